Background: an optimization exercise with open tools, aiming at small area, a short achievable clock period and few clock cycles. Do not read the settings as production practice. Where RTL was checked, it was by simulation tests only, not by an equivalence proof against the original. Order is by start time. A run may have started before the one above it ended, and the first run may already hold edits. Some runs may be left out. An edit can pass the tests and still lose a function that they never use. Only the layout flow was run in runs 2 to 4; the RTL was not checked for function there. No activity file was given, so power comes from the tool's default toggle rates.

<file path="run.sh">
#!/bin/bash
# synth_recipe.tcl (not shown) runs the flow's synth.tcl, then flattens the netlist and writes it again
# the make line also repeats each setting of config.mk as NAME=value (left out here)
make -C /OpenROAD-flow-scripts/flow DESIGN_CONFIG=/design/flow/config.mk WORK_HOME=/design/flow/orfs CLKGATE_MAP_FILE= SYNTH_SCRIPT=/design/flow/synth_recipe.tcl finish
</file>
<file path="config.mk">
export PLATFORM = sky130hd
export DESIGN_NAME = riscie
export DESIGN_NICKNAME = riscie
export VERILOG_FILES = /design/flow/design.v
export SDC_FILE = /design/flow/constraint.sdc
export NUM_CORES = 4
export LEC_CHECK = 0
export CAP_MARGIN = 20
export CORE_MARGIN = 2
export CORE_UTILIZATION = 40
export PLACE_DENSITY = 0.6
export SLEW_MARGIN = 20
</file>
<file path="constraint.sdc">
create_clock -name core_clock -period 8.0 [get_ports {clk}]
set_input_delay 1.6000 -clock core_clock [delete_from_list [all_inputs] [get_ports {clk}]]
set_output_delay 1.6000 -clock core_clock [all_outputs]
set_load 0.01 [all_outputs]
</file>
<file path="design.v">
module PC(
	input [31:0] branchAddr,
	input clk, pcSrc, pcwrite, reset,
	output [31:0] addrOut
);
	reg [31:0] store;
	parameter ofsetAddr = 4;     
	assign addrOut = store;
	always@(posedge clk)
	begin
		if(reset)
			store <= 32'b0;
		else if(pcSrc)
			store <= branchAddr;
		else if(pcwrite)
			store <= store;
		else
			store <= store + ofsetAddr;
	end
	endmodule
module stage1(
	input [31:0] branchAddr,   
	input clk, reset, pcSrc,   
	input pcWrite, ifidWrite,   
	output [31:0] imemAddr,    
	input [31:0] imemData,     
	output reg [31:0] ifidINST, ifidPc   
);
	wire[31:0] nextAddr, data;
	PC pc(branchAddr, clk, pcSrc, pcWrite, reset, nextAddr);
	assign imemAddr = nextAddr;
	assign data = imemData;
	always@(posedge clk)
	begin
		if(reset || pcSrc) begin
			ifidPc <= 32'b0;
			ifidINST <= 32'b0;    
		end
		else if(ifidWrite) begin
			ifidPc <= ifidPc;
			ifidINST <= ifidINST;
		end
		else begin
			ifidPc <= nextAddr;
			ifidINST <= data;
		end
	end
endmodule
module REGFILE(
	input [4:0] readReg1, readReg2,
	input [4:0] writeReg,
	input clk,
	input writeEnable,
	input [31:0] writeData,
	output [31:0] data1, data2
);
	reg [31:0] store [31:0];
	assign data1 = (readReg1 == 5'd0) ? 32'b0 :
		(writeEnable && writeReg == readReg1) ? writeData : store[readReg1];
	assign data2 = (readReg2 == 5'd0) ? 32'b0 :
		(writeEnable && writeReg == readReg2) ? writeData : store[readReg2];
	always@(posedge clk)
	begin
		if(writeEnable)
			store[writeReg] <= writeData;
	end
endmodule
module BITEXPAND(
	input [31:0] inData,
	output [63:0] outData
);
	assign outData[31:0] = inData[31:0];
	assign outData[63:32] = inData[31] ? 32'hFFFFFFFF : 32'h00000000;
endmodule
module controlUnit(
    input [31:0] inst,
    output [2:0] exCtrl,
    output[2:0] memCtrl,
    output[1:0] wbCtrl
);
    reg AluSrc;
    reg [1:0] AluOp;
    assign exCtrl = {AluSrc, AluOp};
    reg dataMemRead, dataMemWrite, Branch;
    assign memCtrl = {dataMemRead, dataMemWrite, Branch};
    reg MemtoReg;  
    reg regwrite;  
    assign wbCtrl = {MemtoReg, regwrite};
    always@(*)
    begin
        AluSrc = 1'b0; AluOp = 2'b00;
        dataMemRead = 1'b0; dataMemWrite = 1'b0; Branch = 1'b0;
        MemtoReg = 1'b0; regwrite = 1'b0;
        case(inst[6:0])
            7'b0110011: begin   
                AluOp = 2'b10; regwrite = 1'b1;
            end
            7'b0010011: begin   
                AluSrc = 1'b1; regwrite = 1'b1;
            end
            7'b0000011: begin   
                AluSrc = 1'b1; dataMemRead = 1'b1; MemtoReg = 1'b1; regwrite = 1'b1;
            end
            7'b0100011: begin   
                AluSrc = 1'b1; dataMemWrite = 1'b1;
            end
            7'b1100011: begin   
                AluOp = 2'b01; Branch = 1'b1;
            end
            default: ;
        endcase
    end
endmodule
module hazardDetectionUnit(
	input [4:0] idexregrd, ifidRs1, ifidRs2,
	input idexMemRead,
	output reg ifidWrite, idexStall , pcwrite
);
	always@(*)
	begin
		if(idexMemRead && (idexregrd == ifidRs1 || idexregrd == ifidRs2))
		begin
			ifidWrite = 1;
			idexStall = 1;
			pcwrite = 1;
		end
		else
		begin
			ifidWrite = 0;
			idexStall = 0;
			pcwrite = 0;
		end
	end
endmodule
module stage2(
	input[31:0] ifidInst, ifidPc,   
	input clk,
	input reset,            
	input flush,            
	input stall,            
	input regWriteEnable,   
	input [4:0] writeReg,   
	input [31:0] writeData,   
	output reg [31:0] idexPc,
	output reg [31:0] idexData1, idexData2,
	output reg [4:0] idexRd,
	output reg [6:0] idexFunc7,
	output reg [2:0] idexFunc3,
	output reg [63:0] idexExpandInst,
	output reg [2:0] idexExCtrl,    
	output reg [2:0] idexMemCtrl,   
	output reg [1:0] idexWbCtrl    
);
	wire [31:0] d1, d2;
	wire [63:0] expandInst;
	REGFILE regFile(ifidInst[24:20], ifidInst[19:15], writeReg,  
		clk, regWriteEnable, writeData, d2, d1);
	BITEXPAND bitExpand(ifidInst, expandInst);
	wire [2:0] wire_exCtrl, wire_memCtrl;
	wire [1:0] wire_wbCtrl;
	controlUnit ctrlUnit(ifidInst, wire_exCtrl, wire_memCtrl, wire_wbCtrl);
	always@(posedge clk) begin
		idexData1 <= d1;
		idexData2 <= d2;
		idexPc <= ifidPc;
		idexRd <= ifidInst[11:7];
		idexFunc7 <= ifidInst[31:25];
		idexFunc3 <= ifidInst[14:12];
		idexExpandInst <= expandInst;
		if(reset || flush || stall) begin
			idexExCtrl <= 3'b0;
			idexMemCtrl <= 3'b0;
			idexWbCtrl <= 2'b0;
		end
		else begin
			idexExCtrl <= wire_exCtrl;
			idexMemCtrl <= wire_memCtrl;
			idexWbCtrl <= wire_wbCtrl;
		end
	end
endmodule
module ALU(
	input [31:0] a, b,
	input [3:0] control,
	output [31:0] c,
	output zero
);
	parameter AND = 4'h0,
		OR = 4'h1,
		ADD = 4'h2,
		SUB = 4'h6;
	assign c = (control == AND) ? a&b :
		(control == OR) ? a | b :
		(control == ADD) ? a + b:
		(control == SUB) ? a-b:
		32'h0;
	assign zero = (c == 0) ? 1'b1 : 1'b0;
endmodule
module ALUCONTROL(
	input[31:0] inReg1, inReg2, imm,
	input ALUSrc,
	input [6:0] func7,
	input [2:0] func3,
	input [1:0] AluOp,
	output [31:0] result,
	output zero
);
	wire [31:0] dataOut1, dataOut2;
	wire [3:0] controlOut;
	ALU Alu(dataOut1, dataOut2, controlOut, result, zero);
	assign dataOut1 = inReg1;
	assign dataOut2 = ALUSrc ? imm : inReg2;
	parameter loadStore = 2'b00,
		branch = 2'b01,
		AluInstruction = 2'b10;
	parameter AND = 4'h0,
		OR = 4'h1,
		ADD = 4'h2,
		SUB = 4'h6;
	assign controlOut = (AluOp == loadStore) ? ADD :
		(AluOp == branch) ? SUB :
		(AluOp == AluInstruction) ?
			(func7 == 7'b0000000 && func3 == 3'b000) ? ADD :
			(func7 == 7'b0100000 && func3 == 3'b000) ? SUB :
			(func7 == 7'b0000000 && func3 == 3'b111) ? AND :
			(func7 == 7'b0000000 && func3 == 3'b110) ? OR  :
			4'hf:
		4'hf;
endmodule
module FORWARDUNIT(
	input [4:0] idexRs1, idexRs2,
	input [4:0] exmemRegrd, memwbRegrd,
	input exmemWb, memwbWb,
	output reg[1:0] forwardA, forwardB
);
	always@(*)
	begin
		forwardA = 2'b00;
		forwardB = 2'b00;
		if(exmemWb && exmemRegrd != 0 && exmemRegrd == idexRs1)
			forwardA = 2'b10;
		if(exmemWb && exmemRegrd != 0 && exmemRegrd == idexRs2)
			forwardB = 2'b10;
		if(memwbWb && memwbRegrd != 0 && 
			!(exmemWb && exmemRegrd != 0 && exmemRegrd == idexRs1) &&
			memwbRegrd == idexRs1)
			forwardA = 2'b01;
		if(memwbWb && memwbRegrd != 0 &&
			!(exmemWb && exmemRegrd != 0 && exmemRegrd == idexRs2) &&
			memwbRegrd == idexRs2)
			forwardB = 2'b01;
	end
	endmodule
module stage3(
	input [31:0] idexPc,
	input [31:0] idexData1, idexData2,
	input [4:0] idexRd,
	input [6:0] idexFunc7,
	input [2:0] idexFunc3,
	input [63:0] idexExpandInst,
	input [2:0] idexExCtrl,    
	input [2:0] idexMemCtrl,   
	input [1:0] idexWbCtrl,    
	input clk,
	input reset,          
	input flush,          
	input memwbWb,        
	input [4:0] memwbRd,  
	input [31:0] wbData,  
	output reg [4:0] exmemRd,   
	output reg [31:0] exmemAlu, exmemReg2,
	output reg exmemZero,
	output reg [31:0] exmemBranchAddr,   
	output reg [2:0] exmemMemCtrl,
	output reg [1:0] exmemWbCtrl
);
	wire AluSrc;
	wire [1:0] AluOp;
	assign AluSrc = idexExCtrl[2];
	assign AluOp = idexExCtrl[1:0];
	wire [1:0] forwardA, forwardB;
	FORWARDUNIT forwardUnit(idexExpandInst[19:15], idexExpandInst[24:20],
		exmemRd, memwbRd, exmemWbCtrl[0], memwbWb, forwardA, forwardB);
	wire[31:0] AluinA, AluinB;
	assign AluinA = (forwardA == 0) ? idexData1 :
		(forwardA == 2'b10) ? exmemAlu :
		(forwardA == 2'b01) ? wbData : 0;
	assign AluinB = (forwardB == 0) ? idexData2 :
		(forwardB == 2'b10) ? exmemAlu :
		(forwardB == 2'b01) ? wbData : 0;
	wire [31:0] inst = idexExpandInst[31:0];
	wire [31:0] immI = {{20{inst[31]}}, inst[31:20]};
	wire [31:0] immS = {{20{inst[31]}}, inst[31:25], inst[11:7]};
	wire [31:0] immB = {{19{inst[31]}}, inst[31], inst[7], inst[30:25], inst[11:8], 1'b0};
	wire [31:0] imm = idexMemCtrl[1] ? immS : immI;
	wire [31:0] AluResult;
	wire zero;
	ALUCONTROL AluControl(AluinA, AluinB, imm, AluSrc, idexFunc7, idexFunc3, AluOp, AluResult, zero);
	always@(posedge clk)
	begin
		exmemRd <= idexRd;
		exmemAlu <= AluResult;
		exmemReg2 <= AluinB;
		exmemZero <= zero;
		exmemBranchAddr <= idexPc + immB;
		if(reset || flush) begin
			exmemMemCtrl <= 3'b0;
			exmemWbCtrl <= 2'b0;
		end
		else begin
			exmemMemCtrl<= idexMemCtrl;
			exmemWbCtrl<= idexWbCtrl;
		end
	end
endmodule
module stage4 (
	input [31:0] exmemMemWriteAddr, exmemMemWriteData,
	input [4:0] exmemRd,  
	input [31:0] exmemBranchAddr,  
	input clk,
	input reset,
	input [2:0] exmemMemCtrl,
	input [1:0] exmemWbCtrl,
	input exmemZero,
	output [31:0] dmemAddr, dmemWData,
	output dmemWe,
	input [31:0] dmemRData,
	output reg [31:0] memwbData, memwbAddr,
	output reg branch,
	output reg [31:0] branchAddr,
	output reg [4:0] memwbRd,   
	output reg [1:0] memwbWbCtrl   
);
	wire exmemMemWrite, exmemMemRead, exmemBranch;
	assign  exmemMemRead = exmemMemCtrl[2];
	assign exmemMemWrite = exmemMemCtrl[1];
	assign  exmemBranch = exmemMemCtrl[0];
	wire [31:0] memData;
	assign dmemAddr = exmemMemWriteAddr;
	assign dmemWData = exmemMemWriteData;
	assign dmemWe = exmemMemWrite & ~branch;
	assign memData = dmemRData;
	always@(posedge clk)
	begin
		memwbData <= memData;
		memwbAddr <= exmemMemWriteAddr;
		branchAddr <= exmemBranchAddr;
		memwbRd <= exmemRd;   
		if(reset || branch) begin
			branch <= 1'b0;
			memwbWbCtrl <= 2'b0;
		end
		else begin
			branch <= exmemBranch & exmemZero;
			memwbWbCtrl <= exmemWbCtrl;   
		end
	end
endmodule
module stage5(
    input[31:0] memwbData, memwbAddr,
	input [4:0] memwbRd,   
    input [1:0] memwbWbCtrl,
    output regwrite,  
    output[31:0] writebackData,  
    output [4:0] wbRd   
);
    assign regwrite = memwbWbCtrl[0];
    assign writebackData = memwbWbCtrl[1] ? memwbData : memwbAddr;
    assign wbRd = memwbRd;
endmodule
module riscie(
	input clk,
	input reset,
	output [31:0] imem_addr,
	input [31:0] imem_rdata,
	output [31:0] dmem_addr,
	output [31:0] dmem_wdata,
	output dmem_we,
	input [31:0] dmem_rdata
);
wire branch;
wire [31:0] ifidINST, ifidPc;
wire [31:0] branchAddr;
wire pcWrite, ifidWrite, idexStall;
stage1 s1(branchAddr, clk, reset, branch, pcWrite, ifidWrite,
    imem_addr, imem_rdata, ifidINST, ifidPc);
wire regWriteEnable;
wire [4:0] writeReg;
wire [31:0] writeData;
wire [31:0] idexPc, idexData1, idexData2;
wire [4:0] idexRd;
wire [6:0] idexFunc7;
wire [2:0] idexFunc3;
wire [63:0] idexExpandInst;
wire [2:0] idexExCtrl, idexMemCtrl;
wire [1:0] idexWbCtrl;
stage2 s2(ifidINST, ifidPc, clk, reset, branch, idexStall, regWriteEnable, writeReg, writeData,
    idexPc, idexData1, idexData2, idexRd, idexFunc7, idexFunc3,idexExpandInst,
    idexExCtrl, idexMemCtrl, idexWbCtrl);
hazardDetectionUnit hdu(idexRd, ifidINST[19:15], ifidINST[24:20], idexMemCtrl[2],
    ifidWrite, idexStall, pcWrite);
wire [4:0] exmemRd;
wire [31:0] exmemAlu, exmemReg2, exmemBranchAddr;
wire exmemZero;
wire [2:0] exmemMemCtrl;
wire [1:0] exmemWbCtrl;
stage3 s3(idexPc, idexData1, idexData2, idexRd, idexFunc7, idexFunc3, idexExpandInst,
    idexExCtrl, idexMemCtrl, idexWbCtrl, clk, reset, branch, regWriteEnable, writeReg, writeData,
    exmemRd, exmemAlu, exmemReg2, exmemZero, exmemBranchAddr, exmemMemCtrl, exmemWbCtrl);
wire [31:0] memwbData, memwbAddr;
wire [4:0] memwbRd;
wire [1:0] memwbWbCtrl;
stage4 s4(exmemAlu, exmemReg2, exmemRd, exmemBranchAddr, clk, reset, exmemMemCtrl, exmemWbCtrl, exmemZero,
    dmem_addr, dmem_wdata, dmem_we, dmem_rdata,
    memwbData, memwbAddr, branch, branchAddr, memwbRd, memwbWbCtrl);
stage5 s5(memwbData, memwbAddr, memwbRd, memwbWbCtrl, regWriteEnable, writeData, writeReg);
endmodule
</file>
==> key figures, run 1 <==
Status
  • Outcome: timing/DRC/antenna clean

Timing
  • Max Clock Skew: 0.02958 ns
  • PnR worst setup slack: 0.7449 ns
  • Pins over their slew limit: 0
  • Slew HR: 25.10%
  • Least-Margin Pin Slew: 1.117 ns
  • Setup Viol. Count Final: 0
  • Fin. Hold Viols: 0
  • Tcrit/Tclk final: 90.69%
  • Max Freq: 137.8 MHz
  • Fin crit period: 7.255 ns
  • RSZ-0062 raised after global routing: no
  • Post-route setup TNS: 0 ns

Global routing
  • Routing usage on met3: 4.983%
  • Met1 Track Usage GR: 32.63%
  • Via count of the first global-routing pass: 42,195
  • Initial antenna violation count: 7
  • Global Route met2 Usage: 37.97%
  • First-pass GRT wire length: 301.7 mm
  • GR Overflow Total: 0
  • Most Crowded Layer GR: met2
  • Gr usage total: 23.97%
  • Pin count of the biggest net entering global routing: 113

CTS
  • Hold buffers post-CTS: 0
  • Post-CTS Setup Repair Bufs: 0
  • Skew-Pair Late Insertion Delay: 0.79 ns
  • H-Tree Depth: 4
  • Root buffer cell: clkbuf_16
  • CTS resizes: 0
  • CTS tree: yes
  • Inserted Clock Buffers: 157
  • Clock Tree Buf Depth: 3
  • Sink Count: 1,457
  • Reg clk slew, reported paths: 0.06 ns

Cells and area
  • Final Instance Count excl. Fillers: 7,060
  • FF+latch area: 39,460 µm²
  • Multi-input logic area: 26,790 µm²
  • Fill cell count: 14,505
  • Final net count: 4,924
  • Fraction of layout cells with a size suffix above 1: 20.19%
  • P&R area growth vs syn: 14.38%
  • Fin util: 46.13%

Setup path
  • Crit-path max FO: 36
  • Critical path arrival: 7.92 ns
  • Most used cell, CP: o21ai_0
  • Crit-path slowest cell: nor4_1
  • Cell Chain, Critical Path: or3_1, o31ai_1, nor4_2, buf_4, nand2_1, o21ai_0, o21ai_0, o21ai_0, ha_1, nor2b_1, o211ai_1, a21oi_1, nor3_1, or2_2, a221oi_1, o22ai_1, nor4_1, nand4b_1, or4_1, or4b_1, nor4_2
  • CP Class: register to register
  • Slowest stage delay, CP: 0.65 ns
  • CP required: 8.67 ns
  • CP startpoint kind: register
  • Setup crit end kind: register

Floorplanning
  • Rows: 150
  • Initial Util: 40.33%
  • Die width: 414.9 µm
  • Die span in y: 414.9 µm
  • IO Count: 163
  • Die area: 172,100 µm²
  • CORE AREA: 167,400 µm²

Min path
  • Worst hold-check path type: register to register

Power
  • P_int: 14,380 µW
  • Cell Pwr Density: 257.8 nW/µm²
  • Tot Pwr: 19,910 µW
  • Sequential Power Share: 46.9%
  • Switching Fraction: 27.79%
  • Combinational Power Share: 16.2%
  • Leakage power: 0.02605 µW
  • Clock power frac: 36.9%
  • Peak supply drop: 0.1556 mV
  • Net switching power: 5533 µW

Synthesis
  • Post-Syn Nets: 4,805
  • Synth Cell Area: 67,520 µm²
  • Yosys synthesis warning count: 9
  • Mean Syn Cell Area: 14.65 µm²
  • Asr flop ratio synth: 0%
  • Top FF cell, synth: edfxtp_1
  • Yosys cell types: 78
  • Mapped Cells: 4,610
  • Post-synth EDFFs: 1,024
  • Post-synthesis register bit count: 1,457
  • Seq/Total Area, Yosys: 58.38%

Place
  • Dpl ws: 0.9274 ns
  • PortBufs: 162
  • DPL Wire Length: 125.6 mm
  • GPL Wtd Cong: 0.9040
  • DP Cell Count: 6,770

Route
  • ANT nets after route: 0
  • Post-detailed-route wirelength per cell: 29.78 µm
  • WL final: 210.2 mm
  • Drt pass-1 iters: 5
  • DRT iter0 DRCs: 5,097
  • Drt via density: 6.073
  • # DRC: 0
  • Via count: 42,874

Flow run
  • Max-cap viol count: 0
layer usage:
metal  vias up  wire, µm  share of wire, %
met4         6      7469               3.6
met1     22069     85120                40
met2      2106     98340                47
met3       391     19290               9.2
met5         -        29             0.014
li1      18302         -                 -
critical path, delay by kind of cell, from the launching register on:
| kind | cells | cell delay, ns |
|---|---|---|
| AO/OA/AOI/OAI | 8 | 2.14 |
| adder cells (fa/ha/maj) | 1 | 0.37 |
| buffers and inverters | 1 | 0.45 |
| flip-flops | 1 | 0.58 |
| AND/OR/NAND/NOR | 11 | 3.60 |
registers in the layout, summed over array words and instances (netlist names), 4 cells and up:
register	flops
s1.ifidINST	32
s2.idexPc	32
s3.exmemRd	5
s1.ifidPc	32
s4.memwbRd	5
s3.exmemBranchAddr	32
s1.pc.store	32
s4.memwbData	32
s2.idexFunc7	7
s4.memwbAddr	32
s2.regFile.store	1024
s3.exmemAlu	32
s4.branchAddr	32
s2.idexRd	4
s2.idexExpandInst	12
s3.exmemReg2	32
s2.idexData1	32
s2.idexData2	32
synthesized netlist by cell type (72+ instances only):
library cell  number  share of area, %
edfxtp_1        1024                46
a21oi_1          202               1.5
ha_1             126               2.3
clkbuf_1         221               1.2
mux4_2           502                17
nand2_1          198               1.1
inv_1            117              0.65
o21ai_0          213               1.6
dfxtp_1          433                13
nor2_1           355               2.0
mux2i_1          329               4.9
buf_1             72              0.40
stage by stage:
step | hold slack, ns | area, µm²
6_report | 0.3223 | 77230
5_1_grt | 0.3309 | 77230
4_1_cts | 0.3260 | 77140
3_5_place_dp | 0.3121 | 71920
3_3_place_gp | 0.3107 | 71890
2_1_floorplan | 0.3096 | 67520
area by class of cell:
cell class	instances	area share [%]
clock inverter	84	1.124
clock buffer	200	5.633
timing repair buffer	269	3.315
inverter	117	0.5686
sequential	1457	51.09
antenna	2	0.006480
multi-input combinational	2727	34.69
tap	2204	3.571
cells in the final DEF (no fill, tap or decap), drive strengths merged, types with 115 or more instances in the layout:
cell | netlist | layout
nor2 | 355 | 355
ha | 126 | 126
mux2i | 329 | 329
nand2 | 198 | 198
clkbuf | 221 | 201
o21ai | 216 | 216
inv | 117 | 115
clkdlybuf4s50 | 0 | 162
dfxtp | 433 | 433
a21oi | 202 | 202
mux4 | 502 | 502
edfxtp | 1024 | 1024
final timing paths:
| kind | startpoint | to | slack (ns) | cells past startpoint |
|---|---|---|---|---|
| worst max-delay path | s4.memwbRd[2] | s3.exmemZero | 0.74 | 21 |
| worst min-delay path | s3.exmemBranchAddr[12] | s4.branchAddr[12] | 0.32 | 0 |
| worst max register to register | s4.memwbRd[2] | s3.exmemZero | 0.74 | 21 |
| worst min register to register | s3.exmemBranchAddr[12] | s4.branchAddr[12] | 0.32 | 0 |
cell families (layout without fill, tap and decap cells):
family                     Yosys count  after routing  share of synthesized area, %
DFF                               1457           1457                         58.38
muxes                              881            881                         22.45
AOI/OAI and AO/OA                  777            777                         7.299
adders and majority gates          129            129                         2.424
other                                0              2                             0
and+or+nand+nor                    831            831                         5.607
xor gates and xnor gates           109            109                         1.414
buffers and inverters              426            670                         2.426
power groups by stage:
stage	sequential, µW	clock (µW)	combinational, µW
global route	9360	7750	3440
detailed placement	9500	0	3120
floorplan	9320	0	1830
global placement	9510	0	3080
CTS	9340	7450	3130
finish	9340	7340	3230
Testbench counts, summed over its fixed seeds: cycles 80,938.
==> inputs of run 2 (changes only) <==
==> design.v (replaced) <==
module riscie(
	input clk,
	input reset,
	output [31:0] imem_addr,
	input [31:0] imem_rdata,
	output [31:0] dmem_addr,
	output [31:0] dmem_wdata,
	output dmem_we,
	input [31:0] dmem_rdata
);
	reg [31:1] pc;
	assign imem_addr = {pc, 1'b0};
	wire [31:0] fi = imem_rdata;
	wire f_beq = fi[6:0] == 7'b1100011 && fi[14:12] == 3'b000;
	wire f_pred = f_beq && (fi[19:15] == fi[24:20] || fi[31]);
	wire [12:1] f_immb = {fi[31], fi[7], fi[30:25], fi[11:8]};
	wire [12:0] f_lo = {1'b0, pc[12:1]} + {1'b0, f_immb};
	wire [31:13] pc_hi_inc = pc[31:13] + 19'd1;
	wire [31:13] pc_hi_dec = pc[31:13] - 19'd1;
	wire [31:13] f_hi = (f_lo[12] & ~fi[31]) ? pc_hi_inc :
		(~f_lo[12] & fi[31]) ? pc_hi_dec : pc[31:13];
	wire [31:1] f_target = {f_hi, f_lo[11:0]};
	wire [31:1] pc_plus4 = pc + 31'd2;
	reg [31:0] d_inst;
	reg [31:1] d_pc;
	reg d_pred, d_valid;
	wire [4:0] d_rs1 = d_inst[19:15];
	wire [4:0] d_rs2 = d_inst[24:20];
	wire [4:0] d_rd = d_inst[11:7];
	wire [6:0] d_op = d_inst[6:0];
	wire d_isR = d_op == 7'b0110011;
	wire d_isI = d_op == 7'b0010011;
	wire d_isL = d_op == 7'b0000011;
	wire d_isS = d_op == 7'b0100011;
	wire d_isB = d_op == 7'b1100011;
	wire d_we = d_valid && (d_isR || d_isI || d_isL) && d_rd != 5'd0;
	wire d_uses2 = d_isR || d_isS || d_isB;
	reg [31:0] e_a, e_b;
	reg [11:0] e_imm;
	reg [31:1] e_alt;
	reg [4:0] e_rd;
	reg e_fwda, e_fwdb, e_useimm, e_sub, e_and, e_or;
	reg e_we, e_ld, e_st, e_br, e_pred;
	reg [31:0] m_res, m_wdata;
	reg [4:0] m_rd;
	reg m_we, m_ld, m_st;
	reg [31:0] rf [1:31];
	wire [31:0] wb_data = m_ld ? dmem_rdata : m_res;
	always @(posedge clk)
		if (m_we)
			rf[m_rd] <= wb_data;
	wire [31:0] r1 = (d_rs1 == 5'd0) ? 32'd0 : rf[d_rs1];
	wire [31:0] r2 = (d_rs2 == 5'd0) ? 32'd0 : rf[d_rs2];
	wire byp1 = m_we && m_rd == d_rs1;
	wire byp2 = m_we && m_rd == d_rs2;
	wire [31:0] d_a = byp1 ? wb_data : r1;
	wire [31:0] d_b = byp2 ? wb_data : r2;
	wire stall = e_ld && (e_rd == d_rs1 || (d_uses2 && e_rd == d_rs2));
	wire [31:1] d_pc4 = d_pc + 31'd2;
	wire [31:1] d_tgt = d_pc + {{19{d_inst[31]}}, d_inst[31], d_inst[7], d_inst[30:25], d_inst[11:8]};
	wire [31:0] x_a = e_fwda ? m_res : e_a;
	wire [31:0] x_b = e_fwdb ? m_res : e_b;
	wire [31:0] x_op2 = e_useimm ? {{20{e_imm[11]}}, e_imm} : x_b;
	wire [31:0] x_sum = x_a + (x_op2 ^ {32{e_sub}}) + {31'd0, e_sub};
	wire [31:0] x_res = e_and ? (x_a & x_op2) : e_or ? (x_a | x_op2) : x_sum;
	wire x_eq = x_a == x_b;
	wire redirect = e_br && (x_eq != e_pred);
	assign dmem_addr = m_res;
	assign dmem_wdata = m_wdata;
	assign dmem_we = m_st;
	always @(posedge clk) begin
		if (reset)
			pc <= 31'd0;
		else if (redirect)
			pc <= e_alt;
		else if (!stall)
			pc <= f_pred ? f_target : pc_plus4;
		if (reset || redirect)
			d_valid <= 1'b0;
		else if (!stall)
			d_valid <= 1'b1;
		if (!stall) begin
			d_inst <= fi;
			d_pc <= pc;
			d_pred <= f_pred;
		end
		e_a <= d_a;
		e_b <= d_b;
		e_imm <= d_isS ? {d_inst[31:25], d_inst[11:7]} : d_inst[31:20];
		e_alt <= d_pred ? d_pc4 : d_tgt;
		e_rd <= d_rd;
		e_fwda <= e_we && e_rd == d_rs1;
		e_fwdb <= e_we && e_rd == d_rs2;
		e_useimm <= !d_isR;
		e_sub <= d_isR && d_inst[30];
		e_and <= d_isR && d_inst[14:12] == 3'b111;
		e_or <= d_isR && d_inst[14:12] == 3'b110;
		e_pred <= d_pred;
		if (reset || redirect || stall || !d_valid) begin
			e_we <= 1'b0;
			e_ld <= 1'b0;
			e_st <= 1'b0;
			e_br <= 1'b0;
		end else begin
			e_we <= d_we;
			e_ld <= d_isL && d_we;
			e_st <= d_isS;
			e_br <= d_isB && d_inst[14:12] == 3'b000;
		end
		m_res <= x_res;
		m_wdata <= x_b;
		m_rd <= e_rd;
		if (reset) begin
			m_we <= 1'b0;
			m_ld <= 1'b0;
			m_st <= 1'b0;
		end else begin
			m_we <= e_we;
			m_ld <= e_ld;
			m_st <= e_st;
		end
	end
endmodule
==> key figures, run 2 <==
Status
  • Outcome: timing/DRC/antenna clean

Power
  • Clock power frac: 38.3%
  • Peak supply drop: 0.1705 mV
  • Switching Fraction: 26.97%
  • Cell Pwr Density: 238.0 nW/µm²
  • Leakage power: 0.02413 µW
  • Sequential Power Share: 48.4%
  • Net switching power: 4620 µW
  • P_int: 12,510 µW
  • Tot Pwr: 17,130 µW
  • Combinational Power Share: 13.4%

Floorplanning
  • Die area: 160,700 µm²
  • IO Count: 163
  • Die width: 400.9 µm
  • Die span in y: 400.9 µm
  • Initial Util: 40.29%
  • Rows: 145
  • CORE AREA: 156,400 µm²

Synthesis
  • Seq/Total Area, Yosys: 57.86%
  • Most frequent cell after synthesis: edfxtp_1
  • Cell taking the most area after synthesis: edfxtp_1
  • Mapped Cells: 4,042
  • Top FF cell, synth: edfxtp_1
  • Asr flop ratio synth: 0%
  • Post-synthesis register bit count: 1,293
  • Post-Syn Nets: 4,204
  • Synth area leaders: edfxtp_1 50%, mux4_2 19%, dfxtp_1 7.5%
  • Synth Cell Area: 63,010 µm²
  • Top post-synthesis cells by count: 1,056 x edfxtp_1, 544 x mux4_2, 237 x dfxtp_1
  • Yosys cell types: 78
  • Post-synth EDFFs: 1,056
  • Mean Syn Cell Area: 15.59 µm²
  • Yosys synthesis warning count: 1
  • Post-synth top area share: 50.33%

Route
  • Drt pass-1 iters: 6
  • WL final: 192.2 mm
  • Drt via density: 6.204
  • Post-detailed-route wirelength per cell: 30.24 µm
  • DRT iter0 DRCs: 5,152
  • Via count: 39,423
  • ANT nets after route: 0
  • # DRC: 0

Cells and area
  • Fin area: 71,960 µm²
  • Most frequent cells in the layout: 1,056 x edfxtp_1, 544 x mux4_2, 223 x dfxtp_1
  • P&R area growth vs syn: 14.21%
  • Most common cell after layout, fill and taps aside: edfxtp_1
  • Fraction of layout cells with a size suffix above 1: 22.33%
  • Biggest register: rf
  • Final net count: 4,340
  • Fill cell count: 13,358
  • FF+latch area: 36,500 µm²
  • Max reg flops: 992
  • Multi-input logic area: 25,460 µm²

CTS
  • Sink Count: 1,293
  • CTS tree: yes
  • Skew-Pair Late Insertion Delay: 0.81 ns
  • Reg clk slew, reported paths: 0.06 ns
  • H-Tree Depth: 4
  • Clock Tree Buf Depth: 3
  • CTS resizes: 0
  • Root buffer cell: clkbuf_16
  • Inserted Clock Buffers: 140
  • Hold buffers post-CTS: 0
  • Post-CTS Setup Repair Bufs: 0

Timing
  • PnR worst setup slack: 1.342 ns
  • RSZ-0062 raised after global routing: no
  • Max Clock Skew: 0.04215 ns
  • Max Freq: 150.2 MHz
  • Setup Viol. Count Final: 0
  • Fin crit period: 6.658 ns
  • Least-Margin Pin Slew: 1.206 ns
  • Slew HR: 17.32%
  • Post-route setup TNS: 0 ns
  • Tcrit/Tclk final: 83.22%
  • Fin. Hold Viols: 0
  • Worst hold margin: 0.3898 ns
  • Pins over their slew limit: 0

Place
  • Dpl ws: 0.5970 ns
  • PortBufs: 161
  • DP Area: 67,260 µm²
  • GPL Wtd Cong: 0.8881
  • DPL Wire Length: 115.1 mm

Setup path
  • Setup crit end kind: register
  • CP required: 8.67 ns
  • CP Class: input port to register
  • CP startpoint kind: input port
  • Critical path arrival: 7.33 ns
  • Crit-path max FO: 3

Global routing
  • Gr usage total: 23.54%
  • Pin count of the biggest net entering global routing: 134
  • Via count of the first global-routing pass: 38,705
  • First-pass GRT wire length: 275.5 mm
  • GR Overflow Total: 0
  • Initial antenna violation count: 6

Flow run
  • Max-cap viol count: 0

Min path
  • Worst hold-check path type: register to register
==> run 2: cell types whose count changed after synthesis, moves of 31 or more <==
| cell | change |
|---|---|
| ha_1 | -34 |
| nor2_1 | -159 |
| edfxtp_1 | +32 |
| a211oi_1 | +61 |
| xnor2_1 | +72 |
| xor2_1 | +31 |
| mux2i_1 | -111 |
| o21ai_0 | -95 |
| nand2_1 | -62 |
| clkbuf_1 | -43 |
| mux4_2 | +42 |
| dfxtp_1 | -196 |
==> run 2: layer usage <==
| metal | track usage, % | share of wire (%) |
|---|---|---|
| met5 | 0 | 0.014 |
| met4 | 7.077 | 2.7 |
| met3 | 4.690 | 8.9 |
| met2 | 36.96 | 46 |
| met1 | 33.20 | 42 |
==> run 2: stage by stage <==
stage | utilization [%] | instances
CTS | 46.01 | 6352
finish | 46.01 | 6354
detailed placement | 43.01 | 6094
global placement | 43.01 | 6094
global route | 46.01 | 6352
floorplan | - | 4042
==> run 2: kinds of logic (layout without fill, tap and decap cells) <==
| kind of cell | Yosys count | count (layout) | synth area share (%) |
|---|---|---|---|
| mux | 815 | 815 | 23.86 |
| buf+inv | 359 | 611 | 2.230 |
| other cells | 1 | 3 | 0.005952 |
| fa+ha+maj | 96 | 96 | 1.954 |
| flops | 1293 | 1293 | 57.86 |
| xor+xnor | 212 | 212 | 2.947 |
| simple gates | 587 | 587 | 4.422 |
| compound gates | 679 | 679 | 6.722 |
==> run 2: cell type report <==
class | count | area share (%)
diodes | 2 | 0.006955
clock buffers | 178 | 5.194
clock inverters | 80 | 1.323
inverters | 103 | 0.5373
multi-input cells | 2390 | 35.39
flip-flops and latches | 1293 | 50.72
well taps | 2058 | 3.578
repair buffers | 250 | 3.255
==> run 2: power groups by stage <==
| stage | sequential (µW) | clock [µW] | combinational [µW] |
|---|---|---|---|
| 2_1_floorplan | 8270 | 0 | 1330 |
| 3_3_place_gp | 8420 | 0 | 2230 |
| 3_5_place_dp | 8420 | 0 | 2250 |
| 4_1_cts | 8280 | 6660 | 2260 |
| 5_1_grt | 8300 | 6920 | 2440 |
| 6_report | 8290 | 6560 | 2290 |
==> run 2: final timing paths <==
| path | from | to | slack [ns] | cells after the start |
|---|---|---|---|---|
| setup / recovery | imem_rdata[8] | pc[30] | 1.34 | 25 |
| hold / removal | e_rd[0] | m_rd[0] | 0.39 | 0 |
| setup reg to reg | pc[1] | pc[30] | 2.39 | 24 |
| hold reg to reg | e_rd[0] | m_rd[0] | 0.39 | 0 |
==> run 2: critical path: stages <==
cell and delay [ns]:
clkdlybuf4s50_1 0.54, ha_1 0.28, fa_1 0.49, a21o_1 0.22, a21oi_1 0.22, o21bai_1 0.09, a21oi_1 0.22, o21ai_0 0.20
nand3_1 0.14, a21boi_0 0.12, o21ai_0 0.19, nand2b_1 0.08, ha_1 0.25, inv_1 0.13, ha_1 0.24, a21o_1 0.18
a21oi_1 0.21, o21ai_1 0.13, a2111oi_2 0.47, o31ai_1 0.20, o41ai_2 0.45, nor2b_1 0.12, a31oi_1 0.22, xnor2_1 0.11
a41o_1 0.22
==> inputs of run 3 (changes only) <==
--- a/design.v
+++ b/design.v
@@ -22,7 +22,7 @@
 	wire [31:1] f_target = {f_hi, f_lo[11:0]};
 	wire [31:1] pc_plus4 = pc + 31'd2;
 	reg [31:0] d_inst;
-	reg [31:1] d_pc;
+	reg [31:1] d_alt;    
 	reg d_pred, d_valid;
 	wire [4:0] d_rs1 = d_inst[19:15];
 	wire [4:0] d_rs2 = d_inst[24:20];
@@ -35,11 +35,12 @@
 	wire d_isB = d_op == 7'b1100011;
 	wire d_we = d_valid && (d_isR || d_isI || d_isL) && d_rd != 5'd0;
 	wire d_uses2 = d_isR || d_isS || d_isB;
-	reg [31:0] e_a, e_b;
-	reg [11:0] e_imm;
+	reg [31:0] e_a;    
+	reg [31:0] e_b;    
+	reg [31:0] e_sd;   
 	reg [31:1] e_alt;
 	reg [4:0] e_rd;
-	reg e_fwda, e_fwdb, e_useimm, e_sub, e_and, e_or;
+	reg e_fwda, e_fwdb, e_fwds, e_sub, e_and, e_or;
 	reg e_we, e_ld, e_st, e_br, e_pred;
 	reg [31:0] m_res, m_wdata;
 	reg [4:0] m_rd;
@@ -49,21 +50,36 @@
 	always @(posedge clk)
 		if (m_we)
 			rf[m_rd] <= wb_data;
-	wire [31:0] r1 = (d_rs1 == 5'd0) ? 32'd0 : rf[d_rs1];
-	wire [31:0] r2 = (d_rs2 == 5'd0) ? 32'd0 : rf[d_rs2];
+	reg [31:0] r1, r2;
+	integer i;
+	always @(*) begin
+		r1 = 32'd0;
+		r2 = 32'd0;
+		for (i = 1; i < 32; i = i + 1) begin
+			r1 = r1 | (rf[i] & {32{d_rs1 == i}});
+			r2 = r2 | (rf[i] & {32{d_rs2 == i}});
+		end
+	end
 	wire byp1 = m_we && m_rd == d_rs1;
 	wire byp2 = m_we && m_rd == d_rs2;
 	wire [31:0] d_a = byp1 ? wb_data : r1;
 	wire [31:0] d_b = byp2 ? wb_data : r2;
-	wire stall = e_ld && (e_rd == d_rs1 || (d_uses2 && e_rd == d_rs2));
-	wire [31:1] d_pc4 = d_pc + 31'd2;
-	wire [31:1] d_tgt = d_pc + {{19{d_inst[31]}}, d_inst[31], d_inst[7], d_inst[30:25], d_inst[11:8]};
+	reg stall_q;
+	wire stall = stall_q && d_valid;
+	wire f_isB = fi[6:0] == 7'b1100011;
+	wire f_uses2 = fi[6:0] == 7'b0110011 || fi[6:0] == 7'b0100011 || f_isB;
+	wire stall_next = !stall && d_valid && d_isL && d_rd != 5'd0 &&
+		(fi[19:15] == d_rd || (f_uses2 && fi[24:20] == d_rd));
+	wire [31:0] d_imm = d_isS ? {{20{d_inst[31]}}, d_inst[31:25], d_inst[11:7]} :
+		{{20{d_inst[31]}}, d_inst[31:20]};
+	wire d_sub = d_isR && d_inst[30];
+	wire [31:0] d_op2 = (d_isR || d_isB) ? d_b : d_imm;
 	wire [31:0] x_a = e_fwda ? m_res : e_a;
-	wire [31:0] x_b = e_fwdb ? m_res : e_b;
-	wire [31:0] x_op2 = e_useimm ? {{20{e_imm[11]}}, e_imm} : x_b;
-	wire [31:0] x_sum = x_a + (x_op2 ^ {32{e_sub}}) + {31'd0, e_sub};
-	wire [31:0] x_res = e_and ? (x_a & x_op2) : e_or ? (x_a | x_op2) : x_sum;
+	wire [31:0] x_b = e_fwdb ? (m_res ^ {32{e_sub}}) : e_b;
+	wire [31:0] x_sum = x_a + x_b + {31'd0, e_sub};
+	wire [31:0] x_res = e_and ? (x_a & x_b) : e_or ? (x_a | x_b) : x_sum;
 	wire x_eq = x_a == x_b;
+	wire [31:0] x_sd = e_fwds ? m_res : e_sd;
 	wire redirect = e_br && (x_eq != e_pred);
 	assign dmem_addr = m_res;
 	assign dmem_wdata = m_wdata;
@@ -75,24 +91,25 @@
 			pc <= e_alt;
 		else if (!stall)
 			pc <= f_pred ? f_target : pc_plus4;
+		stall_q <= stall_next;
 		if (reset || redirect)
 			d_valid <= 1'b0;
 		else if (!stall)
 			d_valid <= 1'b1;
 		if (!stall) begin
 			d_inst <= fi;
-			d_pc <= pc;
+			d_alt <= f_pred ? pc_plus4 : f_target;
 			d_pred <= f_pred;
 		end
 		e_a <= d_a;
-		e_b <= d_b;
-		e_imm <= d_isS ? {d_inst[31:25], d_inst[11:7]} : d_inst[31:20];
-		e_alt <= d_pred ? d_pc4 : d_tgt;
+		e_b <= d_op2 ^ {32{d_sub}};
+		e_sd <= d_b;
+		e_alt <= d_alt;
 		e_rd <= d_rd;
 		e_fwda <= e_we && e_rd == d_rs1;
-		e_fwdb <= e_we && e_rd == d_rs2;
-		e_useimm <= !d_isR;
-		e_sub <= d_isR && d_inst[30];
+		e_fwdb <= e_we && e_rd == d_rs2 && (d_isR || d_isB);
+		e_fwds <= e_we && e_rd == d_rs2;
+		e_sub <= d_sub;
 		e_and <= d_isR && d_inst[14:12] == 3'b111;
 		e_or <= d_isR && d_inst[14:12] == 3'b110;
 		e_pred <= d_pred;
@@ -108,7 +125,7 @@
 			e_br <= d_isB && d_inst[14:12] == 3'b000;
 		end
 		m_res <= x_res;
-		m_wdata <= x_b;
+		m_wdata <= x_sd;
 		m_rd <= e_rd;
 		if (reset) begin
 			m_we <= 1'b0;
--- a/config.mk
+++ b/config.mk
@@ -9,4 +9,5 @@
 export CORE_MARGIN = 2
 export CORE_UTILIZATION = 40
 export PLACE_DENSITY = 0.6
+export SETUP_SLACK_MARGIN = 4.0
 export SLEW_MARGIN = 20
==> key figures, run 3 <==
CTS
  • Sink Count: 1,304
  • Inserted Clock Buffers: 136
  • Hold buffers post-CTS: 0
  • Clock Tree Buf Depth: 3
  • CTS tree: yes
  • H-Tree Depth: 4
  • Reg clk slew, reported paths: 0.06 ns
  • Root buffer cell: clkbuf_16
  • Skew-Pair Late Insertion Delay: 0.80 ns

Synthesis
  • Post-synthesis simple-gate area fraction: 8.414%
  • Synth Cell Area: 57,680 µm²
  • Post-synthesis mux area share: 2.575%
  • Post-synth top area share: 54.97%
  • Main combinational cell family by area after synthesis: compound AO/OA/AOI/OAI gates
  • Asr flop ratio synth: 0%
  • Adder-cell share of the synthesized area: 1.818%
  • Post-Syn Nets: 4,687
  • Post-synthesis register bit count: 1,304
  • Top FF cell, synth: edfxtp_1
  • Yosys cell types: 77
  • Most frequent cell after synthesis: edfxtp_1
  • Mapped Cells: 4,539
  • Cell taking the most area after synthesis: edfxtp_1
  • Compound-gate portion of the synthesized area: 18.24%
  • Post-synth EDFFs: 1,056
  • Top post-synthesis cells by count: 1,056 x edfxtp_1, 554 x a22oi_1, 299 x clkbuf_1
  • Yosys synthesis warning count: 1
  • Synth Area in XOR/XNOR: 2.323%
  • Synth area leaders: edfxtp_1 55%, dfxtp_1 8.6%, a22oi_1 7.2%
  • Mean Syn Cell Area: 12.71 µm²
  • Seq/Total Area, Yosys: 63.58%

Cells and area
  • Final net count: 4,778
  • Fraction of layout cells with a size suffix above 1: 11.89%
  • Final Instance Count excl. Fillers: 6,646
  • Biggest register: rf
  • Most frequent cells in the layout: 1,056 x edfxtp_1, 554 x a22oi_1, 252 x nand2_1
  • Most common cell after layout, fill and taps aside: edfxtp_1
  • Fin util: 46.51%
  • P&R area growth vs syn: 15.54%
  • Max reg flops: 992

Timing
  • RSZ-0062 raised after global routing: yes
  • Slew HR: 12.17%
  • Fin. Hold Viols: 0
  • Post-route setup TNS: 0 ns
  • Max Freq: 241.7 MHz
  • Fin crit period: 4.137 ns
  • PnR worst setup slack: 3.863 ns
  • Pins over their slew limit: 0
  • Least-Margin Pin Slew: 1.307 ns
  • Setup Viol. Count Final: 0
  • Tcrit/Tclk final: 51.71%
  • Max Clock Skew: 0.02437 ns

Power
  • Cell Pwr Density: 252.7 nW/µm²
  • Switching Fraction: 27.08%
  • Clock power frac: 37.6%
  • Peak supply drop: 0.2571 mV
  • Sequential Power Share: 49.5%
  • Combinational Power Share: 12.9%
  • Net switching power: 4561 µW
  • P_int: 12,280 µW
  • Leakage power: 0.02233 µW

Setup path
  • Critical path arrival: 4.76 ns
  • CP startpoint kind: register
  • CP required: 8.62 ns
  • CP Class: register to register
  • Setup crit end kind: register
  • Crit-path max FO: 25

Place
  • PortBufs: 161
  • DPL Wire Length: 138.3 mm
  • DP Cell Count: 6,374
  • GPL Wtd Cong: 0.9470
  • Dpl ws: 2.970 ns

Global routing
  • Gr usage total: 34.58%
  • Pin count of the biggest net entering global routing: 49
  • Via count of the first global-routing pass: 44,759
  • GR Overflow Total: 0
  • First-pass GRT wire length: 354.5 mm
  • Initial antenna violation count: 5

Floorplanning
  • Die width: 383.8 µm
  • Initial Util: 40.25%
  • IO Count: 163
  • Die span in y: 383.8 µm
  • Die area: 147,300 µm²
  • CORE AREA: 143,300 µm²
  • Rows: 139

Route
  • # DRC: 0
  • ANT nets after route: 0
  • Drt via density: 7.176
  • DRT iter0 DRCs: 11,301
  • WL final: 263.5 mm
  • Post-detailed-route wirelength per cell: 39.65 µm
  • Via count: 47,694
  • Drt pass-1 iters: 9

Min path
  • Worst hold-check path type: register to register

Flow run
  • Max-cap viol count: 0

Status
  • Outcome: timing/DRC/antenna clean
run 3: cell count changes after synthesis, moves of 121 or more:
cell / change
a221oi_1: +168
mux4_2: -544
a22oi_1: +551
clkbuf_1: +121
a22o_1: +172
mux2i_1: -136
run 3: through the flow:
stage | power, µW | hold slack [ns] | cell area [µm²]
after floorplan | 9465 | 0.3233 | 57700
after global placement | 10490 | 0.3236 | 61800
after detailed placement | 10510 | 0.3281 | 61800
after CTS | 16710 | 0.3365 | 66230
after global routing | 17190 | 0.3481 | 66640
final | 16840 | 0.3341 | 66650
run 3: timing repair:
| action | in CTS | in global routing |
|---|---|---|
| setup buffers | 3 | 11 |
| gates cloned | 0 | 4 |
| resized for setup | 17 | 35 |
| pin swaps | 2 | 2 |
| setup endpoints to repair | 61 | 76 |
run 3: power groups by stage:
stage                     Clock, µW  Sequential [µW]  Combinational, µW
after global placement            0             8470               2010
after floorplan                   0             8400               1070
after global routing           6600             8350               2240
after CTS                      6330             8330               2050
final                          6340             8330               2170
after detailed placement          0             8470               2040
run 3: worst paths after layout:
path / startpoint / endpoint / slack (ns) / cells past startpoint
hold reg to reg: d_alt[27] / e_alt[27] / 0.33 / 0
hold / removal: d_alt[27] / e_alt[27] / 0.33 / 0
setup / recovery: d_inst[15] / e_a[17] / 3.86 / 8
setup reg to reg: d_inst[15] / e_a[17] / 3.86 / 8
run 3: logic make-up (layout without fill, tap and decap cells):
group,after synthesis,in the layout
buf+inv,456,653
simple gates,997,997
compound gates,1405,1406
xor+xnor,153,153
other cells,1,7
flops,1304,1304
fa+ha+maj,82,82
mux,141,141
run 3: per-layer routing:
metal / vias to the layer above / share of wire, % / GRT usage (%)
met5: - / 0.057 / 0.3899
met2: 5062 / 41 / 48.42
li1: 18268 / - / -
met1: 23118 / 35 / 44.50
met3: 1235 / 17 / 13.97
met4: 11 / 7.9 / 21.16
run 3: area by class of cell:
class | instances | area, µm²
timing repair buffer | 302 | 2810
sequential | 1304 | 36690
clock buffer | 178 | 3664
tap | 1903 | 2381
inverter | 106 | 402.9
fill | 12725 | 76660
multi-input combinational | 2780 | 20030
antenna | 6 | 15.01
clock inverter | 67 | 665.6
run 3: worst max-delay path: stages, from the launching register on:
cell and delay [ns]:
edfxtp_1 0.49, nand2b_1 0.74, nor2_4 0.28, buf_4 0.47, a22o_1 0.35, a221oi_1 0.22, nand4_1 0.14, nor3_1 1.06
a21oi_1 0.16
==> inputs of run 4 (changes only) <==
--- a/design.v
+++ b/design.v
@@ -24,6 +24,7 @@
 	reg [31:0] d_inst;
 	reg [31:1] d_alt;    
 	reg d_pred, d_valid;
+	reg [31:1] d_sel1, d_sel2;   
 	wire [4:0] d_rs1 = d_inst[19:15];
 	wire [4:0] d_rs2 = d_inst[24:20];
 	wire [4:0] d_rd = d_inst[11:7];
@@ -56,8 +57,8 @@
 		r1 = 32'd0;
 		r2 = 32'd0;
 		for (i = 1; i < 32; i = i + 1) begin
-			r1 = r1 | (rf[i] & {32{d_rs1 == i}});
-			r2 = r2 | (rf[i] & {32{d_rs2 == i}});
+			r1 = r1 | (rf[i] & {32{d_sel1[i]}});
+			r2 = r2 | (rf[i] & {32{d_sel2[i]}});
 		end
 	end
 	wire byp1 = m_we && m_rd == d_rs1;
@@ -67,7 +68,7 @@
 	reg stall_q;
 	wire stall = stall_q && d_valid;
 	wire f_isB = fi[6:0] == 7'b1100011;
-	wire f_uses2 = fi[6:0] == 7'b0110011 || fi[6:0] == 7'b0100011 || f_isB;
+	wire f_uses2 = fi[6:0] == 7'b0110011 || f_isB;
 	wire stall_next = !stall && d_valid && d_isL && d_rd != 5'd0 &&
 		(fi[19:15] == d_rd || (f_uses2 && fi[24:20] == d_rd));
 	wire [31:0] d_imm = d_isS ? {{20{d_inst[31]}}, d_inst[31:25], d_inst[11:7]} :
@@ -79,7 +80,7 @@
 	wire [31:0] x_sum = x_a + x_b + {31'd0, e_sub};
 	wire [31:0] x_res = e_and ? (x_a & x_b) : e_or ? (x_a | x_b) : x_sum;
 	wire x_eq = x_a == x_b;
-	wire [31:0] x_sd = e_fwds ? m_res : e_sd;
+	wire [31:0] x_sd = e_fwds ? wb_data : e_sd;
 	wire redirect = e_br && (x_eq != e_pred);
 	assign dmem_addr = m_res;
 	assign dmem_wdata = m_wdata;
@@ -100,6 +101,10 @@
 			d_inst <= fi;
 			d_alt <= f_pred ? pc_plus4 : f_target;
 			d_pred <= f_pred;
+			for (i = 1; i < 32; i = i + 1) begin
+				d_sel1[i] <= fi[19:15] == i;
+				d_sel2[i] <= fi[24:20] == i;
+			end
 		end
 		e_a <= d_a;
 		e_b <= d_op2 ^ {32{d_sub}};
--- a/config.mk
+++ b/config.mk
@@ -6,8 +6,9 @@
 export NUM_CORES = 4
 export LEC_CHECK = 0
 export CAP_MARGIN = 20
+export CELL_PAD_IN_SITES_DETAIL_PLACEMENT = 1
 export CORE_MARGIN = 2
 export CORE_UTILIZATION = 40
-export PLACE_DENSITY = 0.6
-export SETUP_SLACK_MARGIN = 4.0
+export PLACE_DENSITY = 0.45
+export SETUP_SLACK_MARGIN = 4.8
 export SLEW_MARGIN = 20
==> key figures, run 4 <==
Status
  • Outcome: timing/DRC/antenna clean

CTS
  • H-Tree Depth: 4
  • Reg clk slew, reported paths: 0.06 ns
  • Inserted Clock Buffers: 154
  • Root buffer cell: clkbuf_16
  • Clock Tree Buf Depth: 3
  • Sink Count: 1,366
  • Skew-Pair Late Insertion Delay: 0.79 ns
  • Hold buffers post-CTS: 0
  • CTS tree: yes

Floorplanning
  • IO Count: 163
  • Initial Util: 40.38%
  • Die width: 388.0 µm
  • Die area: 150,600 µm²
  • CORE AREA: 146,100 µm²
  • Rows: 140
  • Die span in y: 388.0 µm

Synthesis
  • Asr flop ratio synth: 0%
  • Top post-synthesis cells by count: 1,118 x edfxtp_1, 451 x a221oi_1, 448 x a22o_1
  • Mean Syn Cell Area: 13.50 µm²
  • Mapped Cells: 4,370
  • Post-Syn Nets: 4,518
  • Top FF cell, synth: edfxtp_1
  • Yosys synthesis warning count: 1
  • Synth area leaders: edfxtp_1 57%, dfxtp_1 8.4%, a221oi_1 6.7%
  • Most frequent cell after synthesis: edfxtp_1
  • Yosys cell types: 79
  • Post-synth EDFFs: 1,118
  • Synth Cell Area: 59,000 µm²
  • Post-synthesis register bit count: 1,366
  • Seq/Total Area, Yosys: 65.32%
  • Post-synth top area share: 56.91%
  • Cell taking the most area after synthesis: edfxtp_1

Setup path
  • CP startpoint kind: register
  • Crit-path max FO: 8
  • CP required: 8.66 ns
  • Reg-to-reg startpoint: e_sub
  • Worst r2r path cells: 14
  • FF-to-FF End: m_res[31]
  • R2r setup slk: 4.57 ns
  • Setup crit end kind: register
  • Critical path arrival: 4.09 ns
  • CP Class: register to register

Cells and area
  • Fraction of layout cells with a size suffix above 1: 20.19%
  • Final net count: 4,849
  • P&R area growth vs syn: 22.65%
  • Max reg flops: 992
  • Biggest register: rf
  • Fin util: 49.53%
  • Fill cell count: 14,385
  • Most frequent cells in the layout: 1,118 x edfxtp_1, 449 x a221oi_1, 448 x a22o_1
  • Most common cell after layout, fill and taps aside: edfxtp_1

Timing
  • Fin crit period: 3.428 ns
  • Setup Viol. Count Final: 0
  • Tcrit/Tclk final: 42.85%
  • Worst hold margin: 0.3395 ns
  • Fin. Hold Viols: 0
  • Pins over their slew limit: 0
  • Post-route setup TNS: 0 ns
  • Max Freq: 291.7 MHz
  • RSZ-0062 raised after global routing: yes
  • Slew HR: 13.67%
  • Least-Margin Pin Slew: 1.285 ns
  • PnR worst setup slack: 4.572 ns
  • Max Clock Skew: 0.02968 ns

Global routing
  • Initial antenna violation count: 7
  • Pin count of the biggest net entering global routing: 84
  • Via count of the first global-routing pass: 47,561
  • Gr usage total: 39.06%
  • First-pass GRT wire length: 405.8 mm
  • GR Overflow Total: 0

Route
  • Via count: 48,654
  • DRT iter0 DRCs: 9,002
  • Drt via density: 7.208
  • Post-detailed-route wirelength per cell: 45.15 µm
  • WL final: 304.7 mm
  • Drt pass-1 iters: 9
  • ANT nets after route: 0
  • # DRC: 0

Place
  • GPL Wtd Cong: 0.8912
  • DPL Wire Length: 170.4 mm
  • PortBufs: 161
  • Dpl ws: 2.515 ns

Min path
  • Hold Path Origin: d_alt[14]
  • Hold path depth: 0
  • Worst hold-check path type: register to register
  • Hold EP: e_alt[14]

Flow run
  • Max-cap viol count: 0

Power
  • Peak supply drop: 0.2124 mV
  • Cell Pwr Density: 261.4 nW/µm²
  • Leakage power: 0.02481 µW
run 4: metal layers:
metal | up-vias | wire length, µm | part of all wire (%) | track usage [%]
met3 | 954 | 38350 | 13 | 11.20
met1 | 25133 | 116900 | 38 | 52.17
met2 | 4031 | 129000 | 42 | 56.98
met5 | - | 25 | 0.0082 | 0.7337
met4 | 4 | 20480 | 6.7 | 21.66
li1 | 18532 | - | - | -
run 4: through the flow:
stage	cells	power (µW)	area, µm²
2_1_floorplan	4370	10000	59340
3_3_place_gp	6311	11300	63620
5_1_grt	6748	19350	72350
6_report	6750	18920	72360
4_1_cts	6695	18780	70930
3_5_place_dp	6312	11330	63650
run 4: worst max-delay path by stage:
stage                               from   endpoint  cells past startpoint
after global placement    imem_rdata[24]     pc[26]                      8
final                              e_sub  m_res[31]                     14
after CTS                          e_sub  m_res[31]                     14
after global routing               e_sub  m_res[31]                     14
after floorplan            imem_rdata[8]     pc[17]                     12
after detailed placement  imem_rdata[24]     pc[24]                      8
run 4: critical path, cell delays in order (launching register included):
cell	delay, ns
dfxtp_4	0.38
buf_12	0.16
xnor2_1	0.15
a21oi_2	0.22
ha_4	0.27
a21oi_4	0.16
o211ai_1	0.10
or4_4	0.59
a31oi_4	0.30
o21ai_4	0.09
a31oi_4	0.20
buf_4	0.15
o21ai_2	0.06
xor2_1	0.15
a221o_1	0.32
run 4: cell families (layout without fill, tap and decap cells):
group                    Yosys count  after routing  share of synthesized area [%]
AO/OA/AOI/OAI                   1422           1422                          19.02
flip-flops                      1366           1366                          65.32
AND/OR/NAND/NOR                  767            772                          6.486
buffers and inverters            450            904                          2.952
XOR/XNOR                         180            180                          2.672
multiplexers                     102            102                          1.765
adder cells (fa/ha/maj)           82             82                          1.777
other                              1              5                       0.006356
run 4: report_power, final:
part / internal [µW] / switching (µW)
Combinational: 808 / 1880
Clock: 4410 / 3020
Sequential: 8570 / 236
run 4: cell type report:
cell class	instances	area, µm²	area share, %
antenna	4	10.01	0.01383
multi-input combinational	2559	20970	28.98
tap	1917	2399	3.315
clock inverter	73	888.4	1.228
timing repair inverter	9	158.9	0.2196
sequential	1366	38690	53.47
timing repair buffer	485	4428	6.120
clock buffer	211	4307	5.952
inverter	126	514.2	0.7107
run 4: what timing repair did:
item                                    4_1_cts  5_1_grt
endpoints found under the setup margin      333       87
resized for setup                           465      219
gates cloned                                 11        9
pin swaps                                    83      101
setup buffers                                88       42
==> inputs of run 5 (changes only) <==
--- a/design.v
+++ b/design.v
@@ -14,12 +14,34 @@
 	wire f_beq = fi[6:0] == 7'b1100011 && fi[14:12] == 3'b000;
 	wire f_pred = f_beq && (fi[19:15] == fi[24:20] || fi[31]);
 	wire [12:1] f_immb = {fi[31], fi[7], fi[30:25], fi[11:8]};
-	wire [12:0] f_lo = {1'b0, pc[12:1]} + {1'b0, f_immb};
+	wire [11:0] f_g = pc[12:1] & f_immb;
+	wire [11:0] f_p = pc[12:1] ^ f_immb;
+	wire [11:0] fg [0:4];
+	wire [11:0] fp [0:4];
+	assign fg[0] = f_g;
+	assign fp[0] = f_p;
+	genvar fk, fj;
+	generate
+		for (fk = 0; fk < 4; fk = fk + 1) begin : fks
+			for (fj = 0; fj < 12; fj = fj + 1) begin : fksbit
+				if (fj >= (1 << fk)) begin : fksop
+					assign fg[fk+1][fj] = fg[fk][fj] | (fp[fk][fj] & fg[fk][fj - (1 << fk)]);
+					assign fp[fk+1][fj] = fp[fk][fj] & fp[fk][fj - (1 << fk)];
+				end else begin : fkspass
+					assign fg[fk+1][fj] = fg[fk][fj];
+					assign fp[fk+1][fj] = fp[fk][fj];
+				end
+			end
+		end
+	endgenerate
+	wire [11:0] f_lo = f_p ^ {fg[4][10:0], 1'b0};
+	wire f_cout = fg[4][11];
 	wire [31:13] pc_hi_inc = pc[31:13] + 19'd1;
 	wire [31:13] pc_hi_dec = pc[31:13] - 19'd1;
-	wire [31:13] f_hi = (f_lo[12] & ~fi[31]) ? pc_hi_inc :
-		(~f_lo[12] & fi[31]) ? pc_hi_dec : pc[31:13];
-	wire [31:1] f_target = {f_hi, f_lo[11:0]};
+	wire [31:13] f_hi1 = fi[31] ? pc[31:13] : pc_hi_inc;    
+	wire [31:13] f_hi0 = fi[31] ? pc_hi_dec : pc[31:13];    
+	wire [31:13] f_hi = f_cout ? f_hi1 : f_hi0;
+	wire [31:1] f_target = {f_hi, f_lo};
 	wire [31:1] pc_plus4 = pc + 31'd2;
 	reg [31:0] d_inst;
 	reg [31:1] d_alt;    
@@ -41,9 +63,10 @@
 	reg [31:0] e_sd;   
 	reg [31:1] e_alt;
 	reg [4:0] e_rd;
-	reg e_fwda, e_fwdb, e_fwds, e_sub, e_and, e_or;
+	reg e_fwds, e_sub, e_and, e_or;
 	reg e_we, e_ld, e_st, e_br, e_pred;
 	reg [31:0] m_res, m_wdata;
+	reg [31:0] m_fa, m_fb;   
 	reg [4:0] m_rd;
 	reg m_we, m_ld, m_st;
 	reg [31:0] rf [1:31];
@@ -66,7 +89,7 @@
 	wire [31:0] d_a = byp1 ? wb_data : r1;
 	wire [31:0] d_b = byp2 ? wb_data : r2;
 	reg stall_q;
-	wire stall = stall_q && d_valid;
+	wire stall = stall_q;
 	wire f_isB = fi[6:0] == 7'b1100011;
 	wire f_uses2 = fi[6:0] == 7'b0110011 || f_isB;
 	wire stall_next = !stall && d_valid && d_isL && d_rd != 5'd0 &&
@@ -75,10 +98,40 @@
 		{{20{d_inst[31]}}, d_inst[31:20]};
 	wire d_sub = d_isR && d_inst[30];
 	wire [31:0] d_op2 = (d_isR || d_isB) ? d_b : d_imm;
-	wire [31:0] x_a = e_fwda ? m_res : e_a;
-	wire [31:0] x_b = e_fwdb ? (m_res ^ {32{e_sub}}) : e_b;
-	wire [31:0] x_sum = x_a + x_b + {31'd0, e_sub};
-	wire [31:0] x_res = e_and ? (x_a & x_b) : e_or ? (x_a | x_b) : x_sum;
+	wire d_fwda = e_we && e_rd == d_rs1;
+	wire d_fwdb = e_we && e_rd == d_rs2 && (d_isR || d_isB);
+	wire [31:0] x_a = e_a | m_fa;
+	wire [31:0] x_b = e_b | m_fb;
+	wire [31:0] x_g = x_a & x_b;
+	wire [31:0] x_p = x_a ^ x_b;
+	wire [31:0] kg [0:5];
+	wire [31:0] kp [0:5];
+	assign kg[0] = {x_g[31:1], x_g[0] | (x_p[0] & e_sub)};
+	assign kp[0] = x_p;
+	genvar k, j;
+	generate
+		for (k = 0; k < 5; k = k + 1) begin : ks
+			for (j = 0; j < 32; j = j + 1) begin : ksbit
+				if (j >= (1 << k)) begin : ksop
+					assign kg[k+1][j] = kg[k][j] | (kp[k][j] & kg[k][j - (1 << k)]);
+					assign kp[k+1][j] = kp[k][j] & kp[k][j - (1 << k)];
+				end else begin : kspass
+					assign kg[k+1][j] = kg[k][j];
+					assign kp[k+1][j] = kp[k][j];
+				end
+			end
+		end
+	endgenerate
+	wire [31:0] x_c = {kg[5][30:0], e_sub};   
+	wire x_logic = e_and | e_or;
+	wire [31:0] x_lres = e_and ? (x_a & x_b) : (x_a | x_b);
+	wire [31:0] x_r0 = x_logic ? x_lres : x_p;
+	wire [31:0] x_r1 = x_logic ? x_lres : ~x_p;
+	wire [31:0] x_res = (x_c & x_r1) | (~x_c & x_r0);
+	wire [31:0] x_fa0 = x_r0 & {32{d_fwda}};
+	wire [31:0] x_fa1 = x_r1 & {32{d_fwda}};
+	wire [31:0] x_fb0 = (x_r0 ^ {32{d_sub}}) & {32{d_fwdb}};
+	wire [31:0] x_fb1 = (x_r1 ^ {32{d_sub}}) & {32{d_fwdb}};
 	wire x_eq = x_a == x_b;
 	wire [31:0] x_sd = e_fwds ? wb_data : e_sd;
 	wire redirect = e_br && (x_eq != e_pred);
@@ -92,7 +145,7 @@
 			pc <= e_alt;
 		else if (!stall)
 			pc <= f_pred ? f_target : pc_plus4;
-		stall_q <= stall_next;
+		stall_q <= !reset && stall_next;
 		if (reset || redirect)
 			d_valid <= 1'b0;
 		else if (!stall)
@@ -106,13 +159,11 @@
 				d_sel2[i] <= fi[24:20] == i;
 			end
 		end
-		e_a <= d_a;
-		e_b <= d_op2 ^ {32{d_sub}};
+		e_a <= d_a & {32{!d_fwda}};
+		e_b <= (d_op2 ^ {32{d_sub}}) & {32{!d_fwdb}};
 		e_sd <= d_b;
 		e_alt <= d_alt;
 		e_rd <= d_rd;
-		e_fwda <= e_we && e_rd == d_rs1;
-		e_fwdb <= e_we && e_rd == d_rs2 && (d_isR || d_isB);
 		e_fwds <= e_we && e_rd == d_rs2;
 		e_sub <= d_sub;
 		e_and <= d_isR && d_inst[14:12] == 3'b111;
@@ -130,6 +181,8 @@
 			e_br <= d_isB && d_inst[14:12] == 3'b000;
 		end
 		m_res <= x_res;
+		m_fa <= (x_c & x_fa1) | (~x_c & x_fa0);
+		m_fb <= (x_c & x_fb1) | (~x_c & x_fb0);
 		m_wdata <= x_sd;
 		m_rd <= e_rd;
 		if (reset) begin
--- a/config.mk
+++ b/config.mk
@@ -9,6 +9,6 @@
 export CELL_PAD_IN_SITES_DETAIL_PLACEMENT = 1
 export CORE_MARGIN = 2
 export CORE_UTILIZATION = 40
-export PLACE_DENSITY = 0.45
+export PLACE_DENSITY = 0.5
 export SETUP_SLACK_MARGIN = 4.8
 export SLEW_MARGIN = 20
==> key figures, run 5 <==
Synthesis
  • Cell taking the most area after synthesis: edfxtp_1
  • Post-Syn Nets: 4,704
  • Asr flop ratio synth: 0%
  • Yosys cell types: 83
  • Main combinational cell family by area after synthesis: compound AO/OA/AOI/OAI gates
  • Seq/Total Area, Yosys: 65.81%
  • Post-synth top area share: 55.54%
  • Mapped Cells: 4,558
  • Post-synthesis register bit count: 1,428
  • Most frequent cell after synthesis: edfxtp_1
  • Top post-synthesis cells by count: 1,118 x edfxtp_1, 365 x a221oi_1, 358 x a22o_1
  • Adder-cell share of the synthesized area: 1.668%
  • Top FF cell, synth: edfxtp_1
  • Compound-gate portion of the synthesized area: 18.44%
  • Synth Area in XOR/XNOR: 1.956%
  • Post-synth EDFFs: 1,118
  • Synth Cell Area: 60,450 µm²
  • Post-synthesis mux area share: 1.186%
  • Yosys synthesis warning count: 1
  • Mean Syn Cell Area: 13.26 µm²
  • Synth area leaders: edfxtp_1 56%, dfxtp_1 10%, a221oi_1 5.3%
  • Post-synthesis simple-gate area fraction: 8.017%

CTS
  • Root buffer cell: clkbuf_16
  • Skew-Pair Late Insertion Delay: 0.80 ns
  • Reg clk slew, reported paths: 0.06 ns
  • Sink Count: 1,428
  • Hold buffers post-CTS: 0
  • Clock Tree Buf Depth: 3
  • Inserted Clock Buffers: 154
  • CTS tree: yes
  • H-Tree Depth: 4

Timing
  • Post-route setup TNS: 0 ns
  • Fin. Hold Viols: 0
  • Pins over their slew limit: 0
  • Setup Viol. Count Final: 0
  • Slew HR: 17.24%
  • Max Freq: 296.0 MHz
  • Fin crit period: 3.378 ns
  • Least-Margin Pin Slew: 1.241 ns
  • RSZ-0062 raised after global routing: yes
  • PnR worst setup slack: 4.622 ns
  • Max Clock Skew: 0.03907 ns
  • Tcrit/Tclk final: 42.23%

Place
  • DPL Wire Length: 166.3 mm
  • Dpl ws: 2.802 ns
  • PortBufs: 161
  • DP Area: 65,320 µm²
  • DP Cell Count: 6,607
  • GPL Wtd Cong: 0.9227

Cells and area
  • Max reg flops: 992
  • Fill cell count: 15,066
  • Most common cell after layout, fill and taps aside: edfxtp_1
  • Biggest register: rf
  • Fraction of layout cells with a size suffix above 1: 17.87%
  • Most frequent cells in the layout: 1,118 x edfxtp_1, 361 x a221oi_1, 358 x a22o_1
  • Final net count: 4,980
  • Final Instance Count excl. Fillers: 6,988
  • P&R area growth vs syn: 19.62%
  • Fin area: 72,300 µm²

Setup path
  • CP required: 8.69 ns
  • CP Class: input port to register
  • Setup crit end kind: register
  • Critical path arrival: 4.07 ns
  • Crit-path max FO: 8
  • CP startpoint kind: input port
  • R2r setup slk: 4.62 ns

Floorplanning
  • Die area: 154,200 µm²
  • Rows: 142
  • IO Count: 163
  • Die width: 392.7 µm
  • Initial Util: 40.31%
  • CORE AREA: 150,000 µm²
  • Die span in y: 392.7 µm

Global routing
  • GR Overflow Total: 0
  • Gr usage total: 37.79%
  • First-pass GRT wire length: 400.2 mm
  • Via count of the first global-routing pass: 48,648
  • Pin count of the biggest net entering global routing: 59
  • Initial antenna violation count: 15

Power
  • Leakage power: 0.02491 µW
  • Tot Pwr: 18,730 µW
  • Cell Pwr Density: 259.1 nW/µm²
  • Peak supply drop: 0.2323 mV

Status
  • Outcome: timing/DRC/antenna clean

Route
  • ANT nets after route: 0
  • Drt pass-1 iters: 10
  • DRT iter0 DRCs: 9,412
  • # DRC: 0
  • WL final: 299.7 mm
  • Drt via density: 7.180
  • Via count: 50,174
  • Post-detailed-route wirelength per cell: 42.89 µm

Min path
  • Worst hold-check path type: register to register

Flow run
  • Max-cap viol count: 0
==> run 5: worst paths after layout <==
check	from	endpoint	cells after the start
worst min register to register	d_alt[16]	e_alt[16]	0
worst min-delay path	d_alt[16]	e_alt[16]	0
worst max register to register	d_sel1[7]	e_a[13]	6
worst max-delay path	imem_rdata[8]	pc[24]	15
==> run 5: worst max-delay path, cell delays in order <==
cell	delay [ns]
buf_8	0.07
ha_4	0.13
inv_4	0.03
fa_2	0.36
nor2b_2	0.15
o31a_1	0.20
o2111ai_2	0.15
a31oi_4	0.34
buf_6	0.18
buf_16	0.14
buf_12	0.11
a311oi_1	0.08
a211oi_1	0.26
xnor2_1	0.16
o21ai_0	0.08
==> run 5: area by class of cell <==
class | count | area, µm² | share of cell area, %
Antenna cell | 14 | 35.03 | 0.04845
Clock buffer | 200 | 4182 | 5.783
Tap cell | 2016 | 2522 | 3.489
Inverter | 133 | 544.3 | 0.7528
Timing Repair inverter | 3 | 18.77 | 0.02596
Clock inverter | 80 | 774.5 | 1.071
Timing Repair Buffer | 440 | 3875 | 5.359
Multi-Input combinational cell | 2674 | 20470 | 28.32
Sequential cell | 1428 | 39880 | 55.15
==> run 5: stage by stage <==
stage	util, %	hold slack (ns)
finish	48.22	0.3288
global placement	43.53	0.3238
detailed placement	43.56	0.3279
floorplan	-	0.3233
CTS	47.53	0.3363
global route	48.20	0.3386
==> run 5: layer usage <==
layer	global-route usage, %	share of wire [%]	vias up
met5	0.6380	0.079	-
met4	25.27	8.2	16
met3	11.82	14	1245
met2	54.94	42	4456
met1	48.20	36	25457
li1	-	-	19000
==> run 5: power by group <==
group,switching [µW],internal (µW),leakage (µW)
logic,1850,766,0.00955
clock network,3140,4060,0.00242
registers,115,8800,0.0129
total,5110,13600,0.0249
==> run 5: cell families (layout without fill, tap and decap cells) <==
group / count (synthesis) / count (layout)
XOR/XNOR: 135 / 135
AO/OA/AOI/OAI: 1422 / 1423
other: 1 / 15
multiplexers: 68 / 68
flip-flops: 1428 / 1428
AND/OR/NAND/NOR: 965 / 967
buffers and inverters: 459 / 856
adder cells (fa/ha/maj): 80 / 80
==> run 5: timing repair <==
| item | 4_1_cts | 5_1_grt |
|---|---|---|
| resized for setup | 304 | 139 |
| buffers inserted | 38 | 35 |
| pin swaps | 35 | 48 |
| gates cloned | 10 | 3 |
| setup endpoints to repair | 245 | 129 |
Testbench counts for the RTL of run 5, summed over its fixed seeds: cycles 59,624.
==> inputs of run 6 (changes only) <==
--- a/design.v
+++ b/design.v
@@ -84,8 +84,7 @@
 			r2 = r2 | (rf[i] & {32{d_sel2[i]}});
 		end
 	end
-	wire byp1 = m_we && m_rd == d_rs1;
-	wire byp2 = m_we && m_rd == d_rs2;
+	reg byp1, byp2;
 	wire [31:0] d_a = byp1 ? wb_data : r1;
 	wire [31:0] d_b = byp2 ? wb_data : r2;
 	reg stall_q;
@@ -98,8 +97,9 @@
 		{{20{d_inst[31]}}, d_inst[31:20]};
 	wire d_sub = d_isR && d_inst[30];
 	wire [31:0] d_op2 = (d_isR || d_isB) ? d_b : d_imm;
-	wire d_fwda = e_we && e_rd == d_rs1;
-	wire d_fwdb = e_we && e_rd == d_rs2 && (d_isR || d_isB);
+	reg d_fwda, d_fwdb;
+	wire [4:0] n_rs1 = stall ? d_rs1 : fi[19:15];
+	wire [4:0] n_rs2 = stall ? d_rs2 : fi[24:20];
 	wire [31:0] x_a = e_a | m_fa;
 	wire [31:0] x_b = e_b | m_fb;
 	wire [31:0] x_g = x_a & x_b;
@@ -154,11 +154,15 @@
 			d_inst <= fi;
 			d_alt <= f_pred ? pc_plus4 : f_target;
 			d_pred <= f_pred;
-			for (i = 1; i < 32; i = i + 1) begin
-				d_sel1[i] <= fi[19:15] == i;
-				d_sel2[i] <= fi[24:20] == i;
-			end
-		end
+		end
+		for (i = 1; i < 32; i = i + 1) begin
+			d_sel1[i] <= n_rs1 == i;
+			d_sel2[i] <= n_rs2 == i;
+		end
+		byp1 <= !reset && e_we && e_rd == n_rs1;
+		byp2 <= !reset && e_we && e_rd == n_rs2;
+		d_fwda <= !reset && !stall && d_we && d_rd == fi[19:15];
+		d_fwdb <= !reset && !stall && d_we && d_rd == fi[24:20] && (fi[6:0] == 7'b0110011 || f_isB);
 		e_a <= d_a & {32{!d_fwda}};
 		e_b <= (d_op2 ^ {32{d_sub}}) & {32{!d_fwdb}};
 		e_sd <= d_b;
--- a/config.mk
+++ b/config.mk
@@ -9,6 +9,6 @@
 export CELL_PAD_IN_SITES_DETAIL_PLACEMENT = 1
 export CORE_MARGIN = 2
 export CORE_UTILIZATION = 40
-export PLACE_DENSITY = 0.5
+export PLACE_DENSITY = 0.6
 export SETUP_SLACK_MARGIN = 4.8
 export SLEW_MARGIN = 20
==> key figures, run 6 <==
Status
  • Outcome: timing/DRC/antenna clean

CTS
  • Skew-Pair Late Insertion Delay: 0.82 ns
  • Reg clk slew, reported paths: 0.07 ns
  • H-Tree Depth: 4
  • Clock Tree Buf Depth: 3
  • CTS tree: yes
  • Root buffer cell: clkbuf_16
  • Inserted Clock Buffers: 147
  • Sink Count: 1,432

Cells and area
  • Max reg flops: 992
  • Biggest register: rf
  • Fill cell count: 14,956
  • Most frequent cells in the layout: 1,056 x edfxtp_1, 513 x a22oi_1, 277 x dfxtp_1
  • Final net count: 4,992
  • Fraction of layout cells with a size suffix above 1: 17.09%
  • Final Instance Count excl. Fillers: 6,914
  • Fin area: 71,260 µm²
  • Most common cell after layout, fill and taps aside: edfxtp_1
  • P&R area growth vs syn: 18.88%

Synthesis
  • Yosys synthesis warning count: 1
  • Post-synth top area share: 52.90%
  • Most frequent cell after synthesis: edfxtp_1
  • Yosys cell types: 71
  • Mean Syn Cell Area: 12.95 µm²
  • Top FF cell, synth: edfxtp_1
  • Cell taking the most area after synthesis: edfxtp_1
  • Post-synth EDFFs: 1,056
  • Post-Syn Nets: 4,773
  • Seq/Total Area, Yosys: 65.46%
  • Asr flop ratio synth: 0%
  • Post-synthesis register bit count: 1,432
  • Mapped Cells: 4,627
  • Top post-synthesis cells by count: 1,056 x edfxtp_1, 513 x a22oi_1, 376 x dfxtp_1
  • Synth Cell Area: 59,940 µm²
  • Synth area leaders: edfxtp_1 53%, dfxtp_1 13%, a22oi_1 6.4%

Setup path
  • Setup crit end kind: register
  • CP required: 8.55 ns
  • CP startpoint kind: input port
  • Crit-path max FO: 7
  • CP Class: input port to register
  • Critical path arrival: 4.13 ns

Route
  • DRT iter0 DRCs: 10,777
  • # DRC: 0
  • Drt via density: 7.320
  • WL final: 285.4 mm
  • ANT nets after route: 0
  • Drt pass-1 iters: 9
  • Via count: 50,612
  • Post-detailed-route wirelength per cell: 41.28 µm

Flow run
  • Max-cap viol count: 0

Timing
  • Tcrit/Tclk final: 44.72%
  • Fin. Hold Viols: 0
  • Fin crit period: 3.577 ns
  • Setup Viol. Count Final: 0
  • Max Freq: 279.5 MHz
  • Pins over their slew limit: 0
  • Slew HR: 13.26%
  • PnR worst setup slack: 4.423 ns
  • Least-Margin Pin Slew: 1.301 ns
  • Max Clock Skew: 0.05474 ns
  • RSZ-0062 raised after global routing: yes
  • Post-route setup TNS: 0 ns

Place
  • GPL Wtd Cong: 0.9756
  • Dpl ws: 2.789 ns
  • PortBufs: 161
  • DP Cell Count: 6,566
  • DPL Wire Length: 153.4 mm
  • DP Area: 64,360 µm²

Floorplanning
  • Die span in y: 391.1 µm
  • Die area: 153,000 µm²
  • Initial Util: 40.16%
  • IO Count: 163
  • Die width: 391.1 µm
  • CORE AREA: 149,200 µm²
  • Rows: 142

Global routing
  • First-pass GRT wire length: 383.2 mm
  • Via count of the first global-routing pass: 49,837
  • GR Overflow Total: 0
  • Pin count of the biggest net entering global routing: 65
  • Initial antenna violation count: 7
  • Gr usage total: 35.79%

Power
  • Peak supply drop: 0.2508 mV
  • Leakage power: 0.02438 µW
  • Tot Pwr: 18,440 µW
  • Cell Pwr Density: 258.7 nW/µm²

Min path
  • Worst hold-check path type: register to register
==> run 6: cell types whose count changed after synthesis, sizes merged, moves of 25 or more <==
cell	before	now
a22oi	186	513
a221oi	366	228
a22o	359	225
nand3	53	122
nor2	321	253
dfxtp	310	376
a222oi	64	0
edfxtp	1118	1056
mux2i	39	84
a21oi	182	223
o22ai	37	3
and2	14	44
nand2	102	131
a211oi	26	51
==> run 6: report_power, final <==
| group | total (µW) | switching [µW] | leakage [µW] | internal [µW] |
|---|---|---|---|---|
| Sequential | 8900 | 148 | 0.0127 | 8750 |
| Clock | 7110 | 3080 | 0.00239 | 4030 |
| Combinational | 2430 | 1730 | 0.00925 | 700 |
| Total | 18400 | 4960 | 0.0244 | 13500 |
==> run 6: critical path, cell delays in order <==
cell	delay [ns]
clkdlybuf4s50_1	0.52
ha_4	0.37
and3_1	0.18
o211ai_1	0.12
buf_4	0.19
a31oi_4	0.27
buf_6	0.15
buf_12	0.14
nor4_4	0.05
a31oi_1	0.25
xnor2_1	0.14
nand2_1	0.07
o21ai_1	0.06
==> run 6: worst paths after layout <==
kind	start	to	slack, ns	cells past startpoint
hold / removal	d_alt[28]	e_alt[28]	0.34	0
setup reg to reg	pc[18]	d_alt[29]	4.59	9
hold reg to reg	d_alt[28]	e_alt[28]	0.34	0
setup / recovery	imem_rdata[30]	d_alt[29]	4.42	13
==> run 6: final cells by class <==
cell class                      count  area [µm²]  share of cell area, %
Timing Repair Buffer              372        3288                  4.614
Inverter                          136       545.5                 0.7656
Tap cell                         1944        2432                  3.413
Antenna cell                        9       22.52                0.03161
Multi-Input combinational cell   2757       20650                  28.98
Sequential cell                  1432       39430                  55.34
Clock buffer                      188        4104                  5.759
Clock inverter                     76       780.7                  1.096
==> run 6: what timing repair did <==
item                       4_1_cts  5_1_grt
resized for setup              260      183
hold buffers                     0        0
cloned                           6        3
buffers inserted                24       41
pin swaps                       22       96
setup endpoints to repair      209      135
==> run 6: routing by layer <==
metal  routed length [µm]  track usage, %
met2               116600           50.44
met1                96180           43.71
met3                45890           15.06
met4                26660           25.98
met5                  154          0.4785
==> run 6: kinds of logic (layout without fill, tap and decap cells) <==
group | count (synthesis) | count (layout) | synth area share (%)
simple gates | 1000 | 1000 | 8.579
compound gates | 1423 | 1428 | 17.62
other cells | 1 | 10 | 0.006256
flops | 1432 | 1432 | 65.46
mux | 94 | 94 | 1.591
xor+xnor | 154 | 154 | 2.250
buf+inv | 443 | 772 | 2.814
fa+ha+maj | 80 | 80 | 1.682
==> run 6: stage by stage <==
step	hold slack [ns]	util [%]
floorplan	0.3233	-
CTS	0.3393	46.87
global route	0.3424	47.73
finish	0.3371	47.75
detailed placement	0.3285	43.13
global placement	0.3239	43.12
Testbench counts for the RTL of run 6, summed over its fixed seeds: cycles 59,624.
==> inputs of run 7 (changes only) <==
--- a/config.mk
+++ b/config.mk
@@ -9,6 +9,9 @@
 export CELL_PAD_IN_SITES_DETAIL_PLACEMENT = 1
 export CORE_MARGIN = 2
 export CORE_UTILIZATION = 40
+export CTS_BUF_LIST = sky130_fd_sc_hd__clkbuf_8
+export CTS_CLUSTER_DIAMETER = 50
+export CTS_CLUSTER_SIZE = 16
 export PLACE_DENSITY = 0.6
 export SETUP_SLACK_MARGIN = 4.8
 export SLEW_MARGIN = 20
==> key figures, run 7 <==
Timing
  • Fin. Hold Viols: 0
  • Setup Viol. Count Final: 0
  • Pins over their slew limit: 0
  • Post-route setup TNS: 0 ns
  • Max Freq: 282.2 MHz
  • Worst hold margin: 0.3367 ns
  • Slew HR: 14.89%
  • Max Clock Skew: 0.07616 ns
  • Fin crit period: 3.544 ns
  • RSZ-0062 raised after global routing: yes
  • Tcrit/Tclk final: 44.30%
  • Least-Margin Pin Slew: 1.266 ns

Global routing
  • Gr usage total: 35.59%
  • Via count of the first global-routing pass: 49,527
  • GR Overflow Total: 0
  • Initial antenna violation count: 6
  • First-pass GRT wire length: 381.4 mm
  • Pin count of the biggest net entering global routing: 65

Cells and area
  • Biggest register: rf
  • Final Instance Count excl. Fillers: 6,928
  • Max reg flops: 992
  • Most common cell after layout, fill and taps aside: edfxtp_1
  • Most frequent cells in the layout: 1,056 x edfxtp_1, 513 x a22oi_1, 254 x dfxtp_1
  • Final net count: 5,019
  • P&R area growth vs syn: 15.83%
  • Fraction of layout cells with a size suffix above 1: 18.80%

Setup path
  • CP required: 8.86 ns
  • CP Class: input port to register
  • Cell Chain, Critical Path: dlygate4sd2_1, ha_4, buf_4, nor3_2, nor2_1, o211ai_1, buf_4, buf_6, a31oi_4, buf_12, or3_1, a21oi_1, xnor2_1, a211oi_2
  • Slowest stage delay, CP: 0.37 ns
  • Crit-path max FO: 7
  • Most used cell, CP: buf_4
  • CP startpoint kind: input port
  • Setup crit end kind: register
  • Critical path arrival: 4.41 ns
  • Crit-path slowest cell: or3_1

Synthesis
  • Most frequent cell after synthesis: edfxtp_1
  • Top post-synthesis cells by count: 1,056 x edfxtp_1, 513 x a22oi_1, 376 x dfxtp_1
  • Post-synth top area share: 52.90%
  • Yosys synthesis warning count: 1
  • Yosys cell types: 71
  • Asr flop ratio synth: 0%
  • Adder-cell share of the synthesized area: 1.682%
  • Post-synthesis mux area share: 1.591%
  • Post-synthesis register bit count: 1,432
  • Mean Syn Cell Area: 12.95 µm²
  • Post-synth EDFFs: 1,056
  • Cell taking the most area after synthesis: edfxtp_1
  • Synth Area in XOR/XNOR: 2.250%
  • Post-synthesis simple-gate area fraction: 8.579%
  • Post-Syn Nets: 4,773
  • Main combinational cell family by area after synthesis: compound AO/OA/AOI/OAI gates
  • Synth area leaders: edfxtp_1 53%, dfxtp_1 13%, a22oi_1 6.4%
  • Seq/Total Area, Yosys: 65.46%
  • Compound-gate portion of the synthesized area: 17.62%
  • Mapped Cells: 4,627
  • Top FF cell, synth: edfxtp_1
  • Synth Cell Area: 59,940 µm²

CTS
  • Sink Count: 1,432
  • Reg clk slew, reported paths: 0.10 ns
  • CTS tree: yes
  • Inserted Clock Buffers: 134
  • Root buffer cell: clkbuf_8
  • Clock Tree Buf Depth: 3
  • Skew-Pair Late Insertion Delay: 0.98 ns
  • H-Tree Depth: 4
  • Hold buffers post-CTS: 0

Min path
  • Worst hold-check path type: register to register

Power
  • Leakage power: 0.02356 µW
  • Peak supply drop: 0.2047 mV
  • Cell Pwr Density: 235.0 nW/µm²

Route
  • WL final: 283.3 mm
  • Post-detailed-route wirelength per cell: 40.89 µm
  • # DRC: 0
  • Drt via density: 7.304
  • Drt pass-1 iters: 9
  • Via count: 50,605
  • DRT iter0 DRCs: 10,929
  • ANT nets after route: 0

Floorplanning
  • Die span in y: 391.1 µm
  • Rows: 142
  • Initial Util: 40.16%
  • Die width: 391.1 µm
  • IO Count: 163
  • CORE AREA: 149,200 µm²
  • Die area: 153,000 µm²

Status
  • Outcome: timing/DRC/antenna clean

Place
  • DP Cell Count: 6,566
  • DPL Wire Length: 153.4 mm
  • GPL Wtd Cong: 0.9756
  • PortBufs: 161

Flow run
  • Max-cap viol count: 0
[run 7: cell counts after synthesis]
No cell type changed its count.
[run 7: report_power, final]
part	switching, µW	internal, µW
Sequential	147	8750
Combinational	1720	727
Clock	2860	2110
[run 7: through the flow]
step | utilization, % | area (µm²) | power (µW) | worst slack [ns]
global route | 46.52 | 69430 | 16640 | 4.422
floorplan | - | 60140 | 10100 | 4.153
CTS | 45.94 | 68560 | 16050 | 4.759
finish | 46.52 | 69430 | 16310 | 4.456
global placement | 43.12 | 64350 | 11160 | 2.877
detailed placement | 43.13 | 64360 | 11220 | 2.789
[run 7: kinds of logic (layout without fill, tap and decap cells)]
logic type      Yosys count  count (layout)
fa+ha+maj                80              80
simple gates           1000            1000
other cells               1               6
mux                      94              94
flops                  1432            1432
xor+xnor                154             154
compound gates         1423            1428
buf+inv                 443             790
[run 7: per-layer routing]
metal	part of all wire (%)	GRT usage [%]	routed length (µm)	vias to the layer above
li1	-	-	-	18853
met2	41	49.98	115500	5350
met5	0.018	0.06380	51	-
met3	16	14.51	45440	1479
met1	34	44.08	96870	24917
met4	9.0	25.53	25420	6
[run 7: critical path: cells and delay by family]
family | cells | cell delay (ns)
buffers and inverters | 5 | 0.91
xor gates and xnor gates | 1 | 0.16
and+or+nand+nor | 3 | 0.75
adders and majority gates | 1 | 0.17
AOI/OAI and AO/OA | 4 | 0.79
[run 7: final timing paths]
kind                                     start         to  slack [ns]  cells after the start
worst min-delay path                 d_alt[28]  e_alt[28]        0.34                      0
worst max-delay path            imem_rdata[26]     pc[15]        4.46                     14
worst min register to register       d_alt[28]  e_alt[28]        0.34                      0
worst max register to register       d_sel2[7]    e_b[30]        4.64                      9
[run 7: repair_timing]
action                     4_1_cts  5_1_grt
setup endpoints to repair      200      101
resized for setup              462      137
setup buffers                   62       40
cloned                           7        2
pin swaps                       26       49
[run 7: area by class of cell]
type	count	area, µm²
sequential	1432	39490
tap	1944	2432
timing repair buffer	412	3581
clock buffer	146	2009
antenna	5	12.51
fill	15105	79810
inverter	136	545.5
multi-input combinational	2757	20460
clock inverter	96	907.1
==> inputs of run 8 (changes only) <==
--- a/design.v
+++ b/design.v
@@ -84,7 +84,8 @@
 			r2 = r2 | (rf[i] & {32{d_sel2[i]}});
 		end
 	end
-	reg byp1, byp2;
+	wire byp1 = m_we && m_rd == d_rs1;
+	wire byp2 = m_we && m_rd == d_rs2;
 	wire [31:0] d_a = byp1 ? wb_data : r1;
 	wire [31:0] d_b = byp2 ? wb_data : r2;
 	reg stall_q;
@@ -97,9 +98,8 @@
 		{{20{d_inst[31]}}, d_inst[31:20]};
 	wire d_sub = d_isR && d_inst[30];
 	wire [31:0] d_op2 = (d_isR || d_isB) ? d_b : d_imm;
-	reg d_fwda, d_fwdb;
-	wire [4:0] n_rs1 = stall ? d_rs1 : fi[19:15];
-	wire [4:0] n_rs2 = stall ? d_rs2 : fi[24:20];
+	wire d_fwda = e_we && e_rd == d_rs1;
+	wire d_fwdb = e_we && e_rd == d_rs2 && (d_isR || d_isB);
 	wire [31:0] x_a = e_a | m_fa;
 	wire [31:0] x_b = e_b | m_fb;
 	wire [31:0] x_g = x_a & x_b;
@@ -154,15 +154,11 @@
 			d_inst <= fi;
 			d_alt <= f_pred ? pc_plus4 : f_target;
 			d_pred <= f_pred;
+			for (i = 1; i < 32; i = i + 1) begin
+				d_sel1[i] <= fi[19:15] == i;
+				d_sel2[i] <= fi[24:20] == i;
+			end
 		end
-		for (i = 1; i < 32; i = i + 1) begin
-			d_sel1[i] <= n_rs1 == i;
-			d_sel2[i] <= n_rs2 == i;
-		end
-		byp1 <= !reset && e_we && e_rd == n_rs1;
-		byp2 <= !reset && e_we && e_rd == n_rs2;
-		d_fwda <= !reset && !stall && d_we && d_rd == fi[19:15];
-		d_fwdb <= !reset && !stall && d_we && d_rd == fi[24:20] && (fi[6:0] == 7'b0110011 || f_isB);
 		e_a <= d_a & {32{!d_fwda}};
 		e_b <= (d_op2 ^ {32{d_sub}}) & {32{!d_fwdb}};
 		e_sd <= d_b;
--- a/config.mk
+++ b/config.mk
@@ -12,6 +12,6 @@
 export CTS_BUF_LIST = sky130_fd_sc_hd__clkbuf_8
 export CTS_CLUSTER_DIAMETER = 50
 export CTS_CLUSTER_SIZE = 16
-export PLACE_DENSITY = 0.6
+export PLACE_DENSITY = 0.5
 export SETUP_SLACK_MARGIN = 4.8
 export SLEW_MARGIN = 20
==> key figures, run 8 <==
Setup path
  • Critical path arrival: 4.12 ns
  • FF-to-FF End: e_a[0]
  • Crit-path slowest cell: mux2i_1
  • Top delay family on crit path: buffers and inverters
  • Reg-to-reg startpoint: d_inst[16]
  • Crit-path max FO: 16
  • Slowest stage delay, CP: 1.03 ns
  • Crit. path cell count: 5
  • Worst r2r path cells: 7
  • Crit path buffers/inverters: 2
  • Critical Path End: e_a[6]
  • R2r setup slk: 4.67 ns
  • CP startpoint kind: input port
  • Setup crit end kind: register
  • CP required: 8.65 ns
  • Cell Chain, Critical Path: clkdlybuf4s50_1, mux2i_1, clkinvlp_4, nor2_1, a211oi_1
  • Critical path origin: dmem_rdata[6]
  • CP Class: input port to register

Status
  • Outcome: timing/DRC/antenna clean

Synthesis
  • Most frequent cell after synthesis: edfxtp_1
  • Main combinational cell family by area after synthesis: compound AO/OA/AOI/OAI gates
  • Post-synthesis mux area share: 1.186%
  • Yosys synthesis warning count: 1
  • Post-synth EDFFs: 1,118
  • Adder-cell share of the synthesized area: 1.668%
  • Synth Cell Area: 60,450 µm²
  • Post-synthesis simple-gate area fraction: 8.017%
  • Synth Area in XOR/XNOR: 1.956%
  • Compound-gate portion of the synthesized area: 18.44%
  • Seq/Total Area, Yosys: 65.81%
  • Top post-synthesis cells by count: 1,118 x edfxtp_1, 365 x a221oi_1, 358 x a22o_1
  • Top FF cell, synth: edfxtp_1
  • Post-synthesis register bit count: 1,428
  • Mapped Cells: 4,558
  • Post-synth top area share: 55.54%
  • Yosys cell types: 83
  • Asr flop ratio synth: 0%
  • Post-Syn Nets: 4,704
  • Synth area leaders: edfxtp_1 56%, dfxtp_1 10%, a221oi_1 5.3%
  • Cell taking the most area after synthesis: edfxtp_1
  • Mean Syn Cell Area: 13.26 µm²

Global routing
  • Initial antenna violation count: 16
  • GR Overflow Total: 0
  • Pin count of the biggest net entering global routing: 59
  • Via count of the first global-routing pass: 48,434
  • Gr usage total: 37.74%
  • First-pass GRT wire length: 399.4 mm

CTS
  • CTS tree: yes
  • Sink Count: 1,428
  • Root buffer cell: clkbuf_8
  • H-Tree Depth: 4
  • Skew-Pair Late Insertion Delay: 0.95 ns
  • Reg clk slew, reported paths: 0.09 ns
  • Inserted Clock Buffers: 149
  • Clock Tree Buf Depth: 3

Timing
  • Slew HR: 8.114%
  • Fin crit period: 3.473 ns
  • Tcrit/Tclk final: 43.42%
  • Max Freq: 287.9 MHz
  • Pins over their slew limit: 0
  • Least-Margin Pin Slew: 1.340 ns
  • Post-route setup TNS: 0 ns
  • Fin. Hold Viols: 0
  • RSZ-0062 raised after global routing: yes
  • Setup Viol. Count Final: 0
  • Max Clock Skew: 0.07209 ns

Route
  • Via count: 49,829
  • Post-detailed-route wirelength per cell: 42.71 µm
  • # DRC: 0
  • WL final: 299.0 mm
  • ANT nets after route: 0
  • Drt via density: 7.119
  • Drt pass-1 iters: 9
  • DRT iter0 DRCs: 9,001

Power
  • Cell Pwr Density: 240.0 nW/µm²
  • Peak supply drop: 0.1547 mV
  • Tot Pwr: 16,990 µW
  • Leakage power: 0.02414 µW

Place
  • GPL Wtd Cong: 0.9227
  • DPL Wire Length: 166.3 mm
  • DP Cell Count: 6,607
  • PortBufs: 161

Floorplanning
  • Die span in y: 392.7 µm
  • Die width: 392.7 µm
  • Rows: 142
  • Die area: 154,200 µm²
  • Initial Util: 40.31%
  • CORE AREA: 150,000 µm²
  • IO Count: 163

Cells and area
  • Fin util: 47.20%
  • Final net count: 4,991
  • Fill cell count: 15,195
  • Biggest register: rf
  • Final Instance Count excl. Fillers: 6,999
  • P&R area growth vs syn: 17.09%
  • Most frequent cells in the layout: 1,118 x edfxtp_1, 363 x a221oi_1, 358 x a22o_1
  • Fraction of layout cells with a size suffix above 1: 18.89%
  • Max reg flops: 992
  • Most common cell after layout, fill and taps aside: edfxtp_1

Min path
  • Worst hold-check path type: register to register

Flow run
  • Max-cap viol count: 0
run 8: changes by cell type after synthesis, moves of 34 or more:
cell,delta
nor2_1,+68
nand3_1,-69
a222oi_1,+64
a221oi_1,+137
mux2i_1,-45
edfxtp_1,+62
o22ai_1,+34
a21oi_1,-43
dfxtp_1,-66
a22o_1,+133
a22oi_1,-327
run 8: kinds of logic (layout without fill, tap and decap cells):
kind of cell,after synthesis,after routing
AO/OA/AOI/OAI,1422,1423
XOR/XNOR,135,135
adder cells (fa/ha/maj),80,80
buffers and inverters,459,864
flip-flops,1428,1428
multiplexers,68,68
other,1,18
AND/OR/NAND/NOR,965,967
run 8: worst reg2reg max path, stage by stage, from the launching register on:
cell	delay, ns
edfxtp_1	0.45
xor2_1	0.19
nor4_1	0.47
nand3_4	0.49
buf_4	0.46
nand4_1	0.17
o22ai_1	0.09
nor2_1	0.80
run 8: area by class of cell:
cell class | instances | area, µm² | share of cell area (%)
timing repair buffer | 456 | 4023 | 5.684
clock inverter | 116 | 1240 | 1.752
tap | 2016 | 2522 | 3.564
sequential | 1428 | 39910 | 56.39
antenna | 17 | 42.54 | 0.06011
multi-input combinational | 2674 | 20340 | 28.74
inverter | 133 | 528.0 | 0.7460
clock buffer | 156 | 2147 | 3.034
timing repair inverter | 3 | 18.77 | 0.02652
run 8: what timing repair did:
| action | CTS | global route |
|---|---|---|
| pin swaps | 30 | 45 |
| setup endpoints to repair | 281 | 129 |
| gates resized for setup | 360 | 142 |
| setup buffers | 60 | 30 |
| gates cloned | 9 | 3 |
| hold buffers | 0 | 0 |
run 8: worst min path at each step:
| stage | startpoint | slack [ns] | depth (start not counted) | end |
|---|---|---|---|---|
| 2_1_floorplan | d_alt[10] | 0.32 | 0 | e_alt[10] |
| 3_3_place_gp | d_alt[31] | 0.32 | 0 | e_alt[31] |
| 3_5_place_dp | d_alt[28] | 0.33 | 0 | e_alt[28] |
| 4_1_cts | d_alt[9] | 0.34 | 0 | e_alt[9] |
| 5_1_grt | d_alt[9] | 0.35 | 0 | e_alt[9] |
| 6_report | d_alt[9] | 0.33 | 0 | e_alt[9] |
run 8: through the flow:
step           setup slack (ns)  cell area, µm²  hold slack [ns]
5_1_grt                   4.558           70740           0.3523
4_1_cts                   4.800           69820           0.3380
3_3_place_gp              2.771           65270           0.3238
6_report                  4.527           70780           0.3331
3_5_place_dp              2.802           65320           0.3279
2_1_floorplan             4.169           60780           0.3233
run 8: layer usage:
metal / GRT usage, % / routed length [µm] / vias to the layer above
met2: 54.96 / 126600 / 4376
met3: 11.72 / 40150 / 1115
met1: 48.26 / 108200 / 25341
met4: 24.93 / 23920 / 14
met5: 0.3190 / 100 / -
li1: - / - / 18983
run 8: where the power goes:
part / internal [µW] / leakage, µW / switching (µW) / total (µW)
clock network: 2420 / 0.00173 / 3070 / 5490
logic: 762 / 0.00947 / 1840 / 2600
registers: 8780 / 0.0129 / 113 / 8900
total: 12000 / 0.0241 / 5020 / 17000
Testbench counts for the RTL of run 8, summed over its fixed seeds: cycles 59,624.
==> inputs of run 9 (changes only) <==
--- a/config.mk
+++ b/config.mk
@@ -12,6 +12,6 @@
 export CTS_BUF_LIST = sky130_fd_sc_hd__clkbuf_8
 export CTS_CLUSTER_DIAMETER = 50
 export CTS_CLUSTER_SIZE = 16
-export PLACE_DENSITY = 0.5
+export PLACE_DENSITY = 0.6
 export SETUP_SLACK_MARGIN = 4.8
 export SLEW_MARGIN = 20
==> key figures, run 9 <==
Global routing
  • Gr usage total: 35.97%
  • Pin count of the biggest net entering global routing: 80
  • GR Overflow Total: 0
  • Via count of the first global-routing pass: 49,957
  • First-pass GRT wire length: 388.1 mm
  • Initial antenna violation count: 14

Timing
  • Fin. Hold Viols: 0
  • Setup Viol. Count Final: 0
  • RSZ-0062 raised after global routing: yes
  • Tcrit/Tclk final: 43.70%
  • Max Freq: 286.0 MHz
  • Slew HR: 22.59%
  • Pins over their slew limit: 0
  • Least-Margin Pin Slew: 1.161 ns
  • Fin crit period: 3.496 ns
  • Worst hold margin: 0.3402 ns
  • Post-route setup TNS: 0 ns
  • Max Clock Skew: 0.05468 ns

Synthesis
  • Most frequent cell after synthesis: edfxtp_1
  • Cell taking the most area after synthesis: edfxtp_1
  • Synth Cell Area: 60,450 µm²
  • Seq/Total Area, Yosys: 65.81%
  • Top post-synthesis cells by count: 1,118 x edfxtp_1, 365 x a221oi_1, 358 x a22o_1
  • Top FF cell, synth: edfxtp_1
  • Post-synthesis register bit count: 1,428
  • Mean Syn Cell Area: 13.26 µm²
  • Post-synth top area share: 55.54%
  • Post-Syn Nets: 4,704
  • Mapped Cells: 4,558
  • Yosys synthesis warning count: 1
  • Post-synth EDFFs: 1,118
  • Asr flop ratio synth: 0%
  • Yosys cell types: 83
  • Synth area leaders: edfxtp_1 56%, dfxtp_1 10%, a221oi_1 5.3%

Power
  • Leakage power: 0.02376 µW
  • Peak supply drop: 0.1990 mV
  • Cell Pwr Density: 233.1 nW/µm²

Setup path
  • CP Class: register to register
  • Setup crit end kind: register
  • Reg-to-reg startpoint: m_rd[4]
  • Crit-path max FO: 37
  • Critical path origin: m_rd[4]
  • Critical path arrival: 4.31 ns
  • CP startpoint kind: register
  • CP required: 8.82 ns
  • R2r setup slk: 4.50 ns

Route
  • Drt pass-1 iters: 15
  • Via count: 51,417
  • DRT iter0 DRCs: 11,810
  • ANT nets after route: 0
  • Post-detailed-route wirelength per cell: 41.89 µm
  • # DRC: 0
  • Drt via density: 7.418
  • WL final: 290.3 mm

CTS
  • CTS tree: yes
  • Clock Tree Buf Depth: 3
  • Reg clk slew, reported paths: 0.10 ns
  • Root buffer cell: clkbuf_8
  • Sink Count: 1,428
  • Skew-Pair Late Insertion Delay: 0.97 ns
  • Inserted Clock Buffers: 133
  • H-Tree Depth: 4

Cells and area
  • P&R area growth vs syn: 16.21%
  • Fill cell count: 15,155
  • Final Instance Count excl. Fillers: 6,931
  • Fraction of layout cells with a size suffix above 1: 19.36%
  • Max reg flops: 992
  • Most frequent cells in the layout: 1,118 x edfxtp_1, 360 x a221oi_1, 358 x a22o_1
  • Final net count: 4,941
  • FF+latch area: 39,930 µm²
  • Biggest register: rf
  • Fin util: 46.85%
  • Multi-input logic area: 20,670 µm²
  • Most common cell after layout, fill and taps aside: edfxtp_1

Status
  • Outcome: timing/DRC/antenna clean

Min path
  • Hold Path Origin: d_alt[12]
  • Worst hold-check path type: register to register

Floorplanning
  • Initial Util: 40.31%
  • Rows: 142
  • CORE AREA: 150,000 µm²
  • IO Count: 163
  • Die area: 154,200 µm²
  • Die span in y: 392.7 µm
  • Die width: 392.7 µm

Place
  • DPL Wire Length: 156.8 mm
  • GPL Wtd Cong: 0.9570
  • PortBufs: 161
  • DP Cell Count: 6,563

Flow run
  • Max-cap viol count: 0
-- run 9: cell counts after synthesis --
Identical to the previous run, type by type.
-- run 9: final cells by class --
cell class | count | share of cell area, %
diodes | 12 | 0.04275
clock buffers | 144 | 2.821
clock inverters | 99 | 1.144
inverters | 133 | 0.7623
multi-input cells | 2676 | 29.43
flip-flops and latches | 1428 | 56.84
well taps | 2016 | 3.591
repair buffers | 422 | 5.354
repair inverters | 1 | 0.01603
-- run 9: per-layer routing --
metal	GRT usage [%]	up-vias	share of wire (%)	wire, µm
met5	1.148	-	0.052	151
met3	14.46	1613	16	47150
met2	50.06	5469	41	118500
met1	45.45	25467	34	99030
met4	24.59	15	8.8	25430
li1	-	18853	-	-
-- run 9: critical path, cell delays in order, from the launching register on --
cell     delay [ns]
dfxtp_1        0.61
xor2_1         0.12
nor4_1         0.48
nand3_4        0.70
buf_4          0.60
o22ai_1        0.67
nor2_1         0.08
-- run 9: cells by family after synthesis --
family                     after synthesis  synth area share [%]
and+or+nand+nor                        965                 8.017
DFF                                   1428                 65.81
xor gates and xnor gates               135                 1.956
muxes                                   68                 1.186
buffers and inverters                  459                 2.917
other                                    1              0.006204
adders and majority gates               80                 1.668
AOI/OAI and AO/OA                     1422                 18.44
-- run 9: path summary, 6_finish.rpt --
kind                                  end  cells past startpoint
worst min register to register  e_alt[12]                      0
worst max register to register    e_a[26]                      6
worst min-delay path            e_alt[12]                      0
worst max-delay path              e_a[26]                      6
-- run 9: timing repair --
item,in CTS,in global routing
resized for setup,459,189
cloned,6,1
pin swaps,45,59
setup buffers,79,26
endpoints found under the setup margin,247,143
hold buffers,0,0
-- run 9: stage by stage --
stage	cell area, µm²	worst slack, ns	power, µW
floorplan	60780	4.169	10250
global placement	64940	2.616	11320
detailed placement	64940	2.512	11400
CTS	69080	4.689	16020
global route	70230	4.500	16670
finish	70250	4.504	16370
-- run 9: report_power, final --
part	total [µW]	internal [µW]	switching, µW
logic	2620	773	1850
clock network	4830	1930	2900
registers	8920	8790	130
==> inputs of run 10 (changes only) <==
--- a/config.mk
+++ b/config.mk
@@ -12,6 +12,6 @@
 export CTS_BUF_LIST = sky130_fd_sc_hd__clkbuf_8
 export CTS_CLUSTER_DIAMETER = 50
 export CTS_CLUSTER_SIZE = 16
-export PLACE_DENSITY = 0.6
-export SETUP_SLACK_MARGIN = 4.8
+export PLACE_DENSITY = 0.5
+export SETUP_SLACK_MARGIN = 4.9
 export SLEW_MARGIN = 20
==> key figures, run 10 <==
Cells and area
  • Final net count: 5,027
  • Fraction of layout cells with a size suffix above 1: 22.53%
  • Most frequent cells in the layout: 1,118 x edfxtp_1, 362 x a221oi_1, 358 x a22o_1
  • P&R area growth vs syn: 17.92%
  • Most common cell after layout, fill and taps aside: edfxtp_1
  • Max reg flops: 992
  • Biggest register: rf
  • Final Instance Count excl. Fillers: 7,034

Global routing
  • Most Crowded Layer GR: met2
  • Gr usage total: 37.98%
  • Initial antenna violation count: 21
  • First-pass GRT wire length: 402.2 mm
  • Met1 Track Usage GR: 48.41%
  • Global Route met2 Usage: 55.25%
  • Routing usage on met3: 12.14%
  • GR Overflow Total: 0
  • Pin count of the biggest net entering global routing: 59
  • Via count of the first global-routing pass: 48,735

Timing
  • Post-route setup TNS: 0 ns
  • Setup Viol. Count Final: 0
  • Max Clock Skew: 0.06815 ns
  • Pins over their slew limit: 0
  • Max Freq: 297.6 MHz
  • Slew HR: 20.71%
  • Tcrit/Tclk final: 42.00%
  • Fin. Hold Viols: 0
  • Least-Margin Pin Slew: 1.189 ns
  • Fin crit period: 3.360 ns
  • RSZ-0062 raised after global routing: yes

Floorplanning
  • Die width: 392.7 µm
  • IO Count: 163
  • CORE AREA: 150,000 µm²
  • Initial Util: 40.31%
  • Rows: 142
  • Die span in y: 392.7 µm
  • Die area: 154,200 µm²

CTS
  • Inserted Clock Buffers: 149
  • Sink Count: 1,428
  • CTS tree: yes
  • Skew-Pair Late Insertion Delay: 0.94 ns
  • Clock Tree Buf Depth: 3
  • Hold buffers post-CTS: 0
  • H-Tree Depth: 4
  • Root buffer cell: clkbuf_8
  • Reg clk slew, reported paths: 0.10 ns

Route
  • WL final: 301.4 mm
  • Drt pass-1 iters: 10
  • # DRC: 0
  • Post-detailed-route wirelength per cell: 42.85 µm
  • Via count: 50,130
  • Drt via density: 7.127
  • ANT nets after route: 0
  • DRT iter0 DRCs: 9,333

Synthesis
  • Cell taking the most area after synthesis: edfxtp_1
  • Post-synth top area share: 55.54%
  • Top post-synthesis cells by count: 1,118 x edfxtp_1, 365 x a221oi_1, 358 x a22o_1
  • Post-Syn Nets: 4,704
  • Synth area leaders: edfxtp_1 56%, dfxtp_1 10%, a221oi_1 5.3%
  • Mapped Cells: 4,558
  • Top FF cell, synth: edfxtp_1
  • Synth Cell Area: 60,450 µm²
  • Mean Syn Cell Area: 13.26 µm²
  • Most frequent cell after synthesis: edfxtp_1
  • Yosys cell types: 83
  • Yosys synthesis warning count: 1
  • Post-synthesis register bit count: 1,428
  • Asr flop ratio synth: 0%
  • Seq/Total Area, Yosys: 65.81%
  • Post-synth EDFFs: 1,118

Setup path
  • CP startpoint kind: input port
  • Crit-path max FO: 5
  • Setup crit end kind: register
  • CP required: 8.78 ns
  • CP Class: input port to register
  • Critical path arrival: 4.14 ns
  • R2r setup slk: 4.76 ns

Min path
  • Worst hold-check path type: register to register

Status
  • Outcome: timing/DRC/antenna clean

Place
  • DP Cell Count: 6,607
  • DPL Wire Length: 166.3 mm
  • PortBufs: 161
  • GPL Wtd Cong: 0.9227

Flow run
  • Max-cap viol count: 0

Power
  • Peak supply drop: 0.1552 mV
  • Leakage power: 0.02438 µW
  • Cell Pwr Density: 239.4 nW/µm²
run 10: cell counts after synthesis:
No cell type changed its count.
run 10: where the power goes:
group / total [µW] / internal [µW] / switching [µW]
registers: 8910 / 8800 / 111
clock network: 5490 / 2420 / 3070
logic: 2670 / 782 / 1880
run 10: final cells by class:
cell class / instances / area (µm²)
repair buffers: 492 / 4069
diodes: 16 / 40.04
clock inverters: 116 / 1240
inverters: 133 / 541.8
repair inverters: 3 / 21.27
clock buffers: 156 / 2147
fillers: 15173 / 78680
flip-flops and latches: 1428 / 39960
well taps: 2016 / 2522
multi-input cells: 2674 / 20740
run 10: cells by family (layout without fill, tap and decap cells):
logic type               after synthesis  count (layout)  synth area share (%)
AND/OR/NAND/NOR                      965             967                 8.017
XOR/XNOR                             135             135                 1.956
adder cells (fa/ha/maj)               80              80                 1.668
other                                  1              17              0.006204
buffers and inverters                459             900                 2.917
flip-flops                          1428            1428                 65.81
AO/OA/AOI/OAI                       1422            1423                 18.44
multiplexers                          68              68                 1.186
run 10: final timing paths:
kind                      start  cells after the start  endpoint
setup reg to reg       m_fb[25]                     12    pc[21]
hold reg to reg        d_alt[9]                      0  e_alt[9]
hold / removal         d_alt[9]                      0  e_alt[9]
setup / recovery  imem_rdata[8]                     16    pc[19]
run 10: routing by layer:
layer / vias to the layer above / share of wire (%)
li1: 19056 / -
met1: 25360 / 36
met2: 4476 / 42
met3: 1220 / 14
met4: 18 / 8.3
met5: - / 0.040
run 10: through the flow:
stage / util (%) / setup WS [ns] / cell area, µm² / hold slack [ns] / power (µW)
final: 47.53 / 4.640 / 71280 / 0.3338 / 17060
after detailed placement: 43.56 / 2.802 / 65320 / 0.3279 / 11470
after CTS: 46.83 / 4.831 / 70220 / 0.3380 / 16860
after global placement: 43.53 / 2.771 / 65270 / 0.3238 / 11440
after global routing: 47.51 / 4.562 / 71250 / 0.3524 / 17480
after floorplan: - / 4.169 / 60780 / 0.3233 / 10250
run 10: what timing repair did:
action,4_1_cts,5_1_grt
cloned,12,2
pin swaps,61,62
hold endpoints to repair,0,0
setup buffers,78,47
setup endpoints to repair,368,181
resized for setup,696,156
run 10: critical path, cell delays in order:
cell,delay [ns]
buf_8,0.10
ha_4,0.15
inv_2,0.06
fa_2,0.20
nor2b_2,0.05
o31a_1,0.31
o2111ai_2,0.24
a31oi_4,0.14
buf_6,0.14
buf_12,0.13
clkbuf_16,0.16
nor2_2,0.16
a21oi_4,0.06
a211oi_2,0.27
xnor2_1,0.10
o21ai_0,0.28

[afterwards: timing with drivers on the ports]
The flow's constraints put no driver on any port. The routed layouts listed below were extracted and timed again, unchanged, in two steps.
Step 1, drivers: a clkbuf_16 drives clk and a buf_2 each remaining input, both assumed.
Step 2 also shifts input and output timing later by t, the mid clock arrival at the registers, as if the neighbouring blocks saw the same clock.
Slacks: ideal ports / drivers / drivers and shift; pairs: ideal ports / drivers.
run | t (ns) | slack for setup (ns) | hold slack, ns | latest minus earliest clock arrival (ns) | worst register clock-pin slew, ns
run 1 | 0.860 | 0.745 / 0.745 / 0.745 | 0.322 / 0.322 / 0.322 | 0.036 / 0.036 | 0.07 / 0.07
run 2 | 0.863 | 1.342 / 1.395 / 0.531 | 0.390 / 0.390 / 0.390 | 0.043 / 0.043 | 0.07 / 0.07
run 3 | 0.859 | 3.863 / 3.863 / 3.331 | 0.334 / 0.334 / 0.334 | 0.032 / 0.031 | 0.07 / 0.07
run 4 | 0.864 | 4.572 / 4.572 / 3.844 | 0.340 / 0.340 / 0.340 | 0.032 / 0.032 | 0.06 / 0.06
run 5 | 0.881 | 4.622 / 4.622 / 3.767 | 0.329 / 0.329 / 0.329 | 0.059 / 0.059 | 0.07 / 0.07
run 6 | 0.869 | 4.423 / 4.472 / 3.602 | 0.337 / 0.337 / 0.337 | 0.058 / 0.059 | 0.07 / 0.07
run 7 | 1.022 | 4.456 / 4.508 / 3.486 | 0.337 / 0.337 / 0.337 | 0.076 / 0.076 | 0.11 / 0.11
run 8 | 0.984 | 4.526 / 4.571 / 3.587 | 0.333 / 0.333 / 0.333 | 0.077 / 0.077 | 0.11 / 0.11
run 9 | 1.038 | 4.504 / 4.504 / 3.522 | 0.340 / 0.340 / 0.340 | 0.069 / 0.069 | 0.11 / 0.11
run 10 | 0.996 | 4.640 / 4.682 / 3.686 | 0.334 / 0.334 / 0.334 | 0.074 / 0.073 | 0.11 / 0.11
After both steps every run listed still meets setup and hold. For run 9, which loses most, drivers alone change the setup slack by 0.000 ns; drivers and shift together by -0.982 ns.
